What follows belongs to an exercise in optimizing a design on an open flow for a short achievable clock period and few clock cycles; a production flow would make more cautious choices.
The RTL was checked by simulation tests, not by an equivalence proof against the original design.
The runs stand in the order in which they began. Some may have run side by side, so a run need not build on the results above it, and the first need not be the original design.
The series may have gaps, and a smaller design here may also do less where the tests do not look.
Power and IR drop assume default switching activity.

### flow/config.mk
export PLATFORM = sky130hd
export DESIGN_NAME = Pipelined_HazardD
export DESIGN_NICKNAME = Pipelined_HazardD
export VERILOG_FILES = /design/flow/design.v
export SDC_FILE = /design/flow/constraint.sdc
export NUM_CORES = 4
export LEC_CHECK = 0
export CAP_MARGIN = 20
export CORE_MARGIN = 2
export CORE_UTILIZATION = 40
export SLEW_MARGIN = 20
### flow/design.v
`timescale 1ns / 1ps
module ALU_64(
input [63:0]a,
input [63:0]b,
input [3:0]ALUop,
output reg [63:0]Result,
output reg Zero,
output reg Is_Greater
);
always @(*)
begin
case (ALUop)
default: Result = a + b;
4'b0000: Result = a & b;
4'b0001: Result = a | b;
4'b0010: Result = a + b;
4'b0110: Result = a - b;
4'b1100: Result = ~(a | b);
4'b0111: Result = a << b;
endcase
    if (Result == 64'd0)
        Zero = 1'b1;
    else
        Zero = 1'b0;
    Is_Greater = ($signed(a) >= $signed(b)) ? 1'b1 : 1'b0;  
end
endmodule
`timescale 1ns / 1ps
module ALU_Control(
    input [1:0] ALUOp, input [3:0] Funct,
    output [3:0] Operation
);
reg [3:0] Op_reg;
always @(*) begin
    Op_reg = 4'b0010;
    case (ALUOp)
    2'b00: begin 
        case ({Funct[2:0]})
            3'b001: Op_reg = 4'b0111;  
            default: Op_reg = 4'b0010;  
        endcase
    end
   2'b01: begin
        case ({Funct[2:0]})
        3'b000: Op_reg = 4'b0110;  
        3'b001: Op_reg = 4'b0110;  
        3'b101: Op_reg = 4'b0110;  
        endcase
    end 
    2'b10: 
    begin
        case (Funct)
        4'b0000: Op_reg = 4'b0010;
        4'b1000: Op_reg = 4'b0110; 
        4'b0111: Op_reg = 4'b0000;
        4'b0110: Op_reg = 4'b0001;
        endcase    
    end 
endcase
end
assign Operation = Op_reg;
endmodule
`timescale 1ns / 1ps
module Adder(
input [63:0] a, b,
    output [63:0] out
);
    assign out = a + b;
endmodule
module Branch
(
    input Branch, Zero, Is_Greater,
    input [3:0] funct,
    output reg switch_branch
);
always @(*) begin
    switch_branch = 0;
    if (Branch) begin
        case ({funct[2:0]})
            3'b000: switch_branch = Zero ? 1 : 0;
            3'b001: switch_branch = Zero ? 0 : 1;
            3'b101: switch_branch = Is_Greater ? 1 : 0;
        endcase
    end
    else
        switch_branch = 0;
end
endmodule  
`timescale 1ns / 1ps
module Control_Unit(
    input [6:0] Opcode,
    output reg Branch, MemRead, MemtoReg, MemWrite, ALUSrc, RegWrite,
    output reg [1:0] ALUop 
); 
    always @(*) begin 
        ALUop = 2'b00; Branch = 0; MemRead = 0; MemtoReg = 0;
        MemWrite = 0; ALUSrc = 0; RegWrite = 0;
        case (Opcode)
            7'b0110011: begin  
                ALUop = 2'b10; 
                Branch = 0; 
                MemRead = 0; 
                MemtoReg = 0; 
                MemWrite = 0; 
                ALUSrc = 0; 
                RegWrite = 1; 
            end
            7'b0000011: begin  
                ALUop = 2'b00; 
                Branch = 0; 
                MemRead = 1; 
                MemtoReg = 1; 
                MemWrite = 0; 
                ALUSrc = 1; 
                RegWrite = 1; 
            end
            7'b0100011: begin  
                ALUop = 2'b00; 
                Branch = 0; 
                MemRead = 0; 
                MemtoReg = 1'b0; 
                MemWrite = 1; 
                ALUSrc = 1; 
                RegWrite = 0; 
            end
            7'b1100011: begin  
                ALUop = 2'b01; 
                Branch = 1; 
                MemRead = 0; 
                MemtoReg = 1'b0; 
                MemWrite = 0; 
                ALUSrc = 0; 
                RegWrite = 0; 
            end
            7'b0010011: begin  
                ALUop = 2'b00; 
                Branch = 0; 
                MemRead = 0; 
                MemtoReg = 0; 
                MemWrite = 0; 
                ALUSrc = 1; 
                RegWrite = 1; 
            end
        endcase
    end 
endmodule
`timescale 1ns / 1ps
module ImmGen
(
    input [31:0] instruc,
    output reg [63:0] imm_data
);
wire [6:0] opcode;
assign opcode = instruc[6:0];
reg [63:0] imm_data_reg;
always @(*)
begin
    case (opcode)
        7'b0000011: imm_data =  {{52{instruc[31]}}, instruc [31:20]};  
        7'b0100011: imm_data = {{52{instruc[31]}}, instruc [31:25], instruc [11:7]};  
        7'b1100011: imm_data = {{52{instruc[31]}}, instruc [31] , instruc [7], instruc [30:25], instruc [11:8]};
        7'b0010011: imm_data = {    {52{instruc[31]}}, instruc[31:20] };
        default : imm_data = 64'd0;
    endcase
end
endmodule
`timescale 1ns / 1ps
module InsParser(
    input [31:0] instruc,
    output [6:0] opcode,
    output [4:0] rd,
    output [2:0] funct3,
    output [4:0] rs1,
    output [4:0] rs2,
    output [6:0] funct7
);
assign opcode = instruc[6:0];
assign rd = instruc[11:7];
assign funct3 = instruc[14:12];
assign rs1 = instruc[19:15];
assign rs2 = instruc[24:20];
assign funct7 = instruc[31:25];
endmodule 
`timescale 1ns / 1ps
module Mux(
input [63:0] a,b,
input sel,  
output [0:63]output_data  
);
assign output_data = sel? a : b;  
endmodule
`timescale 1ns / 1ps
module Program_Counter(
    input clk,           
    input reset,         
    input PCWrite,       
    input [63:0] PC_In,  
    output reg [63:0] PC_Out  
);
always @(posedge clk) begin
    if (reset)
        PC_Out <= 64'd0;
    else if (PCWrite)
        PC_Out <= PC_In;
end
endmodule
`timescale 1ns / 1ps
module RegisterFile(
    input clk, reset, RegWrite,
    input [63:0] WriteData,
    input [4:0] RS1, RS2, RD,
    output reg [63:0] ReadData1, ReadData2    
);
reg [63:0] Registers [31:1];
always @(posedge clk) begin
    if (RegWrite && RD != 5'd0) begin
        Registers[RD] <= WriteData;
    end
end
always@(*) begin
    if (reset || RS1 == 5'd0)
        ReadData1 = 64'd0;
    else if (RegWrite && RD == RS1)
        ReadData1 = WriteData;
    else
        ReadData1 = Registers[RS1];
    if (reset || RS2 == 5'd0)
        ReadData2 = 64'd0;
    else if (RegWrite && RD == RS2)
        ReadData2 = WriteData;
    else
        ReadData2 = Registers[RS2];
end
endmodule 
`timescale 1ns / 1ps
module InstructionF_InstructionD(
    input clk,
    input reset,
    input IFID_Write,    
    input flush,         
    input [63:0] PC_addr,
    input [31:0] Instruc,
    output reg [63:0] PC_store,
    output reg [31:0] Instr_store
);
always @(posedge clk) begin
    if (reset || flush) begin
        PC_store <= 64'd0;
        Instr_store <= 32'h00000013;  
    end
    else if (IFID_Write) begin
        PC_store <= PC_addr;
        Instr_store <= Instruc;
    end
end
endmodule
`timescale 1ns / 1ps
module InstructionD_Exec(
    input clk,
    input reset,
    input bubble,        
    input [63:0] PC_addr,
    input [63:0] read_data1, read_data2,
    input [63:0] imm_val,
    input [3:0] funct_in,
    input [4:0] rd_in,
    input [4:0] rs1_in, rs2_in,
    input MemtoReg, RegWrite,
    input Branch, MemWrite, MemRead,
    input ALUSrc,
    input [1:0] ALU_op,
    output reg [63:0] PC_addr_store,
    output reg [63:0] read_data1_store, read_data2_store,
    output reg [63:0] imm_val_store,
    output reg [3:0] funct_in_store,
    output reg [4:0] rd_in_store,
    output reg [4:0] rs1_in_store, rs2_in_store,
    output reg MemtoReg_store, RegWrite_store,
    output reg Branch_store, MemWrite_store, MemRead_store,
    output reg ALUSrc_store,
    output reg [1:0] ALU_op_store
);
always @(posedge clk) begin
    PC_addr_store <= PC_addr;
    read_data1_store <= read_data1;
    read_data2_store <= read_data2;
    imm_val_store <= imm_val;
    funct_in_store <= funct_in;
    rd_in_store <= rd_in;
    rs1_in_store <= rs1_in;
    rs2_in_store <= rs2_in;
    MemtoReg_store <= MemtoReg;
    ALUSrc_store <= ALUSrc;
    ALU_op_store <= ALU_op;
    if (reset || bubble) begin
        RegWrite_store <= 1'b0;
        Branch_store <= 1'b0;
        MemWrite_store <= 1'b0;
        MemRead_store <= 1'b0;
    end
    else begin
        RegWrite_store <= RegWrite;
        Branch_store <= Branch;
        MemWrite_store <= MemWrite;
        MemRead_store <= MemRead;
    end
end
endmodule
`timescale 1ns / 1ps
module Exec_Mem(
input clk,
    input reset,
    input flush,         
    input RegWrite, MemtoReg,
    input Branch, Zero, MemWrite, MemRead, Is_Greater,
    input [63:0] PCplusimm, ALU_result, WriteData,
    input [3:0] funct_in,
    input [4:0] rd,
    output reg RegWrite_store, MemtoReg_store,
    output reg Branch_store, Zero_store, MemWrite_store, 
                MemRead_store, Is_Greater_store,
    output reg [63:0] PCplusimm_store, ALU_result_store,
            WriteData_store,
    output reg [3:0] funct_in_store,
    output reg [4:0] rd_store
);
always @(posedge clk) begin
    MemtoReg_store <= MemtoReg;
    Zero_store <= Zero;
    Is_Greater_store <= Is_Greater;
    PCplusimm_store <= PCplusimm;
    ALU_result_store <= ALU_result;
    WriteData_store <= WriteData;
    funct_in_store <= funct_in;
    rd_store <= rd;
    if (reset || flush) begin
        RegWrite_store <= 1'b0;
        Branch_store <= 1'b0;
        MemWrite_store <= 1'b0;
        MemRead_store <= 1'b0;
    end
    else begin
        RegWrite_store <= RegWrite;
        Branch_store <= Branch;
        MemWrite_store <= MemWrite;
        MemRead_store <= MemRead;
    end
end
endmodule
`timescale 1ns / 1ps
module Mem_WriteB(
 input clk,
    input reset,
    input RegWrite, MemtoReg,
    input [63:0] ReadData, ALU_result,
    input [4:0] rd,
    output reg RegWrite_store, MemtoReg_store,
    output reg [63:0] ReadData_store, ALU_result_store,
    output reg [4:0] rd_store
);
always @(posedge clk) begin
    RegWrite_store <= reset ? 1'b0 : RegWrite;
    MemtoReg_store <= MemtoReg;
    ReadData_store <= ReadData;
    ALU_result_store <= ALU_result;
    rd_store <= rd;
end
endmodule
`timescale 1ns / 1ps
module Forwarding_Unit(
    input [4:0] EXMEM_rd, MEMWB_rd,
    input [4:0] IDEX_rs1, IDEX_rs2,
    input EXMEM_RegWrite, EXMEM_MemtoReg,
    input MEMWB_RegWrite,
    output reg [1:0] fwd_A, fwd_B
);
always @(*) begin
    fwd_A = 2'b00;  
    fwd_B = 2'b00;
    if (EXMEM_rd == IDEX_rs1 && EXMEM_RegWrite && EXMEM_rd != 0) 
        begin
            fwd_A = 2'b10;
        end
    else if (((MEMWB_rd == IDEX_rs1) && MEMWB_RegWrite && (MEMWB_rd != 0)) 
            &&
            !(EXMEM_RegWrite && (EXMEM_rd != 0) && (EXMEM_rd == IDEX_rs1)))
        begin
            fwd_A = 2'b01;
        end
    else
        begin
            fwd_A = 2'b00;
        end
    if ((EXMEM_rd == IDEX_rs2) && (EXMEM_RegWrite) && (EXMEM_rd != 0))
        begin
            fwd_B = 2'b10;
        end
    else if (((MEMWB_rd == IDEX_rs2) && (MEMWB_RegWrite == 1) && (MEMWB_rd != 0)) 
            &&
            !(EXMEM_RegWrite && (EXMEM_rd != 0) && (EXMEM_rd == IDEX_rs2)
            ))
        begin
            fwd_B = 2'b01;
        end
    else 
        begin
            fwd_B = 2'b00;
        end
end
endmodule
`timescale 1ns / 1ps
module Hazard_Detect(
     input [4:0] IDEX_rd, IFID_rs1, IFID_rs2,
    input IDEX_MemRead,
    output reg IDEX_mux_out,
    output reg IFID_Write, PCWrite
);
always@(*) begin
    if (IDEX_MemRead && (IDEX_rd == IFID_rs1 || IDEX_rd == IFID_rs2))
    begin
        IDEX_mux_out = 0;
        IFID_Write = 0;
        PCWrite = 0;
    end
    else begin
        IDEX_mux_out = 1;
        IFID_Write = 1;
        PCWrite = 1;
    end
end
endmodule
`timescale 1ns / 1ps
module Triple_Mux(
    input [63:0] a, b, c,
    input [1:0] sel,     
    output [63:0] out
);
assign out = (sel == 2'b10) ? c : (sel == 2'b01) ? b : a;
endmodule
`timescale 1ns / 1ps
module Pipelined_HazardD(
    input clk, reset,
    output [63:0] imem_addr,
    input  [31:0] imem_rdata,
    output [63:0] dmem_addr,
    output [63:0] dmem_wdata,
    output dmem_we,
    input  [63:0] dmem_rdata
);
wire [63:0] PC_to_IM;
wire [31:0] IM_to_IFID = imem_rdata;
wire [6:0] opcode_out;
wire [4:0] rd_out, rs1_out, rs2_out;
wire [2:0] funct3_out;
wire [6:0] funct7_out;
wire Branch_out, MemRead_out, MemtoReg_out, MemWrite_out, ALUSrc_out, RegWrite_out;
wire Is_Greater_out;
wire [1:0] ALUOp_out;
wire [63:0] mux_to_reg;
wire [63:0] mux_to_pc_in;
wire [3:0] ALU_C_Operation;
wire [63:0] imm_data_out;
wire [63:0] fixed_4 = 64'd4;
wire [63:0] PC_plus_4_to_mux;
wire [63:0] alu_mux_out;
wire [63:0] alu_result_out;
wire zero_out;
wire [63:0] imm_to_adder;
wire [63:0] DM_Read_Data_out = dmem_rdata;
wire pc_mux_sel_wire;
wire [63:0] ReadData1_out, ReadData2_out;
wire IDEX_Branch_out, IDEX_MemRead_out, IDEX_MemtoReg_out;
wire IDEX_MemWrite_out, IDEX_ALUSrc_out, IDEX_RegWrite_out;
wire [63:0] IDEX_ReadData1_out, IDEX_ReadData2_out;
wire [4:0] IDEX_rd_out, IDEX_rs1_out, IDEX_rs2_out;
wire [63:0] MEMWB_alu_result_out, MEMWB_DM_Read_Data_out;
wire [4:0] MEMWB_rd_out;
wire [63:0] IDEX_PC_addr, IDEX_imm_data_out;
wire [3:0] IDEX_funct_in;
wire [1:0] IDEX_ALUOp_out;
wire EXMEM_Branch_out, EXMEM_MemRead_out, EXMEM_MemtoReg_out;
wire EXMEM_MemWrite_out, EXMEM_RegWrite_out;
wire EXMEM_zero_out, EXMEM_Is_Greater_out;
wire [63:0] EXMEM_PC_plus_imm, EXMEM_alu_result_out, EXMEM_ReadData2_out;
wire [3:0] EXMEM_funct_in;
wire [4:0] EXMEM_rd_out;
wire MEMWB_MemtoReg_out, MEMWB_RegWrite_out;
wire [63:0] IFID_PC_addr;
wire [31:0] IFID_IM_to_parse;
wire [3:0] funct_in;
wire [63:0] pcplusimm_to_EXMEM;
wire [1:0] fwd_A, fwd_B;
wire [63:0] fwd_A_out, fwd_B_out;
wire IDEX_ctrl_keep, IFID_Write, PCWrite;
assign imm_to_adder = IDEX_imm_data_out << 1;
assign imem_addr  = PC_to_IM;
assign dmem_addr  = EXMEM_alu_result_out;
assign dmem_wdata = EXMEM_ReadData2_out;
assign dmem_we    = EXMEM_MemWrite_out;
Mux MUX_PC
(
    EXMEM_PC_plus_imm,    
    PC_plus_4_to_mux,
    pc_mux_sel_wire,
    mux_to_pc_in
);
Program_Counter PC (
    clk,
    reset,
    PCWrite | pc_mux_sel_wire,
    mux_to_pc_in,
    PC_to_IM
);
Adder PC_Inc
(
    PC_to_IM,
    fixed_4,
    PC_plus_4_to_mux
);
InstructionF_InstructionD IF_ID
(
    clk,
    reset,
    IFID_Write,
    pc_mux_sel_wire,
    PC_to_IM,
    IM_to_IFID,
    IFID_PC_addr,
    IFID_IM_to_parse
);
InsParser InsParser
(
    IFID_IM_to_parse,
    opcode_out,
    rd_out,
    funct3_out,
    rs1_out,
    rs2_out,
    funct7_out
);
assign funct_in = {IFID_IM_to_parse[30],IFID_IM_to_parse[14:12]};
Control_Unit CU
(
    opcode_out,
    Branch_out,
    MemRead_out,
    MemtoReg_out,
    MemWrite_out,
    ALUSrc_out,
    RegWrite_out,
    ALUOp_out
);
Hazard_Detect HD
(
    IDEX_rd_out,
    rs1_out,
    rs2_out,
    IDEX_MemRead_out,
    IDEX_ctrl_keep,
    IFID_Write,
    PCWrite
);
RegisterFile RF
(
    clk,
    reset,
    MEMWB_RegWrite_out,
    mux_to_reg,
    rs1_out,
    rs2_out,
    MEMWB_rd_out,
    ReadData1_out,
    ReadData2_out
);
ImmGen IG
(
    IFID_IM_to_parse,
    imm_data_out
);
InstructionD_Exec ID_EX
(
    clk,
    reset,
    ~IDEX_ctrl_keep | pc_mux_sel_wire,
    IFID_PC_addr,
    ReadData1_out,
    ReadData2_out,
    imm_data_out,
    funct_in,
    rd_out,
    rs1_out,
    rs2_out,
    MemtoReg_out,
    RegWrite_out,
    Branch_out,
    MemWrite_out,
    MemRead_out,
    ALUSrc_out,
    ALUOp_out,
    IDEX_PC_addr,
    IDEX_ReadData1_out,
    IDEX_ReadData2_out,
    IDEX_imm_data_out,
    IDEX_funct_in,
    IDEX_rd_out,
    IDEX_rs1_out,
    IDEX_rs2_out,
    IDEX_MemtoReg_out,
    IDEX_RegWrite_out,
    IDEX_Branch_out,
    IDEX_MemWrite_out,
    IDEX_MemRead_out,
    IDEX_ALUSrc_out,
    IDEX_ALUOp_out
);
Forwarding_Unit FU
(
    EXMEM_rd_out,
    MEMWB_rd_out,
    IDEX_rs1_out,
    IDEX_rs2_out,
    EXMEM_RegWrite_out,
    EXMEM_MemtoReg_out,
    MEMWB_RegWrite_out,
    fwd_A,
    fwd_B
);
Triple_Mux MUX_FWD_A
(
    IDEX_ReadData1_out,
    mux_to_reg,
    EXMEM_alu_result_out,
    fwd_A,
    fwd_A_out
);
Triple_Mux MUX_FWD_B
(
    IDEX_ReadData2_out,
    mux_to_reg,
    EXMEM_alu_result_out,
    fwd_B,
    fwd_B_out
);
ALU_Control ALU
(
    IDEX_ALUOp_out,
    IDEX_funct_in,
    ALU_C_Operation
);
Mux MUX_ALU
(
    IDEX_imm_data_out,  
    fwd_B_out,
    IDEX_ALUSrc_out,
    alu_mux_out
);
ALU_64 ALU64
(
    fwd_A_out,
    alu_mux_out,
    ALU_C_Operation,
    alu_result_out,
    zero_out,
    Is_Greater_out
);
Adder IMMInc
(
    IDEX_PC_addr,
    imm_to_adder,
    pcplusimm_to_EXMEM
);
Exec_Mem EX_MEM
(
    clk,
    reset,
    pc_mux_sel_wire,
    IDEX_RegWrite_out,
    IDEX_MemtoReg_out,
    IDEX_Branch_out,
    zero_out,
    Is_Greater_out,
    IDEX_MemWrite_out,
    IDEX_MemRead_out,
    pcplusimm_to_EXMEM,
    alu_result_out,
    fwd_B_out,
    IDEX_funct_in,
    IDEX_rd_out,
    EXMEM_RegWrite_out,
    EXMEM_MemtoReg_out,
    EXMEM_Branch_out,
    EXMEM_zero_out,
    EXMEM_Is_Greater_out,
    EXMEM_MemWrite_out,
    EXMEM_MemRead_out,
    EXMEM_PC_plus_imm,
    EXMEM_alu_result_out,
    EXMEM_ReadData2_out,
    EXMEM_funct_in,
    EXMEM_rd_out
);
Branch BC
(
    EXMEM_Branch_out,
    EXMEM_zero_out,
    EXMEM_Is_Greater_out,
    EXMEM_funct_in,
    pc_mux_sel_wire
);
Mem_WriteB MEM_WB
(
    clk,
    reset,
    EXMEM_RegWrite_out,
    EXMEM_MemtoReg_out,
    DM_Read_Data_out,
    EXMEM_alu_result_out,
    EXMEM_rd_out,
    MEMWB_RegWrite_out,
    MEMWB_MemtoReg_out,
    MEMWB_DM_Read_Data_out,
    MEMWB_alu_result_out,
    MEMWB_rd_out
);
Mux M2
(
    MEMWB_DM_Read_Data_out,  
    MEMWB_alu_result_out,
    MEMWB_MemtoReg_out,
    mux_to_reg
);
endmodule
### flow/constraint.sdc
create_clock -name core_clock -period 11.0 [get_ports {clk}]
set_input_delay 2.2000 -clock core_clock [delete_from_list [all_inputs] [get_ports {clk}]]
set_output_delay 2.2000 -clock core_clock [all_outputs]
set_load 0.01 [all_outputs]
### flow/run.sh
#!/bin/bash
# synth_recipe.tcl (not shown) runs the flow's synth.tcl, then flattens the netlist and writes it again
# the make line also repeats each setting of config.mk as NAME=value (left out here)
make -C /OpenROAD-flow-scripts/flow DESIGN_CONFIG=/design/flow/config.mk WORK_HOME=/design/flow/orfs CLKGATE_MAP_FILE= SYNTH_SCRIPT=/design/flow/synth_recipe.tcl finish
==> flow_summary.json, run 1 <==
{
  "ant_nets": 0,
  "first_pass_iters": 6,
  "layout.nets": 10422,
  "reg2reg_slack_ns": 0.96,
  "cts_resized": 0,
  "wl_met3_um": 62980,
  "rows": 212,
  "htreeDepth": 5,
  "numCtsBuffers": 303,
  "cts_root_buffer": "clkbuf_16",
  "remaining_drc_errors": 0,
  "path_clk_slew_ns": 0.07,
  "worst_slack_ns": 0.9576,
  "critPathRequiredTime_ns": 11.86,
  "io_pins": 291,
  "end_kind": "register",
  "synthArstFlopShare": 0,
  "reg2regPathDepth": 27,
  "gr-usage-all-layers": 0.3164,
  "critPathKind": "reg2reg",
  "maxSlewHeadroom": 0.1947,
  "gp_congestion": 1.009,
  "fmax_mhz": 99.58,
  "wl_per_cell_um": 37.27,
  "layout_common_cells": "edfxtp_1, mux4_2, dfxtp_1",
  "dr.first_iter.drc_count": 13806,
  "final.setup.tns_ns": 0,
  "peakVddDrop_mv": 0.1207,
  "rr_endpoint": "EX_MEM.Zero_store",
  "timing.final.crit_share": 0.9129,
  "drt_wl_total_um": 548500,
  "setup_viol": 0,
  "cts_sinks": 2716,
  "chipHeight_um": 581.5,
  "clock_skew_ns": 0.07434,
  "dp_hpwl_um": 353500,
  "endpoint": "EX_MEM.Zero_store",
  "crit_fanout": 31,
  "maxCapViolCount": 0,
  "synthCells": 9845,
  "p_per_area_nw_per_um2": 182.1,
  "cts_setup_buffers": 0,
  "drv_slew": 0,
  "synth_cell_types": 104,
  "die_area_um2": 338200,
  "clk_latency_ns": 0.96,
  "tritoncts": "done",
  "yosys_warnings": 13,
  "syn_area_um2": 133400,
  "met1_length_um": 214800,
  "syn_area_per_cell_um2": 13.55,
  "via_per_inst": 6.630,
  "hold_viol_final": 0,
  "worstReg2RegStart": "MEM_WB.rd_store[4]",
  "numPortBuffers": 290,
  "antenna_found_initial": 57,
  "hold_path_class": "reg2reg",
  "crit_start": "MEM_WB.rd_store[4]",
  "dr_wl_met2_um": 238400,
  "grt_first_pass_wirelength_um": 757700,
  "status": "complete, no violations",
  "hold_buffers": 0,
  "arrival_ns": 10.90,
  "power.leakage_nw": 50.45,
  "vias": 97561,
  "place_ws_ns": 1.170,
  "initial_core_util": 0.4011,
  "ys.flop_type": "edfxtp_1",
  "seq_area_frac_synth": 0.5564,
  "synth_edf_count": 1984,
  "die_w_um": 581.5,
  "grt_max_degree": 112,
  "rsz0062_at_grt": "no",
  "grt_pass1_vias": 95311,
  "period_needed_ns": 10.04,
  "tightest_slew_ns": 1.198,
  "drive_gt1_frac": 0.2072,
  "gr-total-overflow": 0,
  "ys_seq_elements": 2716,
  "layout_commonest_cell": "edfxtp_1",
  "top_layer": "met5",
  "syn_to_final_growth_pct": 14.15,
  "start_kind": "register",
  "cts_buffer_depth": 4,
  "core_area_um2": 332600
}
-- per-layer routing --
layer | global-route usage | vias to the layer above
met1 | 0.4300 | 50137
met3 | 0.07937 | 1442
li1 | - | 39430
met5 | 0 | -
met4 | 0.1571 | 26
met2 | 0.4716 | 6526
-- synthesized netlist by cell type (all sizes together) (107+ instances only) --
cell type | count | area [um^2]
xnor2 | 108 | 945.9
mux4 | 853 | 19210
nor2 | 535 | 2021
inv | 226 | 848.3
mux2i | 472 | 4728
a221oi | 236 | 2091
nor3 | 347 | 1788
o21ai | 470 | 2356
o221ai | 115 | 1007
buf | 216 | 932.1
ha | 255 | 3191
nand2 | 509 | 1913
a21oi | 712 | 3567
edfxtp | 1984 | 59580
mux2 | 316 | 3562
a211oi | 107 | 813.3
dfxtp | 732 | 14650
clkbuf | 514 | 1929
-- critical path: stages, from the launching register on --
cell       delay, ns
dfxtp_1         0.47
or3_1           0.71
o311ai_4        0.69
nor3_1          0.26
o311ai_4        0.34
nand2_2         0.52
inv_2           0.20
buf_4           0.48
ha_1            0.30
inv_1           0.07
fa_1            0.49
a211oi_1        0.44
o21ai_0         0.18
o211ai_1        0.30
a2111oi_0       0.23
nor2_1          0.30
buf_4           0.21
nand2_1         0.08
a211oi_1        0.36
xnor2_1         0.10
a222oi_1        0.48
o221ai_1        0.36
nor4_1          0.49
nand4b_1        0.32
or4_1           0.71
nor4_1          0.44
nand4_1         0.20
nor3_2          0.19
-- stage by stage --
stage          instances  area, um^2  utilization  power, mW  hold WS, ns
2_1_floorplan       9845      133400            -      14.87       0.3096
5_1_grt            14700      152300       0.4578      28.35       0.3187
3_3_place_gp       14142      142300       0.4278      17.48       0.3172
4_1_cts            14693      152200       0.4575      27.59       0.3034
6_report           14715      152300       0.4579      27.73       0.3104
3_5_place_dp       14146      142400       0.4280      17.51       0.3138
-- flip-flops by register name, summed over array words and instances (netlist names), 12 cells and up --
register / cells
ID_EX.read_data1_store: 64
MEM_WB.ALU_result_store: 64
RF.Registers: 1984
ID_EX.PC_addr_store: 64
MEM_WB.ReadData_store: 64
EX_MEM.WriteData_store: 64
ID_EX.imm_val_store: 12
PC.PC_Out: 64
ID_EX.read_data2_store: 64
EX_MEM.ALU_result_store: 64
IF_ID.PC_store: 64
IF_ID.Instr_store: 32
EX_MEM.PCplusimm_store: 64
-- worst min path at each step --
stage,startpoint,end,depth (start not counted)
floorplan,ID_EX.MemtoReg_store,EX_MEM.MemtoReg_store,0
detailed placement,EX_MEM.MemtoReg_store,MEM_WB.MemtoReg_store,0
finish,EX_MEM.MemtoReg_store,MEM_WB.MemtoReg_store,0
CTS,EX_MEM.MemtoReg_store,MEM_WB.MemtoReg_store,0
global placement,ID_EX.PC_addr_store[0],EX_MEM.PCplusimm_store[0],0
global route,EX_MEM.MemtoReg_store,MEM_WB.MemtoReg_store,0
-- area by class of cell --
| type | count | area [um^2] |
|---|---|---|
| fill | 29165 | 180300 |
| sequential | 2716 | 74280 |
| multi-input combinational | 6172 | 56050 |
| clock buffer | 391 | 8239 |
| timing repair buffer | 646 | 5744 |
| tap | 4387 | 5489 |
| clock inverter | 156 | 1595 |
| inverter | 227 | 852.1 |
| antenna | 20 | 50.05 |
-- kinds of logic (layout without fill, tap and decap cells) --
family	Yosys count	count (layout)	share of synthesized area
buffers and inverters	957	1420	0.02783
other	0	20	0
DFF	2716	2716	0.5564
and+or+nand+nor	1903	1903	0.06665
AOI/OAI and AO/OA	2184	2184	0.1064
adders and majority gates	259	259	0.02444
xor gates and xnor gates	185	185	0.01214
muxes	1641	1641	0.2061
-- where the power goes --
group	switching (mW)	total (mW)	internal, mW
registers	0.431	12.3	11.9
logic	3.70	5.21	1.52
clock network	4.40	10.2	5.83
total	8.53	27.7	19.2
Testbench counts, summed over its fixed seeds: cycles 56,609.
==> run 2: changes to the inputs <==
==> flow/design.v (replaced) <==
`timescale 1ns / 1ps
module Pipelined_HazardD(
    input clk, reset,
    output [63:0] imem_addr,
    input  [31:0] imem_rdata,
    output [63:0] dmem_addr,
    output [63:0] dmem_wdata,
    output dmem_we,
    input  [63:0] dmem_rdata
);
localparam BTB_BITS = 4;
localparam BTB_N    = 1 << BTB_BITS;
reg  [9:0]  pc;
reg         id_valid;
reg  [31:0] ir;
reg  [9:0]  id_pc;
reg         id_pred;
reg         ex_valid, ex_pred, ex_btb;
reg         ex_regwrite, ex_load, ex_store, ex_br;
reg         ex_beq, ex_bne, ex_bge;
reg         ex_op_add, ex_op_sub, ex_op_and, ex_op_or, ex_op_sll;
reg  [4:0]  ex_rd;
reg  [63:0] ex_a, ex_b, ex_sd;
reg  [5:0]  ex_sh;
reg  [9:0]  ex_target, ex_pc1, ex_pc;
reg  [2:0]  ex_cidx;
reg         mem_regwrite, mem_load, mem_we;
reg  [4:0]  mem_rd;
reg  [63:0] mem_result, mem_wdata;
reg         wb_regwrite;
reg  [4:0]  wb_rd;
reg  [63:0] wb_val;
reg  [63:0] rf [1:31];
reg  [BTB_N-1:0] btb_valid;
reg  [9-BTB_BITS:0] btb_tag [0:BTB_N-1];
reg  [9:0]  btb_tgt [0:BTB_N-1];
reg         upd_en, upd_set;
reg  [9:0]  upd_pc, upd_tgt;
reg  [1:0]  bctr [0:5];
reg         cupd_en, cupd_taken;
reg  [2:0]  cupd_idx;
assign imem_addr  = {52'd0, pc, 2'b00};
assign dmem_addr  = mem_result;
assign dmem_wdata = mem_wdata;
assign dmem_we    = mem_we;
wire [BTB_BITS-1:0] f_idx = pc[BTB_BITS-1:0];
wire        btb_hit = btb_valid[f_idx] && (btb_tag[f_idx] == pc[9:BTB_BITS]);
wire [9:0]  pred_pc = btb_hit ? btb_tgt[f_idx] : pc + 10'd1;
wire [6:0] op  = ir[6:0];
wire [4:0] rd  = ir[11:7];
wire [2:0] f3  = ir[14:12];
wire [4:0] rs1 = ir[19:15];
wire [4:0] rs2 = ir[24:20];
wire is_r  = (op == 7'b0110011);
wire is_i  = (op == 7'b0010011);
wire is_ld = (op == 7'b0000011);
wire is_st = (op == 7'b0100011);
wire is_br = (op == 7'b1100011);
wire uses_rs2 = is_r | is_st | is_br;
wire b_reg    = is_r | is_br;           
wire d_regwrite = (is_r | is_i | is_ld) && (rd != 5'd0);
wire d_sub = (is_r && ir[30] && f3 == 3'b000);
wire d_and = (is_r && f3 == 3'b111);
wire d_or  = (is_r && f3 == 3'b110);
wire d_sll = (is_i && f3 == 3'b001);
wire d_add = !(d_sub | d_and | d_or | d_sll);
wire [11:0] d_imm = is_st ? {ir[31:25], ir[11:7]} : ir[31:20];
wire [63:0] imm64 = {{52{d_imm[11]}}, d_imm};
wire [9:0]  br_off    = {ir[7], ir[30:25], ir[11:9]};
wire [9:0]  id_target = id_pc + br_off;
wire [63:0] rf_r1 = (rs1 == 5'd0) ? 64'd0 :
                    (wb_regwrite && wb_rd == rs1) ? wb_val : rf[rs1];
wire [63:0] rf_r2 = (rs2 == 5'd0) ? 64'd0 :
                    (wb_regwrite && wb_rd == rs2) ? wb_val : rf[rs2];
wire fa_ex  = ex_regwrite  && (ex_rd  == rs1);
wire fa_mem = mem_regwrite && (mem_rd == rs1) && !fa_ex;
wire fb_ex  = ex_regwrite  && (ex_rd  == rs2);
wire fb_mem = mem_regwrite && (mem_rd == rs2) && !fb_ex;
wire stall = id_valid && ex_load && ex_regwrite &&
             ((ex_rd == rs1) || (uses_rs2 && ex_rd == rs2));
wire [2:0] cnum = (f3 == 3'b101) ? {2'b10, ir[31]} :
                  (f3 == 3'b001) ? {2'b01, ir[31]} : {2'b00, ir[31]};
wire       bctr_taken = bctr[cnum][1];
wire [63:0] sum  = ex_a + ex_b;
wire [63:0] diff = ex_a - ex_b;
wire [63:0] shl  = ex_a << ex_sh;
wire [63:0] result = ({64{ex_op_add}} & sum) |
                     ({64{ex_op_sub}} & diff) |
                     ({64{ex_op_and}} & (ex_a & ex_b)) |
                     ({64{ex_op_or}}  & (ex_a | ex_b)) |
                     ({64{ex_op_sll}} & shl);
wire eq = (ex_a == ex_b);
wire lt = ($signed(ex_a) < $signed(ex_b));
wire taken   = ex_br && ((ex_beq && eq) || (ex_bne && !eq) || (ex_bge && !lt));
wire mispred = ex_valid && (taken != ex_pred);
wire [9:0] redirect_pc = taken ? ex_target : ex_pc1;
wire id_redirect = id_valid && is_br && !id_pred && bctr_taken && !stall;
wire [63:0] mem_val = mem_load ? dmem_rdata : mem_result;
wire [63:0] fwd_a  = fa_ex ? result : fa_mem ? mem_val : rf_r1;
wire [63:0] fwd_b  = fb_ex ? result : fb_mem ? mem_val : rf_r2;
always @(posedge clk) begin
    if (reset)
        pc <= 10'd0;
    else if (mispred)
        pc <= redirect_pc;
    else if (id_redirect)
        pc <= id_target;
    else if (!stall)
        pc <= pred_pc;
    if (reset || mispred || id_redirect)
        id_valid <= 1'b0;
    else if (!stall)
        id_valid <= 1'b1;
    if (!stall) begin
        ir      <= imem_rdata;
        id_pc   <= pc;
        id_pred <= btb_hit;
    end
    if (reset || mispred || stall || !id_valid) begin
        ex_valid    <= 1'b0;
        ex_pred     <= 1'b0;
        ex_btb      <= 1'b0;
        ex_regwrite <= 1'b0;
        ex_load     <= 1'b0;
        ex_store    <= 1'b0;
        ex_br       <= 1'b0;
    end else begin
        ex_valid    <= 1'b1;
        ex_pred     <= id_pred | id_redirect;
        ex_btb      <= id_pred;
        ex_regwrite <= d_regwrite;
        ex_load     <= is_ld;
        ex_store    <= is_st;
        ex_br       <= is_br;
    end
    ex_beq    <= (f3 == 3'b000);
    ex_bne    <= (f3 == 3'b001);
    ex_bge    <= (f3 == 3'b101);
    ex_op_add <= d_add;
    ex_op_sub <= d_sub;
    ex_op_and <= d_and;
    ex_op_or  <= d_or;
    ex_op_sll <= d_sll;
    ex_rd     <= rd;
    ex_a      <= fwd_a;
    ex_b      <= b_reg ? fwd_b : imm64;
    ex_sd     <= fwd_b;
    ex_sh     <= ir[25:20];
    ex_target <= id_target;
    ex_pc1    <= id_pc + 10'd1;
    ex_pc     <= id_pc;
    ex_cidx   <= cnum;
    mem_regwrite <= !reset && ex_regwrite;
    mem_load     <= ex_load;
    mem_we       <= !reset && ex_store;
    mem_rd       <= ex_rd;
    mem_result   <= result;
    mem_wdata    <= ex_sd;
    wb_regwrite <= !reset && mem_regwrite;
    wb_rd       <= mem_rd;
    wb_val      <= mem_val;
    if (wb_regwrite)
        rf[wb_rd] <= wb_val;
    cupd_en    <= !reset && ex_br;
    cupd_taken <= taken;
    cupd_idx   <= ex_cidx;
    if (reset) begin
        bctr[0] <= 2'b01; bctr[1] <= 2'b10;
        bctr[2] <= 2'b01; bctr[3] <= 2'b10;
        bctr[4] <= 2'b01; bctr[5] <= 2'b10;
    end else if (cupd_en) begin
        if (cupd_taken && bctr[cupd_idx] != 2'b11)
            bctr[cupd_idx] <= bctr[cupd_idx] + 2'b01;
        else if (!cupd_taken && bctr[cupd_idx] != 2'b00)
            bctr[cupd_idx] <= bctr[cupd_idx] - 2'b01;
    end
    upd_en  <= !reset && ex_br && (taken != ex_btb);
    upd_set <= taken;
    upd_pc  <= ex_pc;
    upd_tgt <= ex_target;
    if (reset)
        btb_valid <= {BTB_N{1'b0}};
    else if (upd_en)
        btb_valid[upd_pc[BTB_BITS-1:0]] <= upd_set;
    if (upd_en) begin
        btb_tag[upd_pc[BTB_BITS-1:0]] <= upd_pc[9:BTB_BITS];
        btb_tgt[upd_pc[BTB_BITS-1:0]] <= upd_tgt;
    end
end
endmodule
--- a/flow/config.mk
+++ b/flow/config.mk
@@ -5,7 +5,9 @@
 export SDC_FILE = /design/flow/constraint.sdc
 export NUM_CORES = 4
 export LEC_CHECK = 0
+export ABC_CLOCK_PERIOD_IN_PS = 3000
 export CAP_MARGIN = 20
 export CORE_MARGIN = 2
 export CORE_UTILIZATION = 40
+export SETUP_SLACK_MARGIN = 5
 export SLEW_MARGIN = 20
==> flow_summary.json, run 2 <==
{
  "critPathRequiredTime_ns": 11.77,
  "synth_top_family_by_area": "multiplexers",
  "gr-usage-met2": 0.4388,
  "crit_start": "ex_a[20]",
  "numPortBuffers": 236,
  "clk_latency_ns": 0.90,
  "drive_gt1_frac": 0.2417,
  "drt_wl_total_um": 512200,
  "reg2reg_slack_ns": 5.12,
  "fmax_mhz": 170.1,
  "synthSimpleGateAreaFrac": 0.04371,
  "layout_common_cells": "edfxtp_1, mux4_2, a21oi_1",
  "hold_buffers": 0,
  "peakVddDrop_mv": 0.1167,
  "cts_sinks": 2821,
  "path_clk_slew_ns": 0.07,
  "dp_hpwl_um": 326900,
  "remaining_drc_errors": 0,
  "cts_root_buffer": "clkbuf_16",
  "dr.first_iter.drc_count": 13520,
  "end_kind": "register",
  "start_kind": "register",
  "clock_skew_ns": 0.05904,
  "maxSlewHeadroom": 0.07861,
  "ys_top_cells_by_area": "edfxtp_1, mux4_2, dfxtp_1",
  "synthCells": 8780,
  "synth_area_leader_cell": "edfxtp_1",
  "grt_pass1_vias": 86973,
  "tritoncts": "done",
  "final_util": 0.4553,
  "synth_commonest_cells": "edfxtp_1, mux4_2, nor2_1",
  "seq_area_frac_synth": 0.5818,
  "syn_area_per_cell_um2": 15.56,
  "synthArstFlopShare": 0,
  "synthAdderAreaFrac": 0.01995,
  "busiest_layer": "met2",
  "antenna_found_initial": 46,
  "rr_endpoint": "ex_b[47]",
  "layout_commonest_cell": "edfxtp_1",
  "cts_setup_buffers": 0,
  "hold_viol_final": 0,
  "hold_path_class": "reg2reg",
  "critPathKind": "reg2reg",
  "gr-total-overflow": 0,
  "grtUsageMet1": 0.4105,
  "numCtsBuffers": 302,
  "via_per_inst": 6.534,
  "chipHeight_um": 588.4,
  "syn_to_final_growth_pct": 13.24,
  "synth_cell_types": 87,
  "arrival_ns": 6.65,
  "drv_slew": 0,
  "first_pass_iters": 7,
  "period_needed_ns": 5.880,
  "power.leakage_nw": 52.38,
  "wl_per_cell_um": 37.33,
  "tightest_slew_ns": 1.368,
  "use_met3": 0.06357,
  "htreeDepth": 5,
  "gr-usage-all-layers": 0.2893,
  "vias": 89638,
  "cts_buffer_depth": 4,
  "initial_core_util": 0.4021,
  "setup_viol": 0,
  "die_w_um": 588.4,
  "grt_max_degree": 155,
  "status": "complete, no violations",
  "maxCapViolCount": 0,
  "syn_area_um2": 136600,
  "cts_resized": 0,
  "final.setup.tns_ns": 0,
  "io_pins": 291,
  "p_per_area_nw_per_um2": 182.8,
  "core_area_um2": 339800,
  "largest_reg_flops": 1984,
  "synth_most_common_cell": "edfxtp_1",
  "die_area_um2": 346300,
  "synth_top_area_share": 0.5053,
  "rows": 214,
  "ys.flop_type": "edfxtp_1",
  "synth_compound_area_frac": 0.07269,
  "worstReg2RegStart": "ex_a[20]",
  "yosys_warnings": 1,
  "layout.nets": 9253,
  "ant_nets": 0,
  "endpoint": "ex_b[47]",
  "reg2regPathDepth": 13,
  "regMostFlops": "rf",
  "synth.area.mux_share": 0.2463,
  "crit_fanout": 13,
  "ys_seq_elements": 2821,
  "gp_congestion": 1.027,
  "synth_edf_count": 2299,
  "yosys.area_share.xor_xnor": 0.004808,
  "timing.final.crit_share": 0.5345,
  "grt_first_pass_wirelength_um": 704500,
  "worst_slack_ns": 5.120,
  "place_ws_ns": 5.329,
  "rsz0062_at_grt": "no"
}
## run 2: cell type report
type,count,area (um^2)
clock inverter,146,1613
clock buffer,388,8307
fill,29179,185100
inverter,344,1292
sequential,2821,79590
multi-input combinational,4981,53690
timing repair buffer,489,4507
tap,4536,5675
antenna,14,35.03
## run 2: power breakdown
part | total [mW] | switching (mW) | internal, mW
clock | 10.4 | 4.34 | 6.09
combinational | 4.21 | 2.70 | 1.51
sequential | 13.6 | 1.07 | 12.6
total | 28.3 | 8.11 | 20.2
## run 2: critical path: stages, from the launching register on
cell and delay (ns):
dfxtp_1 0.54, inv_1 0.09, ha_1 0.56, inv_1 0.20, a21oi_1 0.28, o311ai_0 0.21
a2111oi_0 1.12, o31ai_1 0.16, buf_4 0.24, o21ai_0 0.94, o21ai_0 0.41, xnor2_1 0.22
a211o_1 0.42, a221o_1 0.37
## run 2: per-layer routing
metal  vias up  part of all wire
met3       922              0.11
met2      5801              0.45
li1      35529                 -
met4        16             0.041
met5         -           0.00020
met1     47370              0.40
## run 2: worst min path at each step
stage                    start       endpoint  slack (ns)  cells after the start
floorplan           ex_cidx[0]    cupd_idx[0]        0.31                      0
global placement     ex_sd[25]  mem_wdata[25]        0.31                      0
detailed placement    ex_pc[0]      upd_pc[0]        0.31                      0
CTS                  ex_sd[55]  mem_wdata[55]        0.32                      0
global route         ex_sd[55]  mem_wdata[55]        0.32                      0
finish               ex_sd[55]  mem_wdata[55]        0.32                      0
## run 2: cell families after synthesis
kind of cell | count (synthesis)
adder cells (fa/ha/maj) | 216
other | 1
multiplexers | 1743
XOR/XNOR | 75
buffers and inverters | 1031
AO/OA/AOI/OAI | 1530
flip-flops | 2821
AND/OR/NAND/NOR | 1363
## run 2: through the flow
step                std cells  hold slack, ns  power (mW)  instance area (um^2)
floorplan                8833          0.3096       15.51                136800
global placement        13169          0.3100       17.82                144600
detailed placement      13170          0.3121       17.87                144700
CTS                     13704          0.3227       28.23                154600
global route            13708          0.3225       28.98                154700
finish                  13719          0.3223       28.28                154700
Testbench counts for the RTL of run 2, summed over its fixed seeds: cycles 48,440.
==> run 3: changes to the inputs <==
==> flow/design.v (replaced) <==
`timescale 1ns / 1ps
module Pipelined_HazardD(
    input clk, reset,
    output [63:0] imem_addr,
    input  [31:0] imem_rdata,
    output [63:0] dmem_addr,
    output [63:0] dmem_wdata,
    output dmem_we,
    input  [63:0] dmem_rdata
);
localparam BH_BITS = 3;                  
localparam BH_N    = 1 << BH_BITS;
reg  [9:0]  pc;
reg         id_valid;
reg  [31:0] ir;
reg  [31:1] id_oh1, id_oh2;              
reg  [9:0]  id_pc;
reg         id_pred;
reg         ex_valid, ex_pred;
reg         ex_regwrite, ex_load, ex_store, ex_br;
reg         ex_beq, ex_bne, ex_bge;
reg         ex_op_add, ex_op_sub, ex_op_and, ex_op_or, ex_op_sll;
reg  [4:0]  ex_rd;
reg  [63:0] ex_a, ex_b, ex_sd;
reg  [5:0]  ex_sh;
reg  [9:0]  ex_target, ex_pc1, ex_pc;
reg  [2:0]  ex_kind;
reg         mem_regwrite, mem_load, mem_we;
reg  [4:0]  mem_rd;
reg  [63:0] mem_result, mem_wdata, mem_addr;
reg         wb_regwrite;
reg  [4:0]  wb_rd;
reg  [63:0] wb_val;
reg  [63:0] rf [1:31];
reg  [BH_N-1:0] bh_valid, bh_taken;
reg  [9-BH_BITS:0] bh_tag [0:BH_N-1];
reg  [1:0]  kctr [0:5];
reg         upd_en, upd_taken;
reg  [9:0]  upd_pc;
reg  [2:0]  upd_kind;
assign imem_addr  = {52'd0, pc, 2'b00};
assign dmem_addr  = mem_addr;
assign dmem_wdata = mem_wdata;
assign dmem_we    = mem_we;
wire [31:0] fw = imem_rdata;
wire        f_isbr = (fw[6:0] == 7'b1100011);
wire [9:0]  f_off  = {fw[7], fw[30:25], fw[11:9]};
wire [9:0]  f_tgt  = pc + f_off;
wire [2:0]  f_kind = (fw[14:12] == 3'b101) ? {2'b10, fw[31]} :
                     (fw[14:12] == 3'b001) ? {2'b01, fw[31]} : {2'b00, fw[31]};
wire [BH_BITS-1:0] f_idx = pc[BH_BITS-1:0];
wire        bh_hit = bh_valid[f_idx] && (bh_tag[f_idx] == pc[9:BH_BITS]);
wire        f_dir  = bh_hit ? bh_taken[f_idx] : kctr[f_kind][1];
wire        f_pred = f_isbr && f_dir;
wire [9:0]  pc_inc;
genvar q;
assign pc_inc[0] = ~pc[0];
generate
    for (q = 1; q < 10; q = q + 1) begin : inc
        assign pc_inc[q] = pc[q] ^ (&pc[q-1:0]);
    end
endgenerate
wire [31:1] oh1_n, oh2_n;
genvar h;
generate
    for (h = 1; h < 32; h = h + 1) begin : ohdec
        assign oh1_n[h] = (fw[19:15] == h);
        assign oh2_n[h] = (fw[24:20] == h);
    end
endgenerate
wire [6:0] op  = ir[6:0];
wire [4:0] rd  = ir[11:7];
wire [2:0] f3  = ir[14:12];
wire [4:0] rs1 = ir[19:15];
wire [4:0] rs2 = ir[24:20];
wire is_r  = (op == 7'b0110011);
wire is_i  = (op == 7'b0010011);
wire is_ld = (op == 7'b0000011);
wire is_st = (op == 7'b0100011);
wire is_br = (op == 7'b1100011);
wire uses_rs2 = is_r | is_st | is_br;
wire b_reg    = is_r | is_br;           
wire d_regwrite = (is_r | is_i | is_ld) && (rd != 5'd0);
wire d_sub = (is_r && ir[30] && f3 == 3'b000);
wire d_and = (is_r && f3 == 3'b111);
wire d_or  = (is_r && f3 == 3'b110);
wire d_sll = (is_i && f3 == 3'b001);
wire d_add = !(d_sub | d_and | d_or | d_sll);
wire [11:0] d_imm = is_st ? {ir[31:25], ir[11:7]} : ir[31:20];
wire [63:0] imm64 = {{52{d_imm[11]}}, d_imm};
wire [9:0]  br_off    = {ir[7], ir[30:25], ir[11:9]};
wire [2:0]  d_kind = (f3 == 3'b101) ? {2'b10, ir[31]} :
                     (f3 == 3'b001) ? {2'b01, ir[31]} : {2'b00, ir[31]};
reg  [63:0] rf_r1, rf_r2;
integer k;
always @(*) begin
    rf_r1 = 64'd0;
    rf_r2 = 64'd0;
    for (k = 1; k < 32; k = k + 1) begin
        rf_r1 = rf_r1 | ({64{id_oh1[k]}} & rf[k]);
        rf_r2 = rf_r2 | ({64{id_oh2[k]}} & rf[k]);
    end
end
wire fa_ex  = ex_regwrite  && (ex_rd  == rs1);
wire fa_mem = mem_regwrite && (mem_rd == rs1) && !fa_ex;
wire fa_wb  = wb_regwrite  && (wb_rd  == rs1) && !fa_ex && !fa_mem;
wire fa_rf  = !fa_ex && !fa_mem && !fa_wb;
wire fb_ex  = ex_regwrite  && (ex_rd  == rs2);
wire fb_mem = mem_regwrite && (mem_rd == rs2) && !fb_ex;
wire fb_wb  = wb_regwrite  && (wb_rd  == rs2) && !fb_ex && !fb_mem;
wire fb_rf  = !fb_ex && !fb_mem && !fb_wb;
wire stall = id_valid && ex_load && ex_regwrite &&
             ((ex_rd == rs1) || (uses_rs2 && ex_rd == rs2));
wire [63:0] ag [0:6];
wire [63:0] ap [0:6];
wire [63:0] sg [0:6];
wire [63:0] sp [0:6];
assign ag[0] = ex_a & ex_b;
assign ap[0] = ex_a ^ ex_b;
assign sg[0] = {ex_a[63:1] & ~ex_b[63:1], ex_a[0] | ~ex_b[0]};
assign sp[0] = ex_a ^ ~ex_b;
genvar l, m;
generate
    for (l = 0; l < 6; l = l + 1) begin : ks
        for (m = 0; m < 64; m = m + 1) begin : kb
            if (m >= (1 << l)) begin : comb
                assign ag[l+1][m] = ag[l][m] | (ap[l][m] & ag[l][m-(1<<l)]);
                assign ap[l+1][m] = ap[l][m] & ap[l][m-(1<<l)];
                assign sg[l+1][m] = sg[l][m] | (sp[l][m] & sg[l][m-(1<<l)]);
                assign sp[l+1][m] = sp[l][m] & sp[l][m-(1<<l)];
            end else begin : pass
                assign ag[l+1][m] = ag[l][m];
                assign ap[l+1][m] = ap[l][m];
                assign sg[l+1][m] = sg[l][m];
                assign sp[l+1][m] = sp[l][m];
            end
        end
    end
endgenerate
wire [63:0] sum  = ap[0] ^ {ag[6][62:0], 1'b0};
wire [63:0] diff = sp[0] ^ {sg[6][62:0], 1'b1};
wire [63:0] shl  = ex_a << ex_sh;
wire [63:0] result = ({64{ex_op_add}} & sum) |
                     ({64{ex_op_sub}} & diff) |
                     ({64{ex_op_and}} & (ex_a & ex_b)) |
                     ({64{ex_op_or}}  & (ex_a | ex_b)) |
                     ({64{ex_op_sll}} & shl);
wire [63:0] ca = {~ex_a[63], ex_a[62:0]};
wire [63:0] cb = {~ex_b[63], ex_b[62:0]};
wire [63:0] cg0 = ca & ~cb;
wire [63:0] ce0 = ~(ca ^ cb);
wire [31:0] cg1, ce1;
wire [15:0] cg2, ce2;
wire [7:0]  cg3, ce3;
wire [3:0]  cg4, ce4;
wire [1:0]  cg5, ce5;
genvar j;
generate
    for (j = 0; j < 32; j = j + 1) begin : cmp1
        assign cg1[j] = cg0[2*j+1] | (ce0[2*j+1] & cg0[2*j]);
        assign ce1[j] = ce0[2*j+1] & ce0[2*j];
    end
    for (j = 0; j < 16; j = j + 1) begin : cmp2
        assign cg2[j] = cg1[2*j+1] | (ce1[2*j+1] & cg1[2*j]);
        assign ce2[j] = ce1[2*j+1] & ce1[2*j];
    end
    for (j = 0; j < 8; j = j + 1) begin : cmp3
        assign cg3[j] = cg2[2*j+1] | (ce2[2*j+1] & cg2[2*j]);
        assign ce3[j] = ce2[2*j+1] & ce2[2*j];
    end
    for (j = 0; j < 4; j = j + 1) begin : cmp4
        assign cg4[j] = cg3[2*j+1] | (ce3[2*j+1] & cg3[2*j]);
        assign ce4[j] = ce3[2*j+1] & ce3[2*j];
    end
    for (j = 0; j < 2; j = j + 1) begin : cmp5
        assign cg5[j] = cg4[2*j+1] | (ce4[2*j+1] & cg4[2*j]);
        assign ce5[j] = ce4[2*j+1] & ce4[2*j];
    end
endgenerate
wire eq = ce5[1] & ce5[0];
wire ge = cg5[1] | (ce5[1] & cg5[0]) | eq;
wire taken   = ex_br && ((ex_beq && eq) || (ex_bne && !eq) || (ex_bge && ge));
wire mispred = ex_valid && (taken != ex_pred);
wire [9:0] redirect_pc = taken ? ex_target : ex_pc1;
wire [63:0] mem_val = mem_load ? dmem_rdata : mem_result;
wire [63:0] fwd_a = ({64{fa_ex}}  & result) | ({64{fa_mem}} & mem_val) |
                    ({64{fa_wb}}  & wb_val) | ({64{fa_rf}}  & rf_r1);
wire [63:0] fwd_b = ({64{fb_ex}}  & result) | ({64{fb_mem}} & mem_val) |
                    ({64{fb_wb}}  & wb_val) | ({64{fb_rf}}  & rf_r2);
always @(posedge clk) begin
    if (reset)
        pc <= 10'd0;
    else if (mispred)
        pc <= redirect_pc;
    else if (!stall)
        pc <= f_pred ? f_tgt : pc_inc;
    if (reset || mispred)
        id_valid <= 1'b0;
    else if (!stall)
        id_valid <= 1'b1;
    if (!stall) begin
        ir      <= fw;
        id_oh1  <= oh1_n;
        id_oh2  <= oh2_n;
        id_pc   <= pc;
        id_pred <= f_pred;
    end
    if (reset || mispred || stall || !id_valid) begin
        ex_valid    <= 1'b0;
        ex_pred     <= 1'b0;
        ex_regwrite <= 1'b0;
        ex_load     <= 1'b0;
        ex_store    <= 1'b0;
        ex_br       <= 1'b0;
    end else begin
        ex_valid    <= 1'b1;
        ex_pred     <= id_pred;
        ex_regwrite <= d_regwrite;
        ex_load     <= is_ld;
        ex_store    <= is_st;
        ex_br       <= is_br;
    end
    ex_beq    <= (f3 == 3'b000);
    ex_bne    <= (f3 == 3'b001);
    ex_bge    <= (f3 == 3'b101);
    ex_op_add <= d_add;
    ex_op_sub <= d_sub;
    ex_op_and <= d_and;
    ex_op_or  <= d_or;
    ex_op_sll <= d_sll;
    ex_rd     <= rd;
    ex_a      <= fwd_a;
    ex_b      <= b_reg ? fwd_b : imm64;
    ex_sd     <= fwd_b;
    ex_sh     <= ir[25:20];
    ex_target <= id_pc + br_off;
    ex_pc1    <= id_pc + 10'd1;
    ex_pc     <= id_pc;
    ex_kind   <= d_kind;
    mem_regwrite <= !reset && ex_regwrite;
    mem_load     <= ex_load;
    mem_we       <= !reset && ex_store;
    mem_rd       <= ex_rd;
    mem_result   <= result;
    mem_wdata    <= ex_sd;
    if (ex_load || ex_store)
        mem_addr <= result;
    wb_regwrite <= !reset && mem_regwrite;
    wb_rd       <= mem_rd;
    wb_val      <= mem_val;
    if (wb_regwrite)
        rf[wb_rd] <= wb_val;
    upd_en    <= !reset && ex_br;
    upd_taken <= taken;
    upd_pc    <= ex_pc;
    upd_kind  <= ex_kind;
    if (reset) begin
        kctr[0] <= 2'b01; kctr[1] <= 2'b10;
        kctr[2] <= 2'b01; kctr[3] <= 2'b10;
        kctr[4] <= 2'b01; kctr[5] <= 2'b10;
    end else if (upd_en) begin
        if (upd_taken && kctr[upd_kind] != 2'b11)
            kctr[upd_kind] <= kctr[upd_kind] + 2'b01;
        else if (!upd_taken && kctr[upd_kind] != 2'b00)
            kctr[upd_kind] <= kctr[upd_kind] - 2'b01;
    end
    if (reset)
        bh_valid <= {BH_N{1'b0}};
    else if (upd_en)
        bh_valid[upd_pc[BH_BITS-1:0]] <= 1'b1;
    if (upd_en) begin
        bh_taken[upd_pc[BH_BITS-1:0]] <= upd_taken;
        bh_tag[upd_pc[BH_BITS-1:0]]   <= upd_pc[9:BH_BITS];
    end
end
endmodule
==> flow/flow/run.sh (new file) <==
#!/bin/bash
set -euo pipefail
bash standard.sh SETUP_SLACK_MARGIN=7.5 finish > standard.log 2>&1
==> flow/standard.sh (new file) <==
#!/bin/bash
# synth_recipe.tcl (not shown) runs the flow's synth.tcl, then flattens the netlist and writes it again
# the make line also repeats each setting of config.mk as NAME=value (left out here)
make -C /OpenROAD-flow-scripts/flow DESIGN_CONFIG=/design/flow/config.mk WORK_HOME=/design/flow/orfs CLKGATE_MAP_FILE= SYNTH_SCRIPT=/design/flow/synth_recipe.tcl "${@:-finish}"
--- a/flow/config.mk
+++ b/flow/config.mk
@@ -9,5 +9,4 @@
 export CAP_MARGIN = 20
 export CORE_MARGIN = 2
 export CORE_UTILIZATION = 40
-export SETUP_SLACK_MARGIN = 5
 export SLEW_MARGIN = 20
removed: flow/run.sh
==> flow_summary.json, run 3 <==
{
  "setup_viol": 0,
  "cts_buffer_depth": 4,
  "crit_fanout": 6,
  "hold_start": "ex_sd[44]",
  "via_per_inst": 7.681,
  "clockPowerShare": 0.351,
  "timing.final.crit_share": 0.3926,
  "dp_hpwl_um": 394500,
  "cp.depth": 13,
  "tritoncts": "done",
  "synth_top_area_share": 0.5435,
  "switching_share": 0.3093,
  "arrival_ns": 5.12,
  "reg2reg_slack_ns": 6.68,
  "ant_nets": 0,
  "cts_sinks": 2726,
  "layout_commonest_cell": "edfxtp_1",
  "initial_core_util": 0.4027,
  "rsz0062_at_grt": "yes",
  "largest_reg_flops": 1984,
  "syn_area_um2": 123400,
  "drv_slew": 0,
  "drive_gt1_frac": 0.2421,
  "instances_no_fill": 14443,
  "layout_common_cells": "edfxtp_1, a221oi_1, a22o_1",
  "path_buf_inv": 1,
  "ys_seq_elements": 2726,
  "cts_root_buffer": "clkbuf_16",
  "wl_per_cell_um": 46.91,
  "path_cells": "inv_4 > ha_4 > or4_4 > nor4_4 > nand4_1 > nor4_2 > mux2_4 > o21ai_4 > a31oi_4 > xor2_2 > and2_4 > or4b_4 > nor3_2",
  "synthCells": 9461,
  "chipHeight_um": 559.4,
  "gp_congestion": 1.007,
  "n_fill_cell": 26403,
  "syn_to_final_growth_pct": 22.22,
  "worstHoldPathCells": 0,
  "period_needed_ns": 4.318,
  "clock_skew_ns": 0.1147,
  "drt_wl_total_um": 677600,
  "slowest_delay_ns": 0.56,
  "first_pass_iters": 17,
  "fmax_mhz": 231.6,
  "synth_area_leader_cell": "edfxtp_1",
  "end_kind": "register",
  "antenna_found_initial": 77,
  "grt_max_degree": 108,
  "hold_path_class": "reg2reg",
  "critPathKind": "reg2reg",
  "synthArstFlopShare": 0,
  "maxSlewHeadroom": 0.09421,
  "die_area_um2": 312900,
  "peakVddDrop_mv": 0.1166,
  "htreeDepth": 5,
  "synth_most_common_cell": "edfxtp_1",
  "p_per_area_nw_per_um2": 194.7,
  "p_int_mw": 20.27,
  "grt_pass1_vias": 102184,
  "rows": 203,
  "numCtsBuffers": 295,
  "vias": 110932,
  "gr-usage-all-layers": 0.4132,
  "grt_first_pass_wirelength_um": 892600,
  "reg2regPathDepth": 13,
  "clk_latency_ns": 0.97,
  "synth_cell_types": 100,
  "core_area_um2": 306300,
  "regMostFlops": "rf",
  "hold_viol_final": 0,
  "io_pins": 291,
  "seq_area_um2": 77320,
  "synth_edf_count": 2233,
  "numPortBuffers": 236,
  "seq_area_frac_synth": 0.6235,
  "pwr-share-comb": 0.187,
  "syn_area_per_cell_um2": 13.04,
  "path_clk_slew_ns": 0.07,
  "yosys_warnings": 1,
  "cp_top_family": "simple AND/OR/NAND/NOR gates",
  "multi_input_area_um2": 47590,
  "die_w_um": 559.4,
  "final.setup.tns_ns": 0,
  "critPathSlowestCell": "or4_4",
  "worstReg2RegStart": "ex_b[46]",
  "synth_commonest_cells": "edfxtp_1, a221oi_1, a22o_1",
  "remaining_drc_errors": 0,
  "gr-total-overflow": 0,
  "rr_endpoint": "ex_load",
  "power.leakage_nw": 51.02,
  "maxCapViolCount": 0,
  "dp.cells": 13406,
  "tightest_slew_ns": 1.356,
  "ys_top_cells_by_area": "edfxtp_1, dfxtp_1, a221oi_1",
  "p_sw_mw": 9.081,
  "start_kind": "register",
  "hold_end": "mem_wdata[44]",
  "dr.first_iter.drc_count": 27676,
  "pwr-share-seq": 0.462,
  "layout.nets": 10365,
  "ys.flop_type": "edfxtp_1",
  "status": "complete, no violations",
  "critPathRequiredTime_ns": 11.80
}
-- run 3: changes by cell type in the layout (fill, tap and decap cells not counted), moves of 152 or more --
cell | previous run | this run
mux4_2 | 1272 | 96
a22o_1 | 2 | 656
a221oi_1 | 29 | 664
a22oi_1 | 25 | 483
buf_4 | 233 | 537
mux2i_1 | 387 | 128
nand4_1 | 37 | 289
a21oi_1 | 506 | 271
buf_6 | 0 | 215
nor2_1 | 499 | 347
-- run 3: worst reg2reg max path: stages (launching register included) --
cell and delay, ns:
dfxtp_4 0.39, inv_4 0.05, ha_4 0.27, or4_4 0.56, nor4_4 0.38, nand4_1 0.52, nor4_2 0.39, mux2_4 0.35
o21ai_4 0.18, a31oi_4 0.08, xor2_2 0.20, and2_4 0.18, or4b_4 0.51, nor3_2 0.16
-- run 3: stage by stage --
step                      area, um^2  setup slack (ns)  utilization  hold WS, ns  power (mW)
after detailed placement      131500             5.340       0.4291       0.3121       17.58
after floorplan               123700             6.733            -       0.3096       15.12
after CTS                     147500             6.813       0.4817       0.3117       28.39
final                         150800             6.682       0.4922       0.3129       29.35
after global placement        131400             5.312       0.4289       0.3126       17.54
after global routing          150600             6.708       0.4918       0.3243       29.68
-- run 3: area by class of cell --
type                    count  area share
flip-flops and latches   2726      0.5128
multi-input cells        5724      0.3157
repair buffers           1020     0.06455
clock buffers             383     0.05374
well taps                4100     0.03402
clock inverters           149     0.01083
inverters                 277    0.007294
diodes                     64    0.001062
-- run 3: worst max path at each step --
stage	startpoint	slack, ns	to
floorplan	wb_rd[2]	6.73	rf[5][0]
CTS	ex_b[51]	6.81	ex_regwrite
global placement	ex_a[18]	5.31	mem_addr[63]
finish	ex_b[46]	6.68	ex_load
global route	ex_b[46]	6.71	ex_regwrite
detailed placement	ex_a[18]	5.34	mem_addr[63]
-- run 3: power groups by stage --
stage / Combinational (mW) / Sequential [mW] / Clock, mW
6_report: 5.49 / 13.6 / 10.3
2_1_floorplan: 1.88 / 13.2 / 0
5_1_grt: 5.47 / 13.6 / 10.6
3_3_place_gp: 3.88 / 13.7 / 0
4_1_cts: 4.70 / 13.5 / 10.2
3_5_place_dp: 3.86 / 13.7 / 0
-- run 3: kinds of logic (layout without fill, tap and decap cells) --
group | Yosys count | count (layout) | synth area share
AOI/OAI and AO/OA | 3248 | 3248 | 0.2023
xor gates and xnor gates | 124 | 124 | 0.008803
adders and majority gates | 223 | 223 | 0.02286
buffers and inverters | 1068 | 1829 | 0.03531
DFF | 2726 | 2726 | 0.6235
muxes | 343 | 343 | 0.03859
other | 1 | 118 | 0.00003040
and+or+nand+nor | 1728 | 1732 | 0.06857
-- run 3: layer usage --
layer  GRT usage  up-vias  wire length [um]
met1      0.5023    54017            223600
met5    0.004421        -               673
met4      0.3148       62             68140
met2      0.5627    13169            264000
li1            -    39832                 -
met3      0.1949     3852            121200
-- run 3: repair_timing --
action                     in CTS  in global routing
buffers inserted              294                135
resized for setup            1583                459
cloned                         11                  0
setup endpoints to repair    1174                575
pin swaps                     203                205
hold buffers                    0                  0
Testbench counts for the RTL of run 3, summed over its fixed seeds: cycles 46,870.
==> run 4: changes to the inputs <==
--- a/flow/design.v
+++ b/flow/design.v
@@ -14,16 +14,20 @@
 reg         id_valid;
 reg  [31:0] ir;
 reg  [31:1] id_oh1, id_oh2;              
+reg         fa_ex, fa_mem, fa_wb, fa_rf;
+reg         fb_ex, fb_mem, fb_wb, fb_rf;
+reg         stall_raw;                   
 reg  [9:0]  id_pc;
 reg         id_pred;
-reg         ex_valid, ex_pred;
 reg         ex_regwrite, ex_load, ex_store, ex_br;
-reg         ex_beq, ex_bne, ex_bge;
+reg         ex_bge;
+reg         ex_t1, ex_t0, ex_m1, ex_m0;
+reg  [9:0]  ex_r1, ex_r0;
 reg         ex_op_add, ex_op_sub, ex_op_and, ex_op_or, ex_op_sll;
 reg  [4:0]  ex_rd;
 reg  [63:0] ex_a, ex_b, ex_sd;
 reg  [5:0]  ex_sh;
-reg  [9:0]  ex_target, ex_pc1, ex_pc;
+reg  [9:0]  ex_pc;
 reg  [2:0]  ex_kind;
 reg         mem_regwrite, mem_load, mem_we;
 reg  [4:0]  mem_rd;
@@ -101,16 +105,25 @@
         rf_r2 = rf_r2 | ({64{id_oh2[k]}} & rf[k]);
     end
 end
-wire fa_ex  = ex_regwrite  && (ex_rd  == rs1);
-wire fa_mem = mem_regwrite && (mem_rd == rs1) && !fa_ex;
-wire fa_wb  = wb_regwrite  && (wb_rd  == rs1) && !fa_ex && !fa_mem;
-wire fa_rf  = !fa_ex && !fa_mem && !fa_wb;
-wire fb_ex  = ex_regwrite  && (ex_rd  == rs2);
-wire fb_mem = mem_regwrite && (mem_rd == rs2) && !fb_ex;
-wire fb_wb  = wb_regwrite  && (wb_rd  == rs2) && !fb_ex && !fb_mem;
-wire fb_rf  = !fb_ex && !fb_mem && !fb_wb;
-wire stall = id_valid && ex_load && ex_regwrite &&
-             ((ex_rd == rs1) || (uses_rs2 && ex_rd == rs2));
+wire        d_t1 = is_br && (f3 != 3'b001);           
+wire        d_t0 = is_br && (f3 == 3'b001);           
+wire [9:0]  d_target = id_pc + br_off;
+wire [9:0]  d_pc1    = id_pc + 10'd1;
+wire stall = id_valid && stall_raw;
+wire        f_uses_rs2 = (fw[6:0] == 7'b0110011) || (fw[6:0] == 7'b0100011) ||
+                         (fw[6:0] == 7'b1100011);
+wire [4:0]  n_rs1 = stall ? rs1 : fw[19:15];
+wire [4:0]  n_rs2 = stall ? rs2 : fw[24:20];
+wire        n_uses_rs2 = stall ? uses_rs2 : f_uses_rs2;
+wire        n_ex_wr   = id_valid && !stall && d_regwrite;
+wire        n_ex_load = id_valid && !stall && d_regwrite && is_ld;
+wire        na_ex  = n_ex_wr && (rd == n_rs1);
+wire        na_mem = ex_regwrite && (ex_rd == n_rs1) && !na_ex;
+wire        na_wb  = mem_regwrite && (mem_rd == n_rs1) && !na_ex && !na_mem;
+wire        nb_ex  = n_ex_wr && (rd == n_rs2);
+wire        nb_mem = ex_regwrite && (ex_rd == n_rs2) && !nb_ex;
+wire        nb_wb  = mem_regwrite && (mem_rd == n_rs2) && !nb_ex && !nb_mem;
+wire        n_stall = n_ex_load && ((rd == n_rs1) || (n_uses_rs2 && rd == n_rs2));
 wire [63:0] ag [0:6];
 wire [63:0] ap [0:6];
 wire [63:0] sg [0:6];
@@ -179,14 +192,38 @@
 endgenerate
 wire eq = ce5[1] & ce5[0];
 wire ge = cg5[1] | (ce5[1] & cg5[0]) | eq;
-wire taken   = ex_br && ((ex_beq && eq) || (ex_bne && !eq) || (ex_bge && ge));
-wire mispred = ex_valid && (taken != ex_pred);
-wire [9:0] redirect_pc = taken ? ex_target : ex_pc1;
+wire c  = ex_bge ? ge : eq;
+wire taken   = c ? ex_t1 : ex_t0;
+wire mispred = c ? ex_m1 : ex_m0;
+wire [9:0] redirect_pc = c ? ex_r1 : ex_r0;
 wire [63:0] mem_val = mem_load ? dmem_rdata : mem_result;
-wire [63:0] fwd_a = ({64{fa_ex}}  & result) | ({64{fa_mem}} & mem_val) |
-                    ({64{fa_wb}}  & wb_val) | ({64{fa_rf}}  & rf_r1);
-wire [63:0] fwd_b = ({64{fb_ex}}  & result) | ({64{fb_mem}} & mem_val) |
-                    ({64{fb_wb}}  & wb_val) | ({64{fb_rf}}  & rf_r2);
+wire [63:0] lg_and = ex_a & ex_b;
+wire [63:0] lg_or  = ex_a | ex_b;
+wire [63:0] fwd_a = ({64{fa_ex && ex_op_add}} & sum) |
+                    ({64{fa_ex && ex_op_sub}} & diff) |
+                    ({64{fa_ex && ex_op_and}} & lg_and) |
+                    ({64{fa_ex && ex_op_or}}  & lg_or) |
+                    ({64{fa_ex && ex_op_sll}} & shl) |
+                    ({64{fa_mem}} & mem_val) |
+                    ({64{fa_wb}}  & wb_val) |
+                    ({64{fa_rf}}  & rf_r1);
+wire [63:0] fwd_b = ({64{fb_ex && ex_op_add}} & sum) |
+                    ({64{fb_ex && ex_op_sub}} & diff) |
+                    ({64{fb_ex && ex_op_and}} & lg_and) |
+                    ({64{fb_ex && ex_op_or}}  & lg_or) |
+                    ({64{fb_ex && ex_op_sll}} & shl) |
+                    ({64{fb_mem}} & mem_val) |
+                    ({64{fb_wb}}  & wb_val) |
+                    ({64{fb_rf}}  & rf_r2);
+wire [63:0] fwd_bi = ({64{b_reg && fb_ex && ex_op_add}} & sum) |
+                     ({64{b_reg && fb_ex && ex_op_sub}} & diff) |
+                     ({64{b_reg && fb_ex && ex_op_and}} & lg_and) |
+                     ({64{b_reg && fb_ex && ex_op_or}}  & lg_or) |
+                     ({64{b_reg && fb_ex && ex_op_sll}} & shl) |
+                     ({64{b_reg && fb_mem}} & mem_val) |
+                     ({64{b_reg && fb_wb}}  & wb_val) |
+                     ({64{b_reg && fb_rf}}  & rf_r2) |
+                     ({64{!b_reg}}          & imm64);
 always @(posedge clk) begin
     if (reset)
         pc <= 10'd0;
@@ -198,6 +235,15 @@
         id_valid <= 1'b0;
     else if (!stall)
         id_valid <= 1'b1;
+    fa_ex     <= na_ex;
+    fa_mem    <= na_mem;
+    fa_wb     <= na_wb;
+    fa_rf     <= !na_ex && !na_mem && !na_wb;
+    fb_ex     <= nb_ex;
+    fb_mem    <= nb_mem;
+    fb_wb     <= nb_wb;
+    fb_rf     <= !nb_ex && !nb_mem && !nb_wb;
+    stall_raw <= n_stall;
     if (!stall) begin
         ir      <= fw;
         id_oh1  <= oh1_n;
@@ -206,23 +252,25 @@
         id_pred <= f_pred;
     end
     if (reset || mispred || stall || !id_valid) begin
-        ex_valid    <= 1'b0;
-        ex_pred     <= 1'b0;
         ex_regwrite <= 1'b0;
         ex_load     <= 1'b0;
         ex_store    <= 1'b0;
         ex_br       <= 1'b0;
+        ex_m1       <= 1'b0;
+        ex_m0       <= 1'b0;
     end else begin
-        ex_valid    <= 1'b1;
-        ex_pred     <= id_pred;
         ex_regwrite <= d_regwrite;
         ex_load     <= is_ld;
         ex_store    <= is_st;
         ex_br       <= is_br;
-    end
-    ex_beq    <= (f3 == 3'b000);
-    ex_bne    <= (f3 == 3'b001);
+        ex_m1       <= id_pred != d_t1;
+        ex_m0       <= id_pred != d_t0;
+    end
     ex_bge    <= (f3 == 3'b101);
+    ex_t1     <= d_t1;
+    ex_t0     <= d_t0;
+    ex_r1     <= d_t1 ? d_target : d_pc1;
+    ex_r0     <= d_t0 ? d_target : d_pc1;
     ex_op_add <= d_add;
     ex_op_sub <= d_sub;
     ex_op_and <= d_and;
@@ -230,11 +278,9 @@
     ex_op_sll <= d_sll;
     ex_rd     <= rd;
     ex_a      <= fwd_a;
-    ex_b      <= b_reg ? fwd_b : imm64;
+    ex_b      <= fwd_bi;
     ex_sd     <= fwd_b;
     ex_sh     <= ir[25:20];
-    ex_target <= id_pc + br_off;
-    ex_pc1    <= id_pc + 10'd1;
     ex_pc     <= id_pc;
     ex_kind   <= d_kind;
     mem_regwrite <= !reset && ex_regwrite;
@@ -243,8 +289,7 @@
     mem_rd       <= ex_rd;
     mem_result   <= result;
     mem_wdata    <= ex_sd;
-    if (ex_load || ex_store)
-        mem_addr <= result;
+    mem_addr     <= {64{ex_load || ex_store}} & sum;    
     wb_regwrite <= !reset && mem_regwrite;
     wb_rd       <= mem_rd;
     wb_val      <= mem_val;
==> flow_summary.json, run 4 <==
{
  "n_fill_cell": 26013,
  "critPathRequiredTime_ns": 11.75,
  "seq_area_frac_synth": 0.6256,
  "dr.first_iter.drc_count": 27320,
  "wl_per_cell_um": 45.97,
  "cts_sinks": 2735,
  "arrival_ns": 4.65,
  "numPortBuffers": 236,
  "peakVddDrop_mv": 0.1336,
  "synth_edf_count": 2169,
  "layout.nets": 10217,
  "rsz0062_at_grt": "yes",
  "gr-usage-all-layers": 0.4019,
  "numCtsBuffers": 289,
  "antenna_found_initial": 67,
  "fin_hold_ws_ns": 0.3206,
  "hold_path_class": "reg2reg",
  "setup_viol": 0,
  "hold_buffers": 0,
  "layout_commonest_cell": "edfxtp_1",
  "period_needed_ns": 3.897,
  "tritoncts": "done",
  "status": "complete, no violations",
  "power.leakage_nw": 50.90,
  "syn_to_final_growth_pct": 21.68,
  "htreeDepth": 5,
  "fmax_mhz": 256.6,
  "hold_viol_final": 0,
  "remaining_drc_errors": 0,
  "core_area_um2": 303500,
  "largest_reg_flops": 1984,
  "dp_hpwl_um": 368700,
  "crit_fanout": 47,
  "tightest_slew_ns": 1.397,
  "syn_area_per_cell_um2": 13.04,
  "die_area_um2": 310000,
  "synth_top_area_share": 0.5329,
  "drive_gt1_frac": 0.2327,
  "drv_slew": 0,
  "rows": 202,
  "p_per_area_nw_per_um2": 193.9,
  "timing.final.crit_share": 0.3543,
  "ys_seq_elements": 2735,
  "grt_first_pass_wirelength_um": 855400,
  "critPathKind": "reg2reg",
  "initial_core_util": 0.4026,
  "grt_max_degree": 79,
  "start_kind": "register",
  "synthArstFlopShare": 0,
  "maxCapViolCount": 0,
  "ys_top_cells_by_area": "edfxtp_1, dfxtp_1, a22oi_1",
  "gp_congestion": 1.003,
  "final.setup.tns_ns": 0,
  "synthCells": 9374,
  "synth_commonest_cells": "edfxtp_1, a22oi_1, dfxtp_1",
  "end_kind": "register",
  "ys.flop_type": "edfxtp_1",
  "ant_nets": 0,
  "io_pins": 291,
  "regMostFlops": "rf",
  "maxSlewHeadroom": 0.05885,
  "synth_most_common_cell": "edfxtp_1",
  "cts_root_buffer": "clkbuf_16",
  "yosys_warnings": 1,
  "gr-total-overflow": 0,
  "first_pass_iters": 15,
  "clk_latency_ns": 0.93,
  "grt_pass1_vias": 100212,
  "drt_wl_total_um": 656900,
  "vias": 110179,
  "layout_common_cells": "edfxtp_1, a22oi_1, a221oi_1",
  "synth_cell_types": 91,
  "clock_skew_ns": 0.05675,
  "die_w_um": 556.8,
  "chipHeight_um": 556.8,
  "path_clk_slew_ns": 0.06,
  "via_per_inst": 7.711,
  "syn_area_um2": 122200,
  "cts_buffer_depth": 4,
  "synth_area_leader_cell": "edfxtp_1"
}
==> run 4: worst paths after layout <==
check                           startpoint            end  slack (ns)  cells past startpoint
worst max register to register   id_oh2[1]       ex_b[53]        7.10                      9
worst max-delay path             id_oh2[1]       ex_b[53]        7.10                      9
worst min-delay path             ex_sd[51]  mem_wdata[51]        0.32                      0
worst min register to register   ex_sd[51]  mem_wdata[51]        0.32                      0
==> run 4: cell type report <==
type | instances | area (um^2) | share of cell area
multi-input combinational | 5686 | 46240 | 0.3109
timing repair buffer | 952 | 9718 | 0.06535
tap | 4080 | 5105 | 0.03433
clock inverter | 161 | 1783 | 0.01199
antenna | 81 | 202.7 | 0.001363
clock buffer | 361 | 7859 | 0.05285
sequential | 2735 | 76900 | 0.5171
inverter | 232 | 909.6 | 0.006117
==> run 4: metrics by stage <==
stage | setup WS (ns) | cell area (um^2) | utilization | instances | total power, mW
2_1_floorplan | 6.652 | 122600 | - | 9427 | 15.35
5_1_grt | 7.045 | 148500 | 0.4893 | 14211 | 29.28
3_5_place_dp | 5.770 | 130300 | 0.4292 | 13307 | 17.48
4_1_cts | 7.203 | 144800 | 0.4770 | 14034 | 27.96
6_report | 7.103 | 148700 | 0.4899 | 14288 | 28.83
3_3_place_gp | 5.720 | 130200 | 0.4290 | 13302 | 17.41
==> run 4: worst max-delay path: stages, from the launching register on <==
cell       delay (ns)
edfxtp_1         0.41
buf_12           0.23
buf_4            0.52
a221oi_1         0.41
nand3_1          0.14
or4_4            0.46
a222oi_1         0.66
o21ai_1          0.24
a2111oi_2        0.37
nor2_1           0.06
==> run 4: cell families (layout without fill, tap and decap cells) <==
logic type / after synthesis / count (layout) / share of synthesized area
fa+ha+maj: 223 / 223 / 0.02308
simple gates: 1823 / 1823 / 0.07260
other cells: 1 / 135 / 0.00003068
buf+inv: 1007 / 1706 / 0.03290
mux: 280 / 280 / 0.03398
compound gates: 3144 / 3145 / 0.2002
flops: 2735 / 2735 / 0.6256
xor+xnor: 161 / 161 / 0.01154
==> run 4: metal layers <==
layer / wire [um] / global-route usage
met4: 62780 / 0.2854
met5: 576 / 0.002316
met2: 250100 / 0.5311
met1: 221000 / 0.5118
met3: 122400 / 0.1882
==> run 4: timing repair <==
item,in CTS,in global routing
pin swaps,170,225
setup endpoints to repair,678,379
gates cloned,16,11
buffers inserted,189,162
gates resized for setup,1490,527
==> run 4: power breakdown <==
group	leakage, nW	internal, mW	switching, mW
clock	4.71	5.83	4.39
combinational	21.6	1.88	3.20
sequential	24.5	12.5	1.02
total	50.9	20.2	8.61
Testbench counts for the RTL of run 4, summed over its fixed seeds: cycles 46,870.
==> run 5: changes to the inputs <==
--- a/flow/design.v
+++ b/flow/design.v
@@ -17,6 +17,7 @@
 reg         fa_ex, fa_mem, fa_wb, fa_rf;
 reg         fb_ex, fb_mem, fb_wb, fb_rf;
 reg         stall_raw;                   
+reg         zf, zf_bne;                  
 reg  [9:0]  id_pc;
 reg         id_pred;
 reg         ex_regwrite, ex_load, ex_store, ex_br;
@@ -26,9 +27,11 @@
 reg         ex_op_add, ex_op_sub, ex_op_and, ex_op_or, ex_op_sll;
 reg  [4:0]  ex_rd;
 reg  [63:0] ex_a, ex_b, ex_sd;
-reg  [5:0]  ex_sh;
+reg         ex_sd_ex;                    
+reg  [7:0]  ex_sh_lo, ex_sh_hi;          
 reg  [9:0]  ex_pc;
-reg  [2:0]  ex_kind;
+reg  [1:0]  ex_kind;
+reg         ex_fwd;
 reg         mem_regwrite, mem_load, mem_we;
 reg  [4:0]  mem_rd;
 reg  [63:0] mem_result, mem_wdata, mem_addr;
@@ -38,10 +41,11 @@
 reg  [63:0] rf [1:31];
 reg  [BH_N-1:0] bh_valid, bh_taken;
 reg  [9-BH_BITS:0] bh_tag [0:BH_N-1];
-reg  [1:0]  kctr [0:5];
+reg  [1:0]  kctr [0:2];
 reg         upd_en, upd_taken;
 reg  [9:0]  upd_pc;
-reg  [2:0]  upd_kind;
+reg  [1:0]  upd_kind;
+reg         upd_fwd;
 assign imem_addr  = {52'd0, pc, 2'b00};
 assign dmem_addr  = mem_addr;
 assign dmem_wdata = mem_wdata;
@@ -50,11 +54,11 @@
 wire        f_isbr = (fw[6:0] == 7'b1100011);
 wire [9:0]  f_off  = {fw[7], fw[30:25], fw[11:9]};
 wire [9:0]  f_tgt  = pc + f_off;
-wire [2:0]  f_kind = (fw[14:12] == 3'b101) ? {2'b10, fw[31]} :
-                     (fw[14:12] == 3'b001) ? {2'b01, fw[31]} : {2'b00, fw[31]};
+wire [1:0]  f_kind = (fw[14:12] == 3'b101) ? 2'd2 :
+                     (fw[14:12] == 3'b001) ? 2'd1 : 2'd0;
 wire [BH_BITS-1:0] f_idx = pc[BH_BITS-1:0];
 wire        bh_hit = bh_valid[f_idx] && (bh_tag[f_idx] == pc[9:BH_BITS]);
-wire        f_dir  = bh_hit ? bh_taken[f_idx] : kctr[f_kind][1];
+wire        f_dir  = bh_hit ? bh_taken[f_idx] : (fw[31] | kctr[f_kind][1]);
 wire        f_pred = f_isbr && f_dir;
 wire [9:0]  pc_inc;
 genvar q;
@@ -93,8 +97,8 @@
 wire [11:0] d_imm = is_st ? {ir[31:25], ir[11:7]} : ir[31:20];
 wire [63:0] imm64 = {{52{d_imm[11]}}, d_imm};
 wire [9:0]  br_off    = {ir[7], ir[30:25], ir[11:9]};
-wire [2:0]  d_kind = (f3 == 3'b101) ? {2'b10, ir[31]} :
-                     (f3 == 3'b001) ? {2'b01, ir[31]} : {2'b00, ir[31]};
+wire [1:0]  d_kind = (f3 == 3'b101) ? 2'd2 :
+                     (f3 == 3'b001) ? 2'd1 : 2'd0;
 reg  [63:0] rf_r1, rf_r2;
 integer k;
 always @(*) begin
@@ -124,6 +128,9 @@
 wire        nb_mem = ex_regwrite && (ex_rd == n_rs2) && !nb_ex;
 wire        nb_wb  = mem_regwrite && (mem_rd == n_rs2) && !nb_ex && !nb_mem;
 wire        n_stall = n_ex_load && ((rd == n_rs1) || (n_uses_rs2 && rd == n_rs2));
+wire        n_zf = id_valid && !stall && d_regwrite && d_add && !is_ld &&
+                   (fw[6:0] == 7'b1100011) && (fw[14:13] == 2'b00) &&
+                   (fw[24:20] == 5'd0) && (rd == fw[19:15]);
 wire [63:0] ag [0:6];
 wire [63:0] ap [0:6];
 wire [63:0] sg [0:6];
@@ -152,7 +159,16 @@
 endgenerate
 wire [63:0] sum  = ap[0] ^ {ag[6][62:0], 1'b0};
 wire [63:0] diff = sp[0] ^ {sg[6][62:0], 1'b1};
-wire [63:0] shl  = ex_a << ex_sh;
+reg  [63:0] sh1, shl;
+integer t;
+always @(*) begin
+    sh1 = 64'd0;
+    shl = 64'd0;
+    for (t = 0; t < 8; t = t + 1)
+        sh1 = sh1 | ({64{ex_sh_lo[t]}} & (ex_a << t));
+    for (t = 0; t < 8; t = t + 1)
+        shl = shl | ({64{ex_sh_hi[t]}} & (sh1 << (8 * t)));
+end
 wire [63:0] result = ({64{ex_op_add}} & sum) |
                      ({64{ex_op_sub}} & diff) |
                      ({64{ex_op_and}} & (ex_a & ex_b)) |
@@ -196,6 +212,13 @@
 wire taken   = c ? ex_t1 : ex_t0;
 wire mispred = c ? ex_m1 : ex_m0;
 wire [9:0] redirect_pc = c ? ex_r1 : ex_r0;
+wire [63:0] zt = (ex_a ^ ex_b) ^ {ex_a[62:0] | ex_b[62:0], 1'b0};
+wire        ex_sum_zero = ~|zt;
+wire        id_fast  = id_valid && zf;
+wire        id_taken = zf_bne ? !ex_sum_zero : ex_sum_zero;
+wire        id_mis   = id_fast && (id_taken != id_pred);
+wire [9:0]  id_fix_pc = id_pred ? d_pc1 : d_target;
+wire        id_pred2 = id_fast ? id_taken : id_pred;
 wire [63:0] mem_val = mem_load ? dmem_rdata : mem_result;
 wire [63:0] lg_and = ex_a & ex_b;
 wire [63:0] lg_or  = ex_a | ex_b;
@@ -207,14 +230,6 @@
                     ({64{fa_mem}} & mem_val) |
                     ({64{fa_wb}}  & wb_val) |
                     ({64{fa_rf}}  & rf_r1);
-wire [63:0] fwd_b = ({64{fb_ex && ex_op_add}} & sum) |
-                    ({64{fb_ex && ex_op_sub}} & diff) |
-                    ({64{fb_ex && ex_op_and}} & lg_and) |
-                    ({64{fb_ex && ex_op_or}}  & lg_or) |
-                    ({64{fb_ex && ex_op_sll}} & shl) |
-                    ({64{fb_mem}} & mem_val) |
-                    ({64{fb_wb}}  & wb_val) |
-                    ({64{fb_rf}}  & rf_r2);
 wire [63:0] fwd_bi = ({64{b_reg && fb_ex && ex_op_add}} & sum) |
                      ({64{b_reg && fb_ex && ex_op_sub}} & diff) |
                      ({64{b_reg && fb_ex && ex_op_and}} & lg_and) |
@@ -229,9 +244,11 @@
         pc <= 10'd0;
     else if (mispred)
         pc <= redirect_pc;
+    else if (id_mis)
+        pc <= id_fix_pc;
     else if (!stall)
         pc <= f_pred ? f_tgt : pc_inc;
-    if (reset || mispred)
+    if (reset || mispred || id_mis)
         id_valid <= 1'b0;
     else if (!stall)
         id_valid <= 1'b1;
@@ -244,6 +261,8 @@
     fb_wb     <= nb_wb;
     fb_rf     <= !nb_ex && !nb_mem && !nb_wb;
     stall_raw <= n_stall;
+    zf        <= n_zf;
+    zf_bne    <= fw[12];
     if (!stall) begin
         ir      <= fw;
         id_oh1  <= oh1_n;
@@ -263,8 +282,8 @@
         ex_load     <= is_ld;
         ex_store    <= is_st;
         ex_br       <= is_br;
-        ex_m1       <= id_pred != d_t1;
-        ex_m0       <= id_pred != d_t0;
+        ex_m1       <= id_pred2 != d_t1;
+        ex_m0       <= id_pred2 != d_t0;
     end
     ex_bge    <= (f3 == 3'b101);
     ex_t1     <= d_t1;
@@ -279,16 +298,20 @@
     ex_rd     <= rd;
     ex_a      <= fwd_a;
     ex_b      <= fwd_bi;
-    ex_sd     <= fwd_b;
-    ex_sh     <= ir[25:20];
+    ex_sd     <= ({64{fb_mem}} & mem_val) | ({64{fb_wb}} & wb_val) |
+                 ({64{fb_rf}}  & rf_r2);
+    ex_sd_ex  <= fb_ex;
+    ex_sh_lo  <= 8'd1 << ir[22:20];
+    ex_sh_hi  <= 8'd1 << ir[25:23];
     ex_pc     <= id_pc;
     ex_kind   <= d_kind;
+    ex_fwd    <= !ir[31];
     mem_regwrite <= !reset && ex_regwrite;
     mem_load     <= ex_load;
     mem_we       <= !reset && ex_store;
     mem_rd       <= ex_rd;
     mem_result   <= result;
-    mem_wdata    <= ex_sd;
+    mem_wdata    <= ex_sd_ex ? mem_result : ex_sd;
     mem_addr     <= {64{ex_load || ex_store}} & sum;    
     wb_regwrite <= !reset && mem_regwrite;
     wb_rd       <= mem_rd;
@@ -299,11 +322,10 @@
     upd_taken <= taken;
     upd_pc    <= ex_pc;
     upd_kind  <= ex_kind;
+    upd_fwd   <= ex_fwd;
     if (reset) begin
-        kctr[0] <= 2'b01; kctr[1] <= 2'b10;
-        kctr[2] <= 2'b01; kctr[3] <= 2'b10;
-        kctr[4] <= 2'b01; kctr[5] <= 2'b10;
-    end else if (upd_en) begin
+        kctr[0] <= 2'b01; kctr[1] <= 2'b01; kctr[2] <= 2'b01;
+    end else if (upd_en && upd_fwd) begin
         if (upd_taken && kctr[upd_kind] != 2'b11)
             kctr[upd_kind] <= kctr[upd_kind] + 2'b01;
         else if (!upd_taken && kctr[upd_kind] != 2'b00)
==> flow_summary.json, run 5 <==
{
  "status": "complete, but fails checks",
  "violations": "antenna violations",
  "pwr-share-seq": 0.446,
  "die_area_um2": 314400,
  "worstReg2RegStart": "ex_a[59]",
  "final.setup.tns_ns": 0,
  "period_needed_ns": 3.847,
  "gr-total-overflow": 0,
  "end_kind": "register",
  "clk_latency_ns": 0.91,
  "reg2reg_slack_ns": 7.15,
  "final_util": 0.4906,
  "grt_pass1_vias": 103554,
  "cts_buffer_depth": 4,
  "hold_viol_final": 0,
  "io_pins": 291,
  "clockPowerShare": 0.341,
  "gp_congestion": 1.026,
  "cts_sinks": 2740,
  "syn_area_per_cell_um2": 12.80,
  "grt_first_pass_wirelength_um": 917000,
  "pwr-share-comb": 0.213,
  "cp.depth": 15,
  "start_kind": "register",
  "yosys_warnings": 1,
  "rr_endpoint": "pc[9]",
  "ys_seq_elements": 2740,
  "slowest_delay_ns": 0.43,
  "wl_per_cell_um": 47.95,
  "ant_nets": 1,
  "layout.nets": 10564,
  "tritoncts": "done",
  "numCtsBuffers": 295,
  "hold_path_class": "reg2reg",
  "rows": 204,
  "path_cells": "inv_1 > ha_4 > inv_2 > nand2_1 > nor2_1 > a221oi_2 > o41ai_4 > buf_4 > a211oi_4 > o221a_4 > a31oi_4 > buf_12 > mux2_4 > or3_4 > a21oi_2",
  "synth_cell_types": 109,
  "p_per_area_nw_per_um2": 200.7,
  "p_int_mw": 20.63,
  "reg2regPathDepth": 15,
  "first_pass_iters": 14,
  "gr-usage-all-layers": 0.4240,
  "chipHeight_um": 560.7,
  "synth_commonest_cells": "edfxtp_1, a22oi_1, a221oi_1",
  "arrival_ns": 4.67,
  "synth_top_area_share": 0.5234,
  "drv_slew": 0,
  "switching_share": 0.3211,
  "critPathSlowestCell": "dfxtp_4",
  "cts_root_buffer": "clkbuf_16",
  "core_area_um2": 308600,
  "fmax_mhz": 260.0,
  "synth_most_common_cell": "edfxtp_1",
  "via_per_inst": 7.787,
  "drive_gt1_frac": 0.2365,
  "clock_skew_ns": 0.05147,
  "grt_max_degree": 70,
  "layout_commonest_cell": "edfxtp_1",
  "largest_reg_flops": 1984,
  "critPathKind": "reg2reg",
  "synth_area_leader_cell": "edfxtp_1",
  "antenna_found_initial": 86,
  "crit_fanout": 8,
  "initial_core_util": 0.4018,
  "vias": 114360,
  "setup_viol": 0,
  "syn_to_final_growth_pct": 22.10,
  "timing.final.crit_share": 0.3497,
  "p_sw_mw": 9.757,
  "synthArstFlopShare": 0,
  "tightest_slew_ns": 1.252,
  "numPortBuffers": 236,
  "peakVddDrop_mv": 0.1385,
  "critPathRequiredTime_ns": 11.82,
  "die_w_um": 560.7,
  "cp_top_family": "compound AO/OA/AOI/OAI gates",
  "synth_edf_count": 2161,
  "crit_start": "ex_a[59]",
  "total_power_mw": 30.38,
  "path_buf_inv": 4,
  "rsz0062_at_grt": "yes",
  "hold_buffers": 0,
  "dp_hpwl_um": 409000,
  "drt_wl_total_um": 704200,
  "maxCapViolCount": 0,
  "remaining_drc_errors": 0,
  "synthCells": 9684,
  "layout_common_cells": "edfxtp_1, a22oi_1, buf_4",
  "path_clk_slew_ns": 0.07,
  "maxSlewHeadroom": 0.1567,
  "seq_area_frac_synth": 0.6169,
  "syn_area_um2": 124000,
  "endpoint": "pc[9]",
  "htreeDepth": 5,
  "ys_top_cells_by_area": "edfxtp_1, dfxtp_1, a22oi_1",
  "dr.first_iter.drc_count": 27649,
  "ys.flop_type": "edfxtp_1",
  "regMostFlops": "rf",
  "power.leakage_nw": 51.51
}
## run 5: cell count changes after synthesis, sizes merged, moves of 31 or more
| cell | change |
|---|---|
| nand2 | -122 |
| a22o | +39 |
| xnor2 | +35 |
| nand4 | +70 |
| o21ai | -31 |
| clkbuf | +67 |
| buf | +39 |
| a22oi | +235 |
| inv | +59 |
| mux2 | +46 |
| mux2i | -32 |
| a221oi | +54 |
| mux4 | -79 |
## run 5: repair_timing
| action | 4_1_cts | 5_1_grt |
|---|---|---|
| cloned | 11 | 9 |
| endpoints found under the setup margin | 676 | 515 |
| buffers inserted | 359 | 118 |
| gates resized for setup | 1597 | 413 |
| pin swaps | 254 | 164 |
## run 5: logic make-up (layout without fill, tap and decap cells)
group                      after synthesis  count (layout)  synth area share
and+or+nand+nor                       1693            1693           0.06880
AOI/OAI and AO/OA                     3420            3420            0.2169
adders and majority gates              223             223           0.02275
DFF                                   2740            2740            0.6169
muxes                                  215             217           0.02080
other                                    1             146        0.00003025
buffers and inverters                 1169            1904           0.03809
xor gates and xnor gates               223             223           0.01575
## run 5: worst register-to-register path, delay by kind of cell, from the launching register on
family / cells / cell delay (ns)
compound gates: 6 / 1.39
simple gates: 3 / 0.64
buf+inv: 4 / 0.55
flops: 1 / 0.43
mux: 1 / 0.39
fa+ha+maj: 1 / 0.37
## run 5: worst min-delay path by stage
| stage | slack [ns] | end | cells after the start | start |
|---|---|---|---|---|
| floorplan | 0.31 | upd_fwd | 0 | ex_fwd |
| global placement | 0.31 | upd_kind[1] | 0 | ex_kind[1] |
| detailed placement | 0.31 | upd_pc[1] | 0 | ex_pc[1] |
| CTS | 0.32 | upd_pc[7] | 0 | ex_pc[7] |
| global route | 0.33 | upd_pc[5] | 0 | ex_pc[5] |
| finish | 0.32 | upd_kind[1] | 0 | ex_kind[1] |
## run 5: area by class of cell
type / instances / area (um^2)
antenna: 92 / 230.2
clock buffer: 367 / 7879
clock inverter: 161 / 1783
fill: 26594 / 157200
inverter: 288 / 1125
multi-input combinational: 5830 / 47570
sequential: 2740 / 77000
tap: 4120 / 5155
timing repair buffer: 1088 / 10640
## run 5: power by group through the flow
stage | Combinational [mW] | Sequential (mW) | Clock (mW)
5_1_grt | 6.50 | 13.6 | 10.7
6_report | 6.48 | 13.6 | 10.3
4_1_cts | 5.66 | 13.5 | 10.3
3_5_place_dp | 4.61 | 13.7 | 0
2_1_floorplan | 2.28 | 13.4 | 0
3_3_place_gp | 4.63 | 13.7 | 0
## run 5: layer usage
layer | part of all wire | global-route usage | vias up
met5 | 0.00037 | 0.0007530 | -
met4 | 0.098 | 0.3183 | 32
met3 | 0.18 | 0.1964 | 4044
met2 | 0.40 | 0.5890 | 13944
li1 | - | - | 40748
met1 | 0.33 | 0.5097 | 55592
## run 5: metrics by stage
stage | cell area [um^2] | hold slack (ns) | worst slack (ns) | cells
after floorplan | 124600 | 0.3096 | 6.831 | 9737
after global placement | 131800 | 0.3123 | 5.519 | 13562
after detailed placement | 131900 | 0.3121 | 5.544 | 13567
after CTS | 148200 | 0.3239 | 7.244 | 14465
after global routing | 151200 | 0.3302 | 7.097 | 14609
final | 151400 | 0.3242 | 7.153 | 14686
Testbench counts for the RTL of run 5, summed over its fixed seeds: cycles 45,447.

-- what the ideal ports hide --
How much do the figures lean on ideal ports? The routed layouts below were timed once more, with nothing changed but the port constraints.
Step 1 assumes that a clkbuf_16 drives the clock port and a buf_2 every other input.
Step 2 adds t to the input delays and takes it off the output delays; t is the mean of the earliest and latest rising clock arrival at the registers after step 1. Input paths then give back, and output paths get back, about the clock's delay inside the block.
a / b / c = no drivers / after step 1 / after step 2; a / b = the first two.
run | shift t [ns] | slack for setup (ns) | worst hold slack (ns)
run 1 | 1.040 | 0.958 / 0.958 / 0.958 | 0.310 / 0.310 / 0.310
run 2 | 0.988 | 5.120 / 5.120 / 5.120 | 0.322 / 0.322 / 0.322
run 3 | 1.019 | 6.682 / 6.682 / 6.028 | 0.313 / 0.313 / 0.313
run 4 | 1.009 | 7.103 / 7.103 / 6.364 | 0.321 / 0.321 / 0.321
run 5 | 0.998 | 7.153 / 7.153 / 6.287 | 0.324 / 0.324 / 0.324
For run 5, which loses most, drivers alone change the setup slack by 0.000 ns; drivers and shift together by -0.866 ns.
